This design comes from an exercise in tuning for a short achievable clock period and few clock cycles on the open sky130 flow, not from production work.
RTL that was checked went through simulation tests only; none was proved equivalent to the original.
Order is by start time. A run may have started before the one above it ended, and the first run may already hold edits.
Not every run is shown, and edits may drop behaviour that the tests do not exercise.
Function not checked in run 4: the RTL went through the layout flow alone.

## config.mk

```make
export PLATFORM = sky130hd
export DESIGN_NAME = cpu
export DESIGN_NICKNAME = cpu
export VERILOG_FILES = /design/flow/design.v
export SDC_FILE = /design/flow/constraint.sdc
export NUM_CORES = 4
export LEC_CHECK = 0
export CAP_MARGIN = 20
export CORE_MARGIN = 2
export CORE_UTILIZATION = 40
export SLEW_MARGIN = 20
```

## constraint.sdc

```tcl
create_clock -name core_clock -period 6.0 [get_ports {clk}]
set_input_delay 1.2000 -clock core_clock [delete_from_list [all_inputs] [get_ports {clk}]]
set_output_delay 1.2000 -clock core_clock [all_outputs]
set_load 0.01 [all_outputs]
```

## design.v

```verilog
module cpu(clk,reset,s,in,out,N,V,Z,w,mem_addr,mem_cmd);
	input clk, reset, s;
	input [15:0] in;
	output N, V, Z, w;
	output [1:0] mem_cmd;
	output [8:0] mem_addr;
	output [15:0] out;
	reg N, V, Z, w;
	reg [1:0] mem_cmd;
	reg [8:0] mem_addr;
	reg [15:0] out;
	reg [4:0] state;
	reg [15:0] instruction;
	reg [1:0] op;
	reg [2:0] opcode;
	reg [1:0] nsel,vsel;
	reg [1:0] shift;
	reg [2:0] readnum, writenum;
	reg [15:0] sximm8, sximm5;
	reg asel, bsel, csel;
	reg loada, loadb, loadc, loads, write;
	reg [8:0] PC,next_pc,data_address;
	reg addr_sel,load_pc,reset_pc,load_ir,load_addr;
	wire [2:0] Z_out;
	wire [15:0] C;
	always @(posedge clk) begin
		if(load_ir == 1)
			instruction <= in;
	end
	always @(*) begin
		opcode = instruction[15:13];
		op  = instruction[12:11];
		case(nsel)
			0: begin
				readnum = instruction[2:0];
				writenum = instruction[2:0];
			end
			1: begin
				readnum = instruction[7:5];
				writenum = instruction[7:5];
			end
			2: begin
				readnum = instruction[10:8];
				writenum = instruction[10:8];
			end
			default: begin
				readnum = instruction[10:8];
				writenum = instruction[10:8];
			end
		endcase
		if(instruction[7] == 0)
			sximm8 = {8'b00000000,instruction[7:0]};
		else
			sximm8 = {8'b11111111,instruction[7:0]};
		if(instruction[4] == 0)
			sximm5 = {11'b00000000000,instruction[4:0]};
		else
			sximm5 = {11'b11111111111,instruction[4:0]};
		if (opcode == 3'b100)
			shift = 2'b00;
		else		
			shift = instruction[4:3];
	end
	always @(posedge clk) begin
		if(reset == 1) begin
			state <= 5'b0;
			w <= 0;
			mem_cmd <= 2'd0;
			write <= 0;
			loada <= 0;
			loadb <= 0;
			loadc <= 0;
			loads <= 0;
			load_ir <= 0;
			load_addr <= 0;
			load_pc <= 0;
			reset_pc <= 0;
			addr_sel <= 0;
		end
		else begin
			case(state)
				5'd0: begin  
					reset_pc <= 1;
					load_pc <= 1;
					mem_cmd <= 2'd0;
					state <= 5'd1;  
				end
				5'd1: begin  
					write <= 0;
					loada <= 0;
					loadb <= 0;
					loadc <= 0;
					loads <= 0;
					load_ir <= 0;
					load_addr <=0;
					asel <= 0;
					bsel <= 0;
					vsel <= 0;
					nsel <= 0;
					reset_pc <= 0;
					load_pc <= 0;
					addr_sel <= 1;
					mem_cmd <= 2'd1;
					state <= 5'd2;  
				end
				5'd2: begin  
					load_ir <= 1;
					state <= 5'd3;  
				end
				5'd3: begin  
					addr_sel <= 0;
					mem_cmd <= 2'd0;
					load_ir <= 0;
					load_pc <= 1;
					state <= 5'd4;  
				end
				5'd4: begin  
					load_pc <= 0;
					if(s == 1) begin
						if(opcode == 3'b110) begin
							case(op)
								2'b00: state <= 5'd5;  
								2'b10: state <= 5'd8;  
							endcase
						end
						if(opcode == 3'b101) begin
							case(op)
								2'b00: state <= 5'd9;  
								2'b01: state <= 5'd13;  
								2'b10: state <= 5'd9;  
								2'b11: state <= 5'd10;  
							endcase
						end
						if(opcode == 3'b011)
							state <= 5'd16;  
						if(opcode == 3'b100)
							state <= 5'd16;  
						if(opcode == 3'b111) begin
							w <= 1;
							state <= 5'd24;  
						end
					end
				end
				5'd5: begin  
					nsel <= 2'd0;
					asel <= 1;
					loadb <= 1;
					state <= 5'd6;
				end  
				5'd6: begin
					loadb <= 0;
					loadc <= 1;
					state <= 5'd7;
				end  
				5'd7: begin
					loadc <= 0;
					vsel <= 2'd0;
					nsel <= 2'd1;
					write <= 1;
					state <= 5'd1;
				end  
				5'd8: begin  
					nsel <= 2'd2;
					vsel <= 2'd2;
					write <= 1;
					state <= 5'd1;
				end  
				5'd9: begin  
					nsel <= 2'd2;
					loada <= 1;
					state <= 5'd10;
				end  
				5'd10: begin  
					loada <= 0;
					loadb <= 1;
					nsel <= 2'd0;
					state <= 5'd11;
				end  
				5'd11: begin
					loadb <= 0;
					loadc <= 1;
					state <= 5'd12;
				end  
				5'd12: begin
					loadc <= 0;
					vsel <= 2'd0;
					nsel <= 2'd1;
					write <= 1;
					state <= 5'd1;
				end  
				5'd13: begin  
					nsel <= 2'd2;
					loada <= 1;
					state <= 5'd14;
				end  
				5'd14: begin
					nsel <= 2'd0;
					loada <= 0;
					loadb <= 1;
					state <= 5'd15;
				end  
				5'd15: begin
					loadb <= 0;
					loads <= 1;
					state <= 5'd1;
				end  
				5'd16: begin  
					nsel <= 2'd2;
					loada <= 1;
					state <= 5'd17;
				end  
				5'd17: begin
					loada <= 0;
					bsel <= 1;
					loadc <= 1;
					state <= 5'd18;
				end  
				5'd18: begin
					loadc <= 0;
					bsel <= 0;
					load_addr <= 1;
					if (opcode == 3'b011)
						state <= 5'd19;  
					if (opcode == 3'b100)
						state <= 5'd21;  
				end  
				5'd19: begin  
					load_addr <= 0;
					addr_sel <= 0;
					mem_cmd <= 2'd1;
					state <= 5'd20;
				end  
				5'd20: begin
					mem_cmd <= 2'd0;
					vsel <= 2'd3;
					nsel <= 2'd1;
					write <= 1;
					state <= 5'd1;
				end  
				5'd21: begin  
					load_addr <= 0;
					addr_sel <= 0;
					nsel <= 2'd1;
					loadb <= 1;
					state <= 5'd22;
				end  
				5'd22: begin
					nsel <= 2'd0;
					loadb <= 0;
					asel <= 1;
					loadc <= 1;
					state <= 5'd23;
				end  
				5'd23: begin
					asel <= 0;
					loadc <= 0;
					mem_cmd <= 2'd2;
					state <= 5'd1;
				end  
				5'd24: begin  
					state <= 5'd24;
				end
			endcase			
		end
	end
	datapath DP
		(
		.clk(clk),
		.readnum(readnum),
		.vsel(vsel),
		.loada(loada),
		.loadb(loadb),
		.shift(shift),
		.asel(asel),
		.bsel(bsel),
		.ALUop(op),
		.loadc(loadc),
		.loads(loads),
		.writenum(writenum),
		.write(write),
		.Z_out(Z_out),
		.sximm5(sximm5),
		.sximm8(sximm8),
		.PC(PC),
		.mdata(in),
		.C(C)
		);
	always @(*) begin
		out = C;
		Z = Z_out[0];
		N = Z_out[1];
		V = Z_out[2];
	end
	always @(*) begin
		if (reset_pc == 1)
			next_pc = 9'b0;
		else
			next_pc = PC + 9'b1;
	end
	always @(*) begin
		if (addr_sel == 1)
			mem_addr = PC;
		else
			mem_addr = data_address;
	end
	always @(posedge clk) begin
		if (load_pc == 1)
			PC <= next_pc;
	end
	always @(posedge clk) begin
		if (load_addr == 1)
			data_address <= out[8:0];
	end
endmodule
module datapath (clk,readnum,vsel,loada,loadb,shift,asel,bsel,ALUop,loadc,loads,writenum,write,Z_out,sximm5,sximm8,PC,mdata,C);
	input clk,loada,loadb,asel,bsel,loadc,loads,write;
	input [1:0] vsel,shift,ALUop;
	input [2:0] readnum,writenum;
	input [8:0] PC;
	input [15:0] sximm5,sximm8, mdata;
	output reg [2:0] Z_out;
	output reg [15:0] C;
	reg [15:0] data_in,A,B,Ain,Bin;
	wire [2:0] Z;
	wire [15:0] data_out,sout,out;
	always @(*) begin
		case(vsel)
			0: data_in = C;
			1: data_in = {7'b0, PC};
			2: data_in = sximm8;
			3: data_in = mdata;
		endcase
	end
	regfile REGFILE (.data_in(data_in),.writenum(writenum),.write(write),.readnum(readnum),.clk(clk),.data_out(data_out));
	always @(posedge clk) begin
		if(loada == 1)
			A <= data_out;
	end
	always @(*) begin
		if(asel == 1)
			Ain = 16'b0;
		else
			Ain = A;
	end
	always @(posedge clk) begin
		if(loadb == 1)
			B <= data_out;
	end
	shifter SHIFTER (.in(B),.shift(shift),.sout(sout));
	always @(*) begin
		if(bsel == 1)
			Bin = sximm5;
		else
			Bin = sout;
	end
	ALU alu(.Ain(Ain),.Bin(Bin),.ALUop(ALUop),.out(out),.Z(Z));
	always @(posedge clk) begin
		if(loads == 1)
			Z_out <= Z;
	end
	always @(posedge clk) begin
		if(loadc == 1) begin
			C <= out;
		end
	end
endmodule
module regfile(data_in,writenum,write,readnum,clk,data_out);
 input [15:0] data_in;
 input [2:0] writenum, readnum;
 input write, clk;
 output reg [15:0] data_out;
 reg [15:0] R0,R1,R2,R3,R4,R5,R6,R7;
always @(*) begin
	case(readnum)
		0: data_out = R0;
		1: data_out = R1;
		2: data_out = R2;
		3: data_out = R3;
		4: data_out = R4;
		5: data_out = R5;
		6: data_out = R6;
		7: data_out = R7;
	endcase
end
always @(posedge clk) begin
	if(write == 1) begin
		case(writenum)
			0: R0 <= data_in;
			1: R1 <= data_in;
			2: R2 <= data_in;
			3: R3 <= data_in;
			4: R4 <= data_in;
			5: R5 <= data_in;
			6: R6 <= data_in;
			7: R7 <= data_in;
		endcase
	end
end
endmodule
module shifter(in,shift,sout);
	input [15:0] in;
	input [1:0] shift;
	output [15:0] sout;
	reg [15:0] sout;
	reg temp;
	always @(*) begin
		temp = in[15];
		case(shift)
			0: sout = in;
			1: sout = in << 1;
			2: sout = in >> 1;
			3: begin
				sout = in >> 1;
				sout[15] = temp;
			end
		endcase
	end
endmodule
module ALU(Ain,Bin,ALUop,out,Z);
	input [15:0] Ain, Bin;
	input [1:0] ALUop;
	output [15:0] out;
	output [2:0] Z;
	reg [15:0] out;
	reg [2:0] Z;
	always @(*) begin
		case(ALUop)
			0: out = Ain + Bin;
			1: out = Ain - Bin;
			2: out = Ain & Bin;
			3: out = ~Bin;
		endcase
		if(out == 16'b0)
			Z[0] = 1'b1;
		else
			Z[0] = 1'b0;
		if(out[15] == 1)
			Z[1] = 1'b1;
		else
			Z[1] = 1'b0;
		if(Ain[15] == Bin[15] && Ain[15] != out[15])
			Z[2] = 1'b1;
		else
			Z[2] = 1'b0;
	end
endmodule
```

## run.sh

```bash
#!/bin/bash
# synth_recipe.tcl (not shown) runs the flow's synth.tcl, then flattens the netlist and writes it again
# the make line also repeats each setting of config.mk as NAME=value (left out here)
make -C /OpenROAD-flow-scripts/flow DESIGN_CONFIG=/design/flow/config.mk WORK_HOME=/design/flow/orfs CLKGATE_MAP_FILE= SYNTH_SCRIPT=/design/flow/synth_recipe.tcl finish
```

==> flow_metrics.env, run 1 <==
export IMPL_drt_first_iter_violations=774
export IMPL_avgSynthCellArea_um2=11.57
export IMPL_layout_drive_gt1_share_pct=11.00
export IMPL_rr_endpoint="DP.Z_out[2]"
export IMPL_path_clk_slew_ps=60
export IMPL_hold_start="w"
export IMPL_ctsResizeCount=0
export IMPL_final_max_slew_viol_count=0
export IMPL_wire_per_inst_um=21.19
export IMPL_ys_warn_count=5
export IMPL_multi_input_area_mm2=0.004765
export IMPL_drt_pre_antenna_iters=6
export IMPL_grt_usage_pct=20.21
export IMPL_grt_pass1_wl_mm=48.33
export IMPL_clock_fmax_mhz=181.5
export IMPL_clkSinkCount=237
export IMPL_hold_viol_final=0
export IMPL_post_cts_setup_buffers=0
export IMPL_synthArstFlopShare_pct=0
export IMPL_place_detailed_hpwl_mm=22.28
export IMPL_skew_ps=15.79
export IMPL_crit_required_ps=6300
export IMPL_startpoint_type="register"
export IMPL_status="timing/DRC/antenna clean"
export IMPL_fin_tns_setup_ps=0
export IMPL_hold_path_endpoint="w"
export IMPL_reg2reg_depth=20
export IMPL_setup_viol=0
export IMPL_synth_commonest_cells="219 x edfxtp_1, 107 x nand2_1, 95 x nor2_1"
export IMPL_post_route_min_period_ps=5511
export IMPL_synth_most_common_cell="edfxtp_1"
export IMPL_cts_tree="yes"
export IMPL_nFillCells=2719
export IMPL_rsz0062_at_grt="false"
export IMPL_synth_xor_area_share_pct=2.335
export IMPL_r2r_start="instruction[14]"
export IMPL_synth_compound_area_share_pct=14.46
export IMPL_drc=0
export IMPL_synth_simple_gate_area_share_pct=13.75
export IMPL_fp_dieArea_mm2=0.03141
export IMPL_netlist_area_mm2=0.01200
export IMPL_final_nets=1124
export IMPL_synth_top_family_by_area="compound AO/OA/AOI/OAI gates"
export IMPL_num_vias=8404
export IMPL_rows=63
export IMPL_die_w_um=177.2
export IMPL_start_util_pct=40.60
export IMPL_cts_path_max_buffers=3
export IMPL_tightest_slew_ps=1023
export IMPL_yosysTopAreaCell="edfxtp_1"
export IMPL_relSlewSlack_pct=31.10
export IMPL_wirelength_mm=31.58
export IMPL_regToRegSetupSlack_ps=490
export IMPL_avgViaCountPerCell=5.640
export IMPL_gp_congestion=0.8650
export IMPL_cp_end_kind="register"
export IMPL_ys_flop_type="edfxtp_1"
export IMPL_first_global_vias=7912
export IMPL_synthAdderAreaFrac_pct=2.460
export IMPL_muxShareOfSynthArea_pct=6.391
export IMPL_final_seq_area_mm2=0.006937
export IMPL_hold_path_class="reg2reg"
export IMPL_drv_cap=0
export IMPL_grt_max_degree=40
export IMPL_cp_arrival_ps=5810
export IMPL_seq_area_frac_synth_pct=57.80
export IMPL_worstSetupPathType="reg2reg"
export IMPL_n_antenna_cell=0
export IMPL_area_growth_pct=15.34
export IMPL_cts_made_buffers=27
export IMPL_ios=50
export IMPL_antenna_found_initial=0
export IMPL_clk_insertion_delay_late_ps=550
export IMPL_cts_root_buf="clkbuf_16"
export IMPL_yosysUniqueCellTypes=72
export IMPL_synth_top_area_share_pct=54.80
export IMPL_synth_seq_cells=237
export IMPL_synth_cells=1037
export IMPL_period_share_pct=91.85
export IMPL_grt_overflow=0
export IMPL_dieHeight_um=177.2
export IMPL_synth_edf_count=219
export IMPL_ctsHoldBuffers=0
export IMPL_ant_nets=0
export IMPL_cp_max_fo=12
export IMPL_core_mm2=0.02956
export IMPL_io_buffers=49
export IMPL_holdPathStages=2
export IMPL_ctsHtreeMaxLevel=1
export IMPL_synthTopCellsByArea="edfxtp_1 55%, a21oi_1 3.5%, mux4_2 3.4%, nand2_1 3.3%, dfxtp_1 3.0%"
export IMPL_synth_nets=1079
-- cells by family after synthesis --
| logic type | Yosys count |
|---|---|
| buffers and inverters | 82 |
| XOR/XNOR | 32 |
| multiplexers | 52 |
| AND/OR/NAND/NOR | 344 |
| adder cells (fa/ha/maj) | 23 |
| AO/OA/AOI/OAI | 267 |
| flip-flops | 237 |
-- worst max path at each step --
| stage | startpoint | to | cells past startpoint |
|---|---|---|---|
| global route | instruction[14] | DP.Z_out[2] | 21 |
| CTS | instruction[14] | DP.Z_out[2] | 20 |
| finish | instruction[14] | DP.Z_out[2] | 20 |
| detailed placement | instruction[14] | DP.Z_out[2] | 20 |
| global placement | instruction[14] | DP.Z_out[2] | 20 |
| floorplan | instruction[14] | DP.Z_out[2] | 24 |
-- per-stage QoR --
step	hold WS (ps)	utilization (%)	cell area (µm²)	worst slack [ps]	cells
2_1_floorplan	487.0	-	12000	959.2	1037
3_3_place_gp	453.0	43.88	12970	652.0	1443
3_5_place_dp	490.6	43.88	12970	555.6	1443
4_1_cts	503.8	46.83	13840	510.6	1490
5_1_grt	514.4	46.83	13840	83.16	1490
6_report	495.2	46.83	13840	489.2	1490
-- cells in the final DEF, fill, tap and decap left out, types with 7 or more instances in the layout --
cell type and instances:
inv_1 23, mux4_2 18, nand2b_1 14, dfxtp_1 18, mux2_2 13, clkbuf_16 27, nand2_1 107, and2_1 10
xor2_1 7, o211ai_1 7, xnor2_1 25, buf_4 25, a211oi_1 7, a31oi_1 14, edfxtp_1 219, a21oi_1 84
nand3_1 22, nor2_1 95, nor3_1 14, nor2b_1 39, clkdlybuf4s50_1 49, ha_1 22, o22ai_1 8, o21a_1 11
a22oi_1 8, o21ai_0 60, mux2i_1 20
-- state kept, by name, indices dropped and copies added (netlist names), 2 cells and up --
| register | flops |
|---|---|
| DP.A | 16 |
| DP.B | 16 |
| DP.C | 16 |
| DP.REGFILE.R0 | 16 |
| DP.REGFILE.R1 | 16 |
| DP.REGFILE.R2 | 16 |
| DP.REGFILE.R3 | 16 |
| DP.REGFILE.R4 | 16 |
| DP.REGFILE.R5 | 16 |
| DP.REGFILE.R6 | 16 |
| DP.REGFILE.R7 | 16 |
| DP.Z_out | 3 |
| PC | 9 |
| data_address | 9 |
| instruction | 16 |
| mem_cmd | 2 |
| nsel | 2 |
| state | 5 |
| vsel | 2 |
-- metal layers --
metal	GRT usage, %	wire (µm)
met5	0	0
met4	4.614	631
met3	3.136	1731
met2	32.36	14870
met1	28.95	14350
-- area by class of cell --
type,instances,area share (%)
clock inverter,18,1.365
multi-input combinational,718,34.42
inverter,24,0.7412
clock buffer,29,4.935
sequential,237,50.11
timing repair buffer,74,4.899
tap,390,3.525
-- worst max-delay path, cell delays in order, from the launching register on --
cell and delay, ps:
edfxtp_1 470, or3b_4 530, and2_4 230, clkinv_8 80, ha_1 180, or3b_2 440
o21ai_0 90, a21oi_1 140, nor3b_2 280, and3_4 250, nor2_1 50, xnor2_1 170
ha_1 370, a21o_1 190, a21oi_1 360, nand2_1 120, o2111ai_1 250, nand2_1 140
and3_4 180, a2111oi_4 390, mux2_4 330
Testbench counts, summed over its fixed seeds: cycles 45,025.
Power of run 1 is not shown: the default activity estimate is doubtful for this run.
==> run 2: changes to the inputs <==
==> design.v (replaced) <==
module cpu(clk,reset,s,in,out,N,V,Z,w,mem_addr,mem_cmd);
	input clk, reset, s;
	input [15:0] in;
	output N, V, Z, w;
	output [1:0] mem_cmd;
	output [8:0] mem_addr;
	output [15:0] out;
	reg N, V, Z, w;
	reg [1:0] mem_cmd;
	reg [8:0] mem_addr;
	reg [15:0] out;
	reg [8:0] pc;           
	reg busF, busL;         
	reg prevF, prevL;       
	reg [2:0] bus_rd;       
	reg [2:0] ld_rd;        
	reg [15:0] q0, q1, q2, q3;
	reg v0, v1, v2, v3;
	reg halt_issued;
	reg ex_v, ex_wen, ex_cmp, ex_ldr, ex_str, ex_halt, ex_and, ex_pass, ex_cin;
	reg [2:0] ex_rd;
	reg [15:0] A, B, S;
	wire [2:0] opc = q0[15:13];
	wire [1:0] op  = q0[12:11];
	wire is_movi = (opc == 3'b110) && (op == 2'b10);
	wire is_movr = (opc == 3'b110) && (op == 2'b00);
	wire is_alu  = (opc == 3'b101);
	wire is_add  = is_alu && (op == 2'b00);
	wire is_cmp  = is_alu && (op == 2'b01);
	wire is_and  = is_alu && (op == 2'b10);
	wire is_mvn  = is_alu && (op == 2'b11);
	wire is_ldr  = (opc == 3'b011);
	wire is_str  = (opc == 3'b100);
	wire is_halt = (opc == 3'b111);
	wire [2:0] rn = q0[10:8];
	wire [2:0] rm = q0[2:0];
	wire [2:0] rdf = q0[7:5];
	wire [2:0] wd = is_movi ? rn : rdf;
	wire useA = is_add | is_cmp | is_and | is_ldr | is_str;
	wire useB = is_movr | is_alu;
	wire useS = is_str;
	wire wen  = is_movi | is_movr | is_add | is_and | is_mvn;
	wire wany = wen | is_ldr;
	wire [15:0] sum;
	wire [15:0] res;
	wire [2:0] fl;
	ALU alu(.A(A), .B(B), .cin(ex_cin), .sel_and(ex_and), .sel_pass(ex_pass),
	        .sum(sum), .res(res), .flags(fl));
	wire ex_fw = ex_v & ex_wen;
	wire [15:0] va, vb, vs;
	regfile RF(.clk(clk),
	           .we1(ex_fw), .wn1(ex_rd), .wd1(res),
	           .we2(prevL), .wn2(ld_rd), .wd2(in),
	           .rn_a(rn), .rn_b(rm), .rn_s(rdf),
	           .da(va), .db(vb), .ds(vs));
	wire [15:0] vb_sh;
	shifter SH(.in(vb), .shift(q0[4:3]), .sout(vb_sh));
	wire [15:0] sx5 = {{11{q0[4]}}, q0[4:0]};
	wire [15:0] sx8 = {{8{q0[7]}}, q0[7:0]};
	wire [15:0] nextB = is_movi ? sx8 :
	                    (is_ldr | is_str) ? sx5 :
	                    ((is_cmp | is_mvn) ? ~vb_sh : vb_sh);
	wire hz_ex = ex_v & ex_ldr &
	             ((useA & (rn == ex_rd)) | (useB & (rm == ex_rd)) |
	              (useS & (rdf == ex_rd)) | (wany & (wd == ex_rd)));
	wire hz_bus = busL &
	             ((useA & (rn == bus_rd)) | (useB & (rm == bus_rd)) |
	              (useS & (rdf == bus_rd)));
	wire rd_go = v0 & ~halt_issued & ~hz_ex & ~hz_bus;
	always @(posedge clk) begin
		A <= va;
		B <= nextB;
		S <= vs;
		ex_rd <= wd;
		ex_wen <= wen;
		ex_cmp <= is_cmp;
		ex_ldr <= is_ldr;
		ex_str <= is_str;
		ex_halt <= is_halt;
		ex_and <= is_and;
		ex_pass <= is_movi | is_movr | is_mvn;
		ex_cin <= is_cmp;
		if (reset)
			ex_v <= 1'b0;
		else
			ex_v <= rd_go;
	end
	always @(posedge clk) begin
		if (ex_v & ex_cmp) begin
			N <= fl[2];
			V <= fl[1];
			Z <= fl[0];
		end
		if (reset)
			w <= 1'b0;
		else if (ex_v & ex_halt)
			w <= 1'b1;
		if (reset)
			halt_issued <= 1'b0;
		else if (rd_go & is_halt)
			halt_issued <= 1'b1;
	end
	wire ex_mem = ex_v & (ex_ldr | ex_str);
	wire [2:0] cnt = {2'b0, v0} + {2'b0, v1} + {2'b0, v2} + {2'b0, v3};
	wire [2:0] pend = cnt + {2'b0, prevF} + {2'b0, busF};
	wire fetch = s & ~halt_issued & ~w & (pend < 3'd4);
	always @(posedge clk) begin
		if (reset) begin
			mem_cmd <= 2'd1;
			mem_addr <= 9'd0;
			pc <= 9'd1;
			busF <= 1'b1;
			busL <= 1'b0;
			prevF <= 1'b0;
			prevL <= 1'b0;
		end else begin
			prevF <= busF;
			prevL <= busL;
			if (ex_mem) begin
				mem_cmd <= ex_ldr ? 2'd1 : 2'd2;
				mem_addr <= sum[8:0];
				busF <= 1'b0;
				busL <= ex_ldr;
			end else if (fetch) begin
				mem_cmd <= 2'd1;
				mem_addr <= pc;
				pc <= pc + 9'd1;
				busF <= 1'b1;
				busL <= 1'b0;
			end else begin
				mem_cmd <= 2'd0;
				busF <= 1'b0;
				busL <= 1'b0;
			end
		end
		out <= S;
		bus_rd <= ex_rd;
		ld_rd <= bus_rd;
	end
	wire e0v = rd_go ? v1 : v0;
	wire e1v = rd_go ? v2 : v1;
	wire e2v = rd_go ? v3 : v2;
	wire e3v = rd_go ? 1'b0 : v3;
	wire [15:0] e0 = rd_go ? q1 : q0;
	wire [15:0] e1 = rd_go ? q2 : q1;
	wire [15:0] e2 = rd_go ? q3 : q2;
	wire [15:0] e3 = q3;
	always @(posedge clk) begin
		q0 <= (prevF & ~e0v) ? in : e0;
		q1 <= (prevF & e0v & ~e1v) ? in : e1;
		q2 <= (prevF & e1v & ~e2v) ? in : e2;
		q3 <= (prevF & e2v & ~e3v) ? in : e3;
		if (reset) begin
			v0 <= 1'b0;
			v1 <= 1'b0;
			v2 <= 1'b0;
			v3 <= 1'b0;
		end else begin
			v0 <= e0v | prevF;
			v1 <= e1v | (prevF & e0v);
			v2 <= e2v | (prevF & e1v);
			v3 <= e3v | (prevF & e2v);
		end
	end
endmodule
module regfile(clk,we1,wn1,wd1,we2,wn2,wd2,rn_a,rn_b,rn_s,da,db,ds);
	input clk, we1, we2;
	input [2:0] wn1, wn2, rn_a, rn_b, rn_s;
	input [15:0] wd1, wd2;
	output [15:0] da, db, ds;
	reg [15:0] R0, R1, R2, R3, R4, R5, R6, R7;
	function [15:0] rd;
		input [2:0] n;
		input [15:0] r0, r1, r2, r3, r4, r5, r6, r7;
		case (n)
			3'd0: rd = r0;
			3'd1: rd = r1;
			3'd2: rd = r2;
			3'd3: rd = r3;
			3'd4: rd = r4;
			3'd5: rd = r5;
			3'd6: rd = r6;
			default: rd = r7;
		endcase
	endfunction
	function [15:0] fw;
		input [2:0] n;
		input [15:0] r;
		input e1, e2;
		input [2:0] n1, n2;
		input [15:0] d1, d2;
		if (e1 && n1 == n)
			fw = d1;
		else if (e2 && n2 == n)
			fw = d2;
		else
			fw = r;
	endfunction
	assign da = fw(rn_a, rd(rn_a, R0, R1, R2, R3, R4, R5, R6, R7), we1, we2, wn1, wn2, wd1, wd2);
	assign db = fw(rn_b, rd(rn_b, R0, R1, R2, R3, R4, R5, R6, R7), we1, we2, wn1, wn2, wd1, wd2);
	assign ds = fw(rn_s, rd(rn_s, R0, R1, R2, R3, R4, R5, R6, R7), we1, we2, wn1, wn2, wd1, wd2);
	always @(posedge clk) begin
		if (we1 && wn1 == 3'd0) R0 <= wd1; else if (we2 && wn2 == 3'd0) R0 <= wd2;
		if (we1 && wn1 == 3'd1) R1 <= wd1; else if (we2 && wn2 == 3'd1) R1 <= wd2;
		if (we1 && wn1 == 3'd2) R2 <= wd1; else if (we2 && wn2 == 3'd2) R2 <= wd2;
		if (we1 && wn1 == 3'd3) R3 <= wd1; else if (we2 && wn2 == 3'd3) R3 <= wd2;
		if (we1 && wn1 == 3'd4) R4 <= wd1; else if (we2 && wn2 == 3'd4) R4 <= wd2;
		if (we1 && wn1 == 3'd5) R5 <= wd1; else if (we2 && wn2 == 3'd5) R5 <= wd2;
		if (we1 && wn1 == 3'd6) R6 <= wd1; else if (we2 && wn2 == 3'd6) R6 <= wd2;
		if (we1 && wn1 == 3'd7) R7 <= wd1; else if (we2 && wn2 == 3'd7) R7 <= wd2;
	end
endmodule
module shifter(in,shift,sout);
	input [15:0] in;
	input [1:0] shift;
	output [15:0] sout;
	reg [15:0] sout;
	always @(*) begin
		case(shift)
			0: sout = in;
			1: sout = {in[14:0], 1'b0};
			2: sout = {1'b0, in[15:1]};
			default: sout = {in[15], in[15:1]};
		endcase
	end
endmodule
module ALU(A,B,cin,sel_and,sel_pass,sum,res,flags);
	input [15:0] A, B;
	input cin, sel_and, sel_pass;
	output [15:0] sum, res;
	output [2:0] flags;
	assign sum = A + B + {15'b0, cin};
	assign res = sel_and ? (A & B) : (sel_pass ? B : sum);
	assign flags = {sum[15], (A[15] != B[15]) && (sum[15] != A[15]), sum == 16'b0};
endmodule
==> run 2 against run 1 <==
Still clean. Critical endpoint is now q2[9]. Worst hold slack worse by 170 ps. Largest cell class is now multi-input combinational cells. Flip-flop and latch count up 69. First-iteration DRC count up 120%. Register-to-register slack gained 1500 ps. Critical path depth shrank 11. Setup slack gained 1500 ps. Clock skew hardly changed. Maximum frequency up 39%.
==> flow_metrics.env, run 2 <==
export IMPL_worstSetupPathType="reg2reg"
export IMPL_synthTopCellsByArea="edfxtp_1 33%, dfxtp_1 13%, mux2_2 6.6%, o21ai_0 4.9%, nand2_1 4.3%"
export IMPL_hold_path_class="reg2reg"
export IMPL_gp_congestion=0.9241
export IMPL_die_w_um=214.8
export IMPL_status="timing/DRC/antenna clean"
export IMPL_grtUsageMet3_pct=5.053
export IMPL_post_route_min_period_ps=3967
export IMPL_wirelength_mm=57.78
export IMPL_grt_use_met1_pct=31.65
export IMPL_first_global_vias=14490
export IMPL_clkSinkCount=306
export IMPL_synth_nets=1848
export IMPL_grt_usage_pct=24.79
export IMPL_avgSynthCellArea_um2=9.838
export IMPL_grt_pass1_wl_mm=88.04
export IMPL_ctsResizeCount=0
export IMPL_drc=0
export IMPL_ys_warn_count=3
export IMPL_worstSetupPathDepth=9
export IMPL_ctsHoldBuffers=0
export IMPL_period_share_pct=66.11
export IMPL_start_util_pct=40.38
export IMPL_yosysUniqueCellTypes=85
export IMPL_cts_tree="yes"
export IMPL_ant_nets=0
export IMPL_final_max_slew_viol_count=0
export IMPL_slowest_stage="o311ai_4"
export IMPL_grt_max_degree=57
export IMPL_skew_ps=16.03
export IMPL_cp_cell_sequence="nand3b_2, nor2_4, mux2_4, xnor2_1, o2111ai_1, o311ai_4, mux2i_1, nand2_2, nand2_1"
export IMPL_met2_usage_pct=40.08
export IMPL_grt_overflow=0
export IMPL_synth_edf_count=195
export IMPL_place_detailed_hpwl_mm=38.42
export IMPL_synth_cells=1807
export IMPL_synth_top_area_share_pct=32.94
export IMPL_ctsHtreeMaxLevel=2
export IMPL_clock_fmax_mhz=252.1
export IMPL_yosysTopAreaCell="edfxtp_1"
export IMPL_avgViaCountPerCell=6.090
export IMPL_r2r_start="q0[11]"
export IMPL_rows=77
export IMPL_rr_endpoint="q2[9]"
export IMPL_path_clk_slew_ps=60
export IMPL_regToRegSetupSlack_ps=2030
export IMPL_crit_buf_inv=0
export IMPL_cts_root_buf="clkbuf_16"
export IMPL_core_mm2=0.04403
export IMPL_critPathLaunch="q0[11]"
export IMPL_dieHeight_um=214.8
export IMPL_final_cell_mix="204 x nand2_1, 195 x edfxtp_1, 167 x o21ai_0, 123 x nor2_1, 111 x dfxtp_1"
export IMPL_hold_viol_final=0
export IMPL_cts_path_max_buffers=3
export IMPL_hold_start="S[13]"
export IMPL_reg2reg_depth=9
export IMPL_setup_worst_path_end="q2[9]"
export IMPL_busiest_layer="met2"
export IMPL_clk_insertion_delay_late_ps=570
export IMPL_tightest_slew_ps=1038
export IMPL_n_antenna_cell=0
export IMPL_area_growth_pct=12.72
export IMPL_setup_viol=0
export IMPL_netlist_area_mm2=0.01778
export IMPL_fin_tns_setup_ps=0
export IMPL_post_cts_setup_buffers=0
export IMPL_final_nets=1831
export IMPL_antenna_found_initial=0
export IMPL_fp_dieArea_mm2=0.04615
export IMPL_ys_flop_type="edfxtp_1"
export IMPL_synth_commonest_cells="204 x nand2_1, 195 x edfxtp_1, 175 x o21ai_0"
export IMPL_synthArstFlopShare_pct=0
export IMPL_crit_required_ps=6190
export IMPL_layout_drive_gt1_share_pct=16.39
export IMPL_cts_made_buffers=36
export IMPL_synth_most_common_cell="nand2_1"
export IMPL_io_buffers=49
export IMPL_num_vias=14680
export IMPL_cp_max_fo=17
export IMPL_cp_arrival_ps=4160
export IMPL_cp_end_kind="register"
export IMPL_ios=50
export IMPL_drv_cap=0
export IMPL_seq_area_frac_synth_pct=45.44
export IMPL_cpPeakStageDelay_ps=700
export IMPL_rsz0062_at_grt="false"
export IMPL_wire_per_inst_um=23.97
export IMPL_synth_seq_cells=306
export IMPL_layout_commonest_cell="nand2_1"
export IMPL_drt_first_iter_violations=1701
export IMPL_critPathTopFamily="simple AND/OR/NAND/NOR gates"
export IMPL_relSlewSlack_pct=29.02
export IMPL_startpoint_type="register"
export IMPL_drt_pre_antenna_iters=7
run 2: changes by cell type after synthesis, moves of 19 or more:
cell,change
o21ai_0,+114
nand2_1,+97
dfxtp_1,+93
mux2_2,+91
clkbuf_1,+85
a211oi_1,+37
mux2i_1,+32
nor2_1,+29
edfxtp_1,-24
o22ai_1,+24
a21oi_1,+19
run 2: worst register-to-register path: cells and delay by family (launching register included):
family | cells | cell delay [ps]
DFF | 1 | 490
muxes | 2 | 640
xor gates and xnor gates | 1 | 140
AOI/OAI and AO/OA | 2 | 880
and+or+nand+nor | 4 | 1450
run 2: how the worst min path moves through the flow:
stage,endpoint,slack [ps],cells past startpoint
2_1_floorplan,out[0],310,0
3_3_place_gp,out[6],310,0
3_5_place_dp,out[13],310,0
4_1_cts,out[13],330,0
5_1_grt,out[12],330,0
6_report,out[13],320,0
run 2: area by class of cell:
class / instances / area, µm²
multi-input cells: 1308 / 9012
clock inverters: 16 / 150.1
well taps: 592 / 740.7
clock buffers: 50 / 1005
fillers: 4092 / 23990
flip-flops and latches: 306 / 8078
inverters: 27 / 101.3
repair buffers: 111 / 950.9
run 2: logic make-up (layout without fill, tap and decap cells):
logic type                 after synthesis  in the layout  share of synthesized area [%]
AOI/OAI and AO/OA                      533            533                          19.07
and+or+nand+nor                        504            504                          13.14
DFF                                    306            306                          45.44
buffers and inverters                  193            204                          4.364
muxes                                  190            190                          13.36
xor gates and xnor gates                59             59                          2.907
adders and majority gates               22             22                          1.717
run 2: layer usage:
metal	part of all wire, %	up-vias
met5	0	-
met4	5.2	0
met3	9.0	166
met2	46	742
met1	40	7062
li1	-	6706
run 2: metrics by stage:
stage / hold WS (ps) / util, % / instance area [µm²] / std cells / setup WS [ps]
2_1_floorplan: 309.6 / - / 17780 / 1807 / 2482
3_3_place_gp: 311.3 / 42.90 / 18890 / 2344 / 2106
3_5_place_dp: 312.1 / 42.90 / 18890 / 2344 / 2042
4_1_cts: 325.4 / 45.52 / 20040 / 2410 / 2026
5_1_grt: 328.6 / 45.51 / 20040 / 2410 / 1727
6_report: 324.3 / 45.51 / 20040 / 2410 / 2033
Testbench counts for the RTL of run 2, summed over its fixed seeds: cycles 8,450.
Power of run 2 is not shown: the default activity estimate is doubtful for this run.
==> run 3: changes to the inputs <==
--- a/config.mk
+++ b/config.mk
@@ -8,4 +8,5 @@
 export CAP_MARGIN = 20
 export CORE_MARGIN = 2
 export CORE_UTILIZATION = 40
+export SETUP_SLACK_MARGIN = 4
 export SLEW_MARGIN = 20
==> run 3 against run 2 <==
Synthesized cell count did not move. Setup slack improved by 970 ps. Final cell count increased by 9.2%. Flip-flop and latch count stayed put. Synthesized area unchanged. Critical path type unchanged. Highest routed layer unchanged.
==> flow_metrics.env, run 3 <==
export IMPL_io_buffers=49
export IMPL_r2r_start="q0[11]"
export IMPL_worstSetupPathType="reg2reg"
export IMPL_placedCellCount=2341
export IMPL_cp_end_kind="register"
export IMPL_synth_nets=1848
export IMPL_seq_area_frac_synth_pct=45.44
export IMPL_final_cell_mix="195 x edfxtp_1, 186 x nand2_1, 151 x buf_4, 103 x nor2_1, 93 x mux2_2"
export IMPL_layout_drive_gt1_share_pct=41.64
export IMPL_cts_path_max_buffers=3
export IMPL_ys_warn_count=3
export IMPL_post_route_min_period_ps=2998
export IMPL_rsz0062_at_grt="true"
export IMPL_crit_required_ps=6320
export IMPL_fp_dieArea_mm2=0.04615
export IMPL_ys_flop_type="edfxtp_1"
export IMPL_core_mm2=0.04403
export IMPL_gp_congestion=0.9274
export IMPL_antenna_found_initial=0
export IMPL_num_vias=16680
export IMPL_fin_cells=2631
export IMPL_cp_arrival_ps=3310
export IMPL_synth_cells=1807
export IMPL_synth_top_area_share_pct=32.94
export IMPL_hold_path_class="reg2reg"
export IMPL_wirelength_mm=71.48
export IMPL_layout_commonest_cell="edfxtp_1"
export IMPL_drt_first_iter_violations=2367
export IMPL_synth_commonest_cells="204 x nand2_1, 195 x edfxtp_1, 175 x o21ai_0"
export IMPL_ant_nets=0
export IMPL_n_antenna_cell=0
export IMPL_drc=0
export IMPL_cts_made_buffers=36
export IMPL_grt_overflow=0
export IMPL_clkSinkCount=306
export IMPL_area_growth_pct=40.47
export IMPL_tightest_slew_ps=1109
export IMPL_drv_cap=0
export IMPL_yosysUniqueCellTypes=85
export IMPL_cts_tree="yes"
export IMPL_final_nets=2052
export IMPL_hold_viol_final=0
export IMPL_dieHeight_um=214.8
export IMPL_period_share_pct=49.97
export IMPL_nFillCells=3563
export IMPL_relSlewSlack_pct=25.80
export IMPL_start_util_pct=40.38
export IMPL_clk_insertion_delay_late_ps=580
export IMPL_ctsHtreeMaxLevel=2
export IMPL_synth_edf_count=195
export IMPL_hold_start="S[1]"
export IMPL_die_w_um=214.8
export IMPL_synth_seq_cells=306
export IMPL_place_detailed_hpwl_mm=39.32
export IMPL_synth_most_common_cell="nand2_1"
export IMPL_synthArstFlopShare_pct=0
export IMPL_cp_max_fo=8
export IMPL_avgViaCountPerCell=6.338
export IMPL_skew_ps=22.31
export IMPL_cts_root_buf="clkbuf_16"
export IMPL_path_clk_slew_ps=60
export IMPL_ios=50
export IMPL_netlist_area_mm2=0.01778
export IMPL_grt_pass1_wl_mm=101.3
export IMPL_grt_max_degree=50
export IMPL_rows=77
export IMPL_yosysTopAreaCell="edfxtp_1"
export IMPL_clock_fmax_mhz=333.5
export IMPL_synthTopCellsByArea="edfxtp_1 33%, dfxtp_1 13%, mux2_2 6.6%, o21ai_0 4.9%, nand2_1 4.3%"
export IMPL_fin_tns_setup_ps=0
export IMPL_first_global_vias=15930
export IMPL_startpoint_type="register"
export IMPL_grt_usage_pct=28.92
export IMPL_wire_per_inst_um=27.17
export IMPL_ctsHoldBuffers=0
export IMPL_final_max_slew_viol_count=0
export IMPL_drt_pre_antenna_iters=9
export IMPL_status="timing/DRC/antenna clean"
export IMPL_avgSynthCellArea_um2=9.838
export IMPL_setup_viol=0
export IMPL_critPathLaunch="q0[11]"
[run 3: cell counts after synthesis]
No cell type changed its count.
[run 3: cell families after synthesis]
family	after synthesis	synth area share [%]
compound gates	533	19.07
xor+xnor	59	2.907
fa+ha+maj	22	1.717
buf+inv	193	4.364
flops	306	45.44
mux	190	13.36
simple gates	504	13.14
[run 3: final timing paths]
check | to | cells after the start | slack (ps)
worst max-delay path | q1[8] | 10 | 3000
worst min-delay path | out[1] | 0 | 320
worst max register to register | q1[8] | 10 | 3000
worst min register to register | out[1] | 0 | 320
[run 3: per-layer routing]
metal  track usage, %  vias to the layer above  routed length, µm
met3            7.006                      365               8050
met2            45.38                     1056              31640
met5                0                        -                  0
met4            17.59                        0               4994
li1                 -                     7194                  -
met1            36.08                     8061              26790
[run 3: final cells by class]
class | instances | area (µm²) | area share, %
Multi-Input combinational cell | 1318 | 11280 | 45.15
Sequential cell | 306 | 8127 | 32.54
Timing Repair Buffer | 322 | 3530 | 14.13
Clock buffer | 44 | 940.9 | 3.768
Tap cell | 592 | 740.7 | 2.966
Clock inverter | 22 | 249.0 | 0.9971
Inverter | 27 | 108.9 | 0.4359
[run 3: per-stage QoR]
step | hold WS (ps) | worst slack, ps | cell area [µm²] | util (%)
after global routing | 330.0 | 2864 | 24970 | 56.72
after detailed placement | 312.1 | 2444 | 19390 | 44.04
final | 324.7 | 3002 | 24970 | 56.72
after CTS | 325.2 | 3047 | 23180 | 52.65
after floorplan | 309.6 | 3149 | 18530 | -
after global placement | 312.9 | 2508 | 19390 | 44.04
[run 3: repair_timing]
item	in CTS	in global routing
pin swaps	72	88
setup buffers	112	77
gates cloned	23	12
endpoints found under the setup margin	464	379
resized for setup	428	227
[run 3: worst max-delay path, cell delays in order (launching register included)]
cell	delay, ps
edfxtp_1	410
nand3b_4	190
nor2_4	190
mux2_4	340
xnor2_2	150
o2111ai_2	150
o311ai_4	300
buf_6	180
mux2i_4	310
nand3_4	190
mux2_2	330
Power of run 3 is not shown: the default activity estimate is doubtful for this run.
==> run 4: changes to the inputs <==
--- a/design.v
+++ b/design.v
@@ -9,77 +9,87 @@
 	reg [1:0] mem_cmd;
 	reg [8:0] mem_addr;
 	reg [15:0] out;
+	function [13:0] predec;
+		input [15:0] x;
+		reg movi, movr, add, cmp, andi, mvn, ldr, str, halt;
+		begin
+			movi = (x[15:11] == 5'b11010);
+			movr = (x[15:11] == 5'b11000);
+			add  = (x[15:11] == 5'b10100);
+			cmp  = (x[15:11] == 5'b10101);
+			andi = (x[15:11] == 5'b10110);
+			mvn  = (x[15:11] == 5'b10111);
+			ldr  = (x[15:13] == 3'b011);
+			str  = (x[15:13] == 3'b100);
+			halt = (x[15:13] == 3'b111);
+			predec = {halt, str, ldr, mvn, andi, cmp, add, movr, movi,
+			          add | cmp | andi | ldr | str,    
+			          movi,                            
+			          str,                             
+			          movr | add | andi | mvn | ldr,   
+			          movr | add | cmp | andi | mvn};  
+		end
+	endfunction
 	reg [8:0] pc;           
 	reg busF, busL;         
 	reg prevF, prevL;       
 	reg [2:0] bus_rd;       
 	reg [2:0] ld_rd;        
-	reg [15:0] q0, q1, q2, q3;
-	reg v0, v1, v2, v3;
+	reg [15:0] b0, b1, b2, b3;
+	reg [13:0] p0, p1, p2, p3;
+	reg [1:0] wp, rp;
+	reg [2:0] cnt;
+	reg [15:0] q0;
+	reg [13:0] qd;
+	reg v0;
 	reg halt_issued;
 	reg ex_v, ex_wen, ex_cmp, ex_ldr, ex_str, ex_halt, ex_and, ex_pass, ex_cin;
 	reg [2:0] ex_rd;
 	reg [15:0] A, B, S;
-	wire [2:0] opc = q0[15:13];
-	wire [1:0] op  = q0[12:11];
-	wire is_movi = (opc == 3'b110) && (op == 2'b10);
-	wire is_movr = (opc == 3'b110) && (op == 2'b00);
-	wire is_alu  = (opc == 3'b101);
-	wire is_add  = is_alu && (op == 2'b00);
-	wire is_cmp  = is_alu && (op == 2'b01);
-	wire is_and  = is_alu && (op == 2'b10);
-	wire is_mvn  = is_alu && (op == 2'b11);
-	wire is_ldr  = (opc == 3'b011);
-	wire is_str  = (opc == 3'b100);
-	wire is_halt = (opc == 3'b111);
-	wire [2:0] rn = q0[10:8];
-	wire [2:0] rm = q0[2:0];
-	wire [2:0] rdf = q0[7:5];
-	wire [2:0] wd = is_movi ? rn : rdf;
-	wire useA = is_add | is_cmp | is_and | is_ldr | is_str;
-	wire useB = is_movr | is_alu;
-	wire useS = is_str;
-	wire wen  = is_movi | is_movr | is_add | is_and | is_mvn;
-	wire wany = wen | is_ldr;
+	wire d_halt = qd[13], d_str = qd[12], d_ldr = qd[11], d_mvn = qd[10];
+	wire d_and = qd[9], d_cmp = qd[8], d_add = qd[7], d_movr = qd[6], d_movi = qd[5];
+	wire rA = qd[4], wA = qd[3], rD = qd[2], wD = qd[1], rM = qd[0];
+	wire [2:0] fa = q0[10:8];
+	wire [2:0] fd = q0[7:5];
+	wire [2:0] fm = q0[2:0];
 	wire [15:0] sum;
 	wire [15:0] res;
 	wire [2:0] fl;
 	ALU alu(.A(A), .B(B), .cin(ex_cin), .sel_and(ex_and), .sel_pass(ex_pass),
 	        .sum(sum), .res(res), .flags(fl));
-	wire ex_fw = ex_v & ex_wen;
 	wire [15:0] va, vb, vs;
 	regfile RF(.clk(clk),
-	           .we1(ex_fw), .wn1(ex_rd), .wd1(res),
+	           .we1(ex_v & ex_wen), .wn1(ex_rd), .wd1(res),
 	           .we2(prevL), .wn2(ld_rd), .wd2(in),
-	           .rn_a(rn), .rn_b(rm), .rn_s(rdf),
+	           .rn_a(fa), .rn_b(fm), .rn_s(fd),
 	           .da(va), .db(vb), .ds(vs));
 	wire [15:0] vb_sh;
 	shifter SH(.in(vb), .shift(q0[4:3]), .sout(vb_sh));
 	wire [15:0] sx5 = {{11{q0[4]}}, q0[4:0]};
 	wire [15:0] sx8 = {{8{q0[7]}}, q0[7:0]};
-	wire [15:0] nextB = is_movi ? sx8 :
-	                    (is_ldr | is_str) ? sx5 :
-	                    ((is_cmp | is_mvn) ? ~vb_sh : vb_sh);
+	wire [15:0] nextB = d_movi ? sx8 :
+	                    (d_ldr | d_str) ? sx5 :
+	                    ((d_cmp | d_mvn) ? ~vb_sh : vb_sh);
 	wire hz_ex = ex_v & ex_ldr &
-	             ((useA & (rn == ex_rd)) | (useB & (rm == ex_rd)) |
-	              (useS & (rdf == ex_rd)) | (wany & (wd == ex_rd)));
+	             (((rA | wA) & (fa == ex_rd)) | ((rD | wD) & (fd == ex_rd)) |
+	              (rM & (fm == ex_rd)));
 	wire hz_bus = busL &
-	             ((useA & (rn == bus_rd)) | (useB & (rm == bus_rd)) |
-	              (useS & (rdf == bus_rd)));
+	             ((rA & (fa == bus_rd)) | (rD & (fd == bus_rd)) |
+	              (rM & (fm == bus_rd)));
 	wire rd_go = v0 & ~halt_issued & ~hz_ex & ~hz_bus;
 	always @(posedge clk) begin
 		A <= va;
 		B <= nextB;
 		S <= vs;
-		ex_rd <= wd;
-		ex_wen <= wen;
-		ex_cmp <= is_cmp;
-		ex_ldr <= is_ldr;
-		ex_str <= is_str;
-		ex_halt <= is_halt;
-		ex_and <= is_and;
-		ex_pass <= is_movi | is_movr | is_mvn;
-		ex_cin <= is_cmp;
+		ex_rd <= wA ? fa : fd;
+		ex_wen <= wA | (wD & ~d_ldr);
+		ex_cmp <= d_cmp;
+		ex_ldr <= d_ldr;
+		ex_str <= d_str;
+		ex_halt <= d_halt;
+		ex_and <= d_and;
+		ex_pass <= d_movi | d_movr | d_mvn;
+		ex_cin <= d_cmp;
 		if (reset)
 			ex_v <= 1'b0;
 		else
@@ -97,12 +107,11 @@
 			w <= 1'b1;
 		if (reset)
 			halt_issued <= 1'b0;
-		else if (rd_go & is_halt)
+		else if (rd_go & d_halt)
 			halt_issued <= 1'b1;
 	end
 	wire ex_mem = ex_v & (ex_ldr | ex_str);
-	wire [2:0] cnt = {2'b0, v0} + {2'b0, v1} + {2'b0, v2} + {2'b0, v3};
-	wire [2:0] pend = cnt + {2'b0, prevF} + {2'b0, busF};
+	wire [2:0] pend = cnt + {2'b0, v0} + {2'b0, prevF} + {2'b0, busF};
 	wire fetch = s & ~halt_issued & ~w & (pend < 3'd4);
 	always @(posedge clk) begin
 		if (reset) begin
@@ -137,29 +146,47 @@
 		bus_rd <= ex_rd;
 		ld_rd <= bus_rd;
 	end
-	wire e0v = rd_go ? v1 : v0;
-	wire e1v = rd_go ? v2 : v1;
-	wire e2v = rd_go ? v3 : v2;
-	wire e3v = rd_go ? 1'b0 : v3;
-	wire [15:0] e0 = rd_go ? q1 : q0;
-	wire [15:0] e1 = rd_go ? q2 : q1;
-	wire [15:0] e2 = rd_go ? q3 : q2;
-	wire [15:0] e3 = q3;
-	always @(posedge clk) begin
-		q0 <= (prevF & ~e0v) ? in : e0;
-		q1 <= (prevF & e0v & ~e1v) ? in : e1;
-		q2 <= (prevF & e1v & ~e2v) ? in : e2;
-		q3 <= (prevF & e2v & ~e3v) ? in : e3;
+	wire [13:0] pin = predec(in);
+	wire ld0 = rd_go | ~v0;
+	wire empty = (cnt == 3'd0);
+	wire avail = ~empty | prevF;
+	wire take = ld0 & avail;
+	reg [15:0] bh;
+	reg [13:0] ph;
+	always @(*) begin
+		case (rp)
+			2'd0: begin bh = b0; ph = p0; end
+			2'd1: begin bh = b1; ph = p1; end
+			2'd2: begin bh = b2; ph = p2; end
+			default: begin bh = b3; ph = p3; end
+		endcase
+	end
+	always @(posedge clk) begin
+		if (prevF) begin
+			case (wp)
+				2'd0: begin b0 <= in; p0 <= pin; end
+				2'd1: begin b1 <= in; p1 <= pin; end
+				2'd2: begin b2 <= in; p2 <= pin; end
+				default: begin b3 <= in; p3 <= pin; end
+			endcase
+		end
+		if (take) begin
+			q0 <= empty ? in : bh;
+			qd <= empty ? pin : ph;
+		end
 		if (reset) begin
+			wp <= 2'd0;
+			rp <= 2'd0;
+			cnt <= 3'd0;
 			v0 <= 1'b0;
-			v1 <= 1'b0;
-			v2 <= 1'b0;
-			v3 <= 1'b0;
 		end else begin
-			v0 <= e0v | prevF;
-			v1 <= e1v | (prevF & e0v);
-			v2 <= e2v | (prevF & e1v);
-			v3 <= e3v | (prevF & e2v);
+			if (prevF)
+				wp <= wp + 2'd1;
+			if (take)
+				rp <= rp + 2'd1;
+			cnt <= cnt + {2'b0, prevF} - {2'b0, take};
+			if (ld0)
+				v0 <= avail;
 		end
 	end
 endmodule
==> run 4 against run 3 <==
Still clean on timing, DRC and antenna. Maximum frequency barely moved. Cell area rose by 5.0%. Highest routed layer unchanged. Synthesized cell count rose by 4.9%. Critical path depth did not move. Critical path type unchanged.
==> flow_metrics.env, run 4 <==
export IMPL_ant_nets=0
export IMPL_rows=81
export IMPL_path_clk_slew_ps=60
export IMPL_dieHeight_um=225.8
export IMPL_tightest_slew_ps=926.2
export IMPL_layout_commonest_cell="edfxtp_1"
export IMPL_drt_first_iter_violations=2017
export IMPL_clkSinkCount=356
export IMPL_die_w_um=225.8
export IMPL_cp_max_fo=10
export IMPL_netlist_area_mm2=0.01968
export IMPL_final_cell_mix="241 x edfxtp_1, 209 x nand2_1, 104 x buf_4, 91 x o21ai_0, 85 x nor2_1"
export IMPL_wire_per_inst_um=27.49
export IMPL_antenna_found_initial=1
export IMPL_grt_usage_pct=28.38
export IMPL_synthArstFlopShare_pct=0
export IMPL_fin_tns_setup_ps=0
export IMPL_seq_area_frac_synth_pct=48.48
export IMPL_num_vias=17110
export IMPL_cp_arrival_ps=3450
export IMPL_grt_overflow=0
export IMPL_synth_nets=1946
export IMPL_skew_ps=27.31
export IMPL_area_growth_pct=33.21
export IMPL_status="timing/DRC/antenna clean"
export IMPL_avgViaCountPerCell=6.277
export IMPL_cts_tree="yes"
export IMPL_synth_cells=1895
export IMPL_hold_path_class="reg2reg"
export IMPL_yosysUniqueCellTypes=81
export IMPL_final_nets=2079
export IMPL_synthTopCellsByArea="edfxtp_1 37%, dfxtp_1 12%, mux2_2 5.0%, o21ai_0 4.8%, nand2_1 4.2%"
export IMPL_ctsHoldBuffers=0
export IMPL_ys_flop_type="edfxtp_1"
export IMPL_worstSetupPathType="reg2reg"
export IMPL_ios=50
export IMPL_final_max_slew_viol_count=0
export IMPL_cts_made_buffers=41
export IMPL_yosysTopAreaCell="edfxtp_1"
export IMPL_synth_most_common_cell="edfxtp_1"
export IMPL_cts_root_buf="clkbuf_16"
export IMPL_cts_path_max_buffers=3
export IMPL_clk_insertion_delay_late_ps=590
export IMPL_drt_pre_antenna_iters=6
export IMPL_startpoint_type="register"
export IMPL_grt_pass1_wl_mm=106.3
export IMPL_core_mm2=0.04875
export IMPL_synth_commonest_cells="241 x edfxtp_1, 218 x nand2_1, 188 x o21ai_0"
export IMPL_first_global_vias=16110
export IMPL_fp_dieArea_mm2=0.05098
export IMPL_synth_top_area_share_pct=36.78
export IMPL_post_route_min_period_ps=2999
export IMPL_drc=0
export IMPL_io_buffers=49
export IMPL_clock_fmax_mhz=333.4
export IMPL_drv_cap=0
export IMPL_ys_warn_count=3
export IMPL_whs_ps=324.1
export IMPL_start_util_pct=40.36
export IMPL_gp_congestion=0.9216
export IMPL_crit_required_ps=6460
export IMPL_avgSynthCellArea_um2=10.38
export IMPL_layout_drive_gt1_share_pct=35.42
export IMPL_hold_viol_final=0
export IMPL_rsz0062_at_grt="true"
export IMPL_ctsHtreeMaxLevel=2
export IMPL_synth_edf_count=241
export IMPL_place_detailed_hpwl_mm=45.30
export IMPL_relSlewSlack_pct=38.25
export IMPL_grt_max_degree=45
export IMPL_setup_viol=0
export IMPL_wirelength_mm=74.93
export IMPL_period_share_pct=49.99
export IMPL_cp_end_kind="register"
export IMPL_synth_seq_cells=356
-- run 4: repair_timing --
item	in CTS	in global routing
gates cloned	12	7
buffers inserted	87	45
pin swaps	60	62
endpoints found under the setup margin	443	364
resized for setup	413	188
-- run 4: cell type report --
class | instances | area, µm²
Timing Repair Buffer | 248 | 2904
Inverter | 36 | 168.9
Tap cell | 664 | 830.8
Antenna cell | 1 | 2.502
Sequential cell | 356 | 9594
Multi-Input combinational cell | 1344 | 11310
Clock buffer | 50 | 1187
Timing Repair inverter | 1 | 11.26
Clock inverter | 26 | 203.9
Fill cell | 4074 | 22540
-- run 4: logic make-up (layout without fill, tap and decap cells) --
kind of cell / Yosys count / after routing / share of synthesized area (%)
AOI/OAI and AO/OA: 547 / 550 / 18.34
and+or+nand+nor: 514 / 514 / 12.15
DFF: 356 / 356 / 48.48
buffers and inverters: 198 / 361 / 4.076
muxes: 190 / 190 / 12.19
xor gates and xnor gates: 58 / 58 / 2.582
adders and majority gates: 32 / 32 / 2.187
other: 0 / 1 / 0
-- run 4: critical path: stages (launching register included) --
cell	delay [ps]
edfxtp_1	440
buf_6	170
buf_12	150
inv_12	100
mux4_2	500
or3_4	340
a22oi_2	250
o21ai_2	90
and2_4	140
or4_1	460
a31o_1	220
-- run 4: per-layer routing --
metal | GRT usage [%] | vias up | share of wire [%] | wire length, µm
met2 | 43.81 | 1004 | 44 | 32870
met4 | 16.96 | 0 | 6.6 | 4967
li1 | - | 7450 | - | -
met1 | 37.00 | 8403 | 40 | 29810
met5 | 0 | - | 0 | 0
met3 | 5.464 | 254 | 9.7 | 7274
-- run 4: worst paths after layout --
path                            start      to  slack, ps  depth (start not counted)
worst max-delay path            q0[0]    B[8]       3000                         10
worst max register to register  q0[0]    B[8]       3000                         10
worst min register to register   S[4]  out[4]        320                          0
worst min-delay path             S[4]  out[4]        320                          0
-- run 4: stage by stage --
| step | area [µm²] | worst slack [ps] | std cells | util [%] |
|---|---|---|---|---|
| floorplan | 20410 | 3036 | 1895 | - |
| global placement | 21360 | 2334 | 2497 | 43.82 |
| detailed placement | 21390 | 2322 | 2498 | 43.88 |
| CTS | 24870 | 3021 | 2673 | 51.02 |
| global route | 26210 | 2930 | 2725 | 53.76 |
| finish | 26210 | 3001 | 2726 | 53.77 |
Power of run 4 is not shown: the default activity estimate is doubtful for this run.
==> run 5: changes to the inputs <==
==> design.v (replaced) <==
module cpu(clk,reset,s,in,out,N,V,Z,w,mem_addr,mem_cmd);
	input clk, reset, s;
	input [15:0] in;
	output N, V, Z, w;
	output [1:0] mem_cmd;
	output [8:0] mem_addr;
	output [15:0] out;
	reg N, V, Z, w;
	reg [1:0] mem_cmd;
	reg [8:0] mem_addr;
	reg [15:0] out;
	localparam BW = 2;           
	localparam BN = 1 << BW;     
	function [7:0] onehot;
		input [2:0] n;
		onehot = 8'b1 << n;
	endfunction
	function [57:0] decode;
		input [15:0] x;
		reg movi, movr, add, cmp, andi, mvn, ldr, str, halt;
		reg [7:0] ma, md, mm, rmask, wmask, dest;
		begin
			movi = (x[15:11] == 5'b11010);
			movr = (x[15:11] == 5'b11000);
			add  = (x[15:11] == 5'b10100);
			cmp  = (x[15:11] == 5'b10101);
			andi = (x[15:11] == 5'b10110);
			mvn  = (x[15:11] == 5'b10111);
			ldr  = (x[15:13] == 3'b011);
			str  = (x[15:13] == 3'b100);
			halt = (x[15:13] == 3'b111);
			ma = onehot(x[10:8]);
			md = onehot(x[7:5]);
			mm = onehot(x[2:0]);
			rmask = ({8{add | cmp | andi | ldr | str}} & ma) |
			        ({8{str}} & md) |
			        ({8{movr | add | cmp | andi | mvn}} & mm);
			dest = movi ? ma : md;
			wmask = {8{movi | movr | add | andi | mvn | ldr}} & dest;
			decode = {halt, str, ldr, mvn, andi, cmp, add, movr, movi,
			          movi | movr | add | andi | mvn,
			          rmask, wmask, ma, md, mm, dest};
		end
	endfunction
	reg [8:0] pc;           
	reg busF, busL;         
	reg prevF, prevL;       
	reg [7:0] bus_ld;       
	reg [7:0] ld_rd;        
	reg [16*BN-1:0] ib;
	reg [BW-1:0] wp, rp;
	reg [BW:0] cnt;
	reg empty;
	reg [15:0] q0;
	reg [57:0] qd;
	reg v0;
	reg ex_v, ex_wen, ex_add, ex_cmp, ex_ldr, ex_str, ex_and, ex_cin;
	reg [7:0] ex_rd;        
	reg [7:0] ex_addm;      
	reg [7:0] ex_ldm;       
	reg [15:0] A, B, S;
	wire d_halt = qd[57], d_str = qd[56], d_ldr = qd[55], d_mvn = qd[54];
	wire d_and = qd[53], d_cmp = qd[52], d_add = qd[51], d_movr = qd[50], d_movi = qd[49];
	wire d_wen = qd[48];
	wire [7:0] rmask = qd[47:40], wmask = qd[39:32];
	wire [7:0] ma = qd[31:24], md = qd[23:16], mm = qd[15:8], dest = qd[7:0];
	wire [15:0] sum, early;
	wire [2:0] fl;
	ALU alu(.A(A), .B(B), .cin(ex_cin), .sel_and(ex_and),
	        .sum(sum), .early(early), .flags(fl));
	wire [15:0] res = ex_add ? sum : early;
	wire [15:0] ra, rb, rs;
	regfile RF(.clk(clk),
	           .we1(ex_v & ex_wen), .wn1(ex_rd), .wd1(res),
	           .we2(prevL), .wn2(ld_rd), .wd2(in),
	           .sel_a(ma), .sel_b(mm), .sel_s(md),
	           .da(ra), .db(rb), .ds(rs));
	wire fw_ok = ex_v & ex_wen & ~ex_add;
	wire [15:0] va = (fw_ok & |(ex_rd & ma)) ? early : (prevL & |(ld_rd & ma)) ? in : ra;
	wire [15:0] vb = (fw_ok & |(ex_rd & mm)) ? early : (prevL & |(ld_rd & mm)) ? in : rb;
	wire [15:0] vs = (fw_ok & |(ex_rd & md)) ? early : (prevL & |(ld_rd & md)) ? in : rs;
	wire [15:0] vb_sh;
	shifter SH(.in(vb), .shift(q0[4:3]), .sout(vb_sh));
	wire [15:0] sx5 = {{11{q0[4]}}, q0[4:0]};
	wire [15:0] sx8 = {{8{q0[7]}}, q0[7:0]};
	wire [15:0] nextB = d_movi ? sx8 :
	                    (d_ldr | d_str) ? sx5 :
	                    ((d_cmp | d_mvn) ? ~vb_sh : vb_sh);
	wire hz = |(rmask & (ex_addm | ex_ldm | (bus_ld & {8{busL}}))) | |(wmask & ex_ldm);
	wire rd_go = v0 & ~d_halt & ~w & ~hz;
	always @(posedge clk) begin
		A <= va;
		B <= nextB;
		S <= vs;
		ex_rd <= dest;
		ex_wen <= d_wen;
		ex_add <= d_add;
		ex_cmp <= d_cmp;
		ex_ldr <= d_ldr;
		ex_str <= d_str;
		ex_and <= d_and;
		ex_cin <= d_cmp;
		ex_addm <= dest & {8{d_add & rd_go}};
		ex_ldm <= dest & {8{d_ldr & rd_go}};
		if (reset)
			ex_v <= 1'b0;
		else
			ex_v <= rd_go;
	end
	wire in_halt = ~v0 & empty & prevF & (in[15:13] == 3'b111);
	wire halt_now = ((v0 & d_halt) | in_halt) & ~(ex_v & ex_str);
	always @(posedge clk) begin
		if (ex_v & ex_cmp) begin
			N <= fl[2];
			V <= fl[1];
			Z <= fl[0];
		end
		if (reset)
			w <= 1'b0;
		else if (halt_now)
			w <= 1'b1;
	end
	wire ex_mem = ex_v & (ex_ldr | ex_str);
	reg [BW+1:0] outst;
	wire fetch = s & ~(v0 & d_halt) & ~w & (outst <= BN);
	wire fetch_go = fetch & ~ex_mem;
	wire [BW+1:0] outst_f = fetch_go ? outst + 1'b1 : outst;
	wire [BW+1:0] outst_fd = fetch_go ? outst : outst - 1'b1;
	always @(posedge clk) begin
		if (reset)
			outst <= 1;
		else
			outst <= rd_go ? outst_fd : outst_f;
	end
	always @(posedge clk) begin
		if (reset) begin
			mem_cmd <= 2'd1;
			mem_addr <= 9'd0;
			pc <= 9'd1;
			busF <= 1'b1;
			busL <= 1'b0;
			prevF <= 1'b0;
			prevL <= 1'b0;
		end else begin
			prevF <= busF;
			prevL <= busL;
			if (ex_mem) begin
				mem_cmd <= ex_ldr ? 2'd1 : 2'd2;
				mem_addr <= sum[8:0];
				busF <= 1'b0;
				busL <= ex_ldr;
			end else if (fetch) begin
				mem_cmd <= 2'd1;
				mem_addr <= pc;
				pc <= pc + 9'd1;
				busF <= 1'b1;
				busL <= 1'b0;
			end else begin
				mem_cmd <= 2'd0;
				busF <= 1'b0;
				busL <= 1'b0;
			end
		end
		out <= S;
		bus_ld <= ex_rd;
		ld_rd <= bus_ld;
	end
	wire ld0 = rd_go | ~v0;
	wire avail = ~empty | prevF;
	wire take = ld0 & avail;
	wire [15:0] bh = ib[16*rp +: 16];
	wire [15:0] nq = empty ? in : bh;
	wire [BW:0] cnt_t = prevF ? cnt : cnt - 1'b1;
	wire [BW:0] cnt_n = prevF ? cnt + 1'b1 : cnt;
	wire empty_t = prevF ? empty : (cnt == 1);
	wire empty_n = empty & ~prevF;
	always @(posedge clk) begin
		if (prevF)
			ib[16*wp +: 16] <= in;
		if (take) begin
			q0 <= nq;
			qd <= decode(nq);
		end
		if (reset) begin
			wp <= 0;
			rp <= 0;
			cnt <= 0;
			empty <= 1'b1;
			v0 <= 1'b0;
		end else begin
			if (prevF)
				wp <= wp + 1'b1;
			if (take)
				rp <= rp + 1'b1;
			cnt <= take ? cnt_t : cnt_n;
			empty <= take ? empty_t : empty_n;
			if (ld0)
				v0 <= avail;
		end
	end
endmodule
module regfile(clk,we1,wn1,wd1,we2,wn2,wd2,sel_a,sel_b,sel_s,da,db,ds);
	input clk, we1, we2;
	input [7:0] wn1, wn2;            
	input [15:0] wd1, wd2;
	input [7:0] sel_a, sel_b, sel_s;  
	output [15:0] da, db, ds;
	reg [16*8-1:0] R;
	function [15:0] rd;
		input [7:0] sel;
		input [16*8-1:0] r;
		integer k;
		begin
			rd = 16'b0;
			for (k = 0; k < 8; k = k + 1)
				rd = rd | (r[16*k +: 16] & {16{sel[k]}});
		end
	endfunction
	assign da = rd(sel_a, R);
	assign db = rd(sel_b, R);
	assign ds = rd(sel_s, R);
	integer i;
	always @(posedge clk) begin
		for (i = 0; i < 8; i = i + 1) begin
			if (we1 && wn1[i])
				R[16*i +: 16] <= wd1;
			else if (we2 && wn2[i])
				R[16*i +: 16] <= wd2;
		end
	end
endmodule
module shifter(in,shift,sout);
	input [15:0] in;
	input [1:0] shift;
	output [15:0] sout;
	reg [15:0] sout;
	always @(*) begin
		case(shift)
			0: sout = in;
			1: sout = {in[14:0], 1'b0};
			2: sout = {1'b0, in[15:1]};
			default: sout = {in[15], in[15:1]};
		endcase
	end
endmodule
module ALU(A,B,cin,sel_and,sum,early,flags);
	input [15:0] A, B;
	input cin, sel_and;
	output [15:0] sum, early;
	output [2:0] flags;
	wire [16:0] s17 = {A, 1'b1} + {B, cin};
	assign sum = s17[16:1];
	assign early = sel_and ? (A & B) : B;
	wire [15:0] p = A ^ B;
	wire [15:0] t = A | B;
	wire zero = &(p ~^ {t[14:0], cin});
	assign flags = {sum[15], (A[15] != B[15]) && (sum[15] != A[15]), zero};
endmodule
==> run 5 against run 4 <==
Still clean. Worst hold slack better by 1.0 ps. Global-route usage is 1.8 points higher. Routed wire length is 13% higher. Cell area is 9.8% higher. Register-to-register slack better by 260 ps. Maximum frequency is 9.6% higher. Non-clock buffer count is 72 higher. Final cell count is 11% higher. Sequential share of layout area is 1.2 points higher. Die area is 6.5% higher. Clock-buffer cell count is 22 higher. Synthesized area is 6.6% higher.
==> flow_metrics.env, run 5 <==
export IMPL_status="timing/DRC/antenna clean"
export IMPL_netlist_area_mm2=0.02098
export IMPL_cts_tree="yes"
export IMPL_synth_edf_count=260
export IMPL_clkSinkCount=409
export IMPL_hold_viol_final=0
export IMPL_num_vias=19160
export IMPL_period_share_pct=45.62
export IMPL_busiest_layer="met2"
export IMPL_grt_pass1_wl_mm=120.3
export IMPL_avgViaCountPerCell=6.332
export IMPL_drv_cap=0
export IMPL_grt_usage_pct=30.19
export IMPL_rr_endpoint="qd[13]"
export IMPL_start_util_pct=40.65
export IMPL_final_max_slew_viol_count=0
export IMPL_crit_required_ps=6320
export IMPL_cts_path_max_buffers=3
export IMPL_die_w_um=233.0
export IMPL_hold_path_endpoint="out[1]"
export IMPL_synthArstFlopShare_pct=0
export IMPL_rows=83
export IMPL_synth_cells=2091
export IMPL_nFillCells=4172
export IMPL_setup_ws_ps=3263
export IMPL_clock_fmax_mhz=365.3
export IMPL_synthTopCellsByArea="edfxtp_1 37%, dfxtp_1 14%, o21ai_0 5.6%, a22oi_1 5.3%, nand2_1 4.9%"
export IMPL_yosysUniqueCellTypes=71
export IMPL_fp_dieArea_mm2=0.05430
export IMPL_layout_commonest_cell="edfxtp_1"
export IMPL_worstSetupPathType="reg2reg"
export IMPL_gp_congestion=0.9243
export IMPL_setup_viol=0
export IMPL_cp_max_fo=8
export IMPL_final_nets=2371
export IMPL_grt_use_met1_pct=39.35
export IMPL_tightest_slew_ps=909.3
export IMPL_ctsHoldBuffers=0
export IMPL_hold_start="S[1]"
export IMPL_ant_nets=0
export IMPL_place_detailed_hpwl_mm=47.86
export IMPL_first_global_vias=18260
export IMPL_cp_arrival_ps=3060
export IMPL_clk_insertion_delay_late_ps=620
export IMPL_finalInstanceArea_mm2=0.02877
export IMPL_avgSynthCellArea_um2=10.03
export IMPL_layout_drive_gt1_share_pct=34.93
export IMPL_path_clk_slew_ps=60
export IMPL_ios=50
export IMPL_synth_most_common_cell="nand2_1"
export IMPL_ys_warn_count=3
export IMPL_core_mm2=0.05161
export IMPL_io_buffers=49
export IMPL_wire_per_inst_um=27.93
export IMPL_cp_end_kind="register"
export IMPL_final_cell_mix="260 x edfxtp_1, 253 x nand2_1, 158 x buf_4, 132 x a22oi_1"
export IMPL_drt_pre_antenna_iters=9
export IMPL_grt_max_degree=39
export IMPL_cts_made_buffers=45
export IMPL_r2r_start="busL"
export IMPL_synth_nets=2154
export IMPL_synth_commonest_cells="276 x nand2_1, 260 x edfxtp_1, 235 x o21ai_0"
export IMPL_post_route_min_period_ps=2737
export IMPL_largest_register_ffs=128
export IMPL_placed_area_mm2=0.02253
export IMPL_area_growth_pct=37.11
export IMPL_largest_register="RF.R"
export IMPL_wirelength_mm=84.49
export IMPL_synth_top_area_share_pct=37.21
export IMPL_met2_usage_pct=45.88
export IMPL_startpoint_type="register"
export IMPL_multi_input_area_mm2=0.01145
export IMPL_top_regs="RF.R: 128 flops, ib: 64 flops, qd: 57 flops"
export IMPL_cts_root_buf="clkbuf_16"
export IMPL_reg2reg_depth=11
export IMPL_dieHeight_um=233.0
export IMPL_drc=0
export IMPL_holdPathStages=0
export IMPL_ctsHtreeMaxLevel=2
export IMPL_antenna_found_initial=0
export IMPL_n_antenna_cell=0
export IMPL_synth_seq_cells=409
export IMPL_drt_first_iter_violations=2934
export IMPL_grt_overflow=0
export IMPL_grtUsageMet3_pct=7.966
export IMPL_final_seq_area_mm2=0.01087
export IMPL_yosysTopAreaCell="edfxtp_1"
export IMPL_skew_ps=25.59
export IMPL_hold_path_class="reg2reg"
export IMPL_fin_tns_setup_ps=0
export IMPL_relSlewSlack_pct=38.74
export IMPL_seq_area_frac_synth_pct=51.43
export IMPL_ys_flop_type="edfxtp_1"
export IMPL_rsz0062_at_grt="true"
export IMPL_regToRegSetupSlack_ps=3260
export IMPL_dpl_worst_slack_ps=1871
-- run 5: changes by cell type after synthesis, sizes merged, moves of 48 or more --
cell,before,now
nand2,218,277
inv,34,128
nand4,13,61
o21ai,193,257
a22oi,14,148
mux2,87,32
-- run 5: cells by family after synthesis --
logic type | synth area share (%)
AOI/OAI and AO/OA | 20.03
and+or+nand+nor | 12.33
DFF | 51.43
buffers and inverters | 5.468
muxes | 5.510
xor gates and xnor gates | 2.546
adders and majority gates | 2.695
-- run 5: how the worst max path moves through the flow --
stage / startpoint / endpoint / slack [ps] / cells past startpoint
after floorplan: busL / cnt[2] / 2590 / 11
after global routing: busL / outst[3] / 3180 / 12
final: busL / qd[13] / 3260 / 11
after detailed placement: s / pc[7] / 1870 / 6
after CTS: A[9] / RF.R[78] / 3300 / 10
after global placement: s / pc[7] / 1960 / 6
-- run 5: area by class of cell --
| type | count | area share (%) |
|---|---|---|
| tap | 680 | 2.958 |
| multi-input combinational | 1404 | 39.79 |
| sequential | 409 | 37.77 |
| timing repair buffer | 320 | 12.27 |
| clock inverter | 12 | 0.4001 |
| inverter | 128 | 1.766 |
| clock buffer | 72 | 5.045 |
-- run 5: worst max-delay path: stages, from the launching register on --
cell and delay (ps):
dfxtp_4 370, a211o_1 320, a222oi_1 370, nand4_1 230, nor2_4 170, buf_12 150
buf_6 110, a2bb2oi_4 220, buf_6 140, buf_12 100, buf_12 110, buf_16 130
-- run 5: layer usage --
metal | up-vias | wire length, µm
met5 | - | 0
met4 | 0 | 5233
met3 | 334 | 10130
met2 | 1389 | 37280
met1 | 9232 | 31850
li1 | 8200 | -
-- run 5: timing repair --
action	4_1_cts	5_1_grt
setup endpoints to repair	581	399
resized for setup	595	224
cloned	16	3
buffers inserted	168	48
pin swaps	127	90
-- run 5: through the flow --
step,utilization (%),instances,hold slack (ps)
floorplan,-,2091,309.6
global placement,43.64,2706,310.2
detailed placement,43.64,2706,312.1
CTS,53.40,2974,325.4
global route,55.74,3025,328.8
finish,55.74,3025,325.2
Testbench counts for the RTL of run 5, summed over its fixed seeds: cycles 8,289.
Power of run 5 is not shown: the default activity estimate is doubtful for this run.
==> run 6: changes to the inputs <==
--- a/design.v
+++ b/design.v
@@ -56,9 +56,13 @@
 	reg v0;
 	reg ex_v, ex_wen, ex_add, ex_cmp, ex_ldr, ex_str, ex_and, ex_cin;
 	reg [7:0] ex_rd;        
-	reg [7:0] ex_addm;      
 	reg [7:0] ex_ldm;       
+	reg hz;                 
+	reg [2:0] fsa, fsb, fss;
 	reg [15:0] A, B, S;
+	reg w_v;
+	reg [7:0] w_rd;
+	reg [15:0] w_val;
 	wire d_halt = qd[57], d_str = qd[56], d_ldr = qd[55], d_mvn = qd[54];
 	wire d_and = qd[53], d_cmp = qd[52], d_add = qd[51], d_movr = qd[50], d_movi = qd[49];
 	wire d_wen = qd[48];
@@ -68,17 +72,26 @@
 	wire [2:0] fl;
 	ALU alu(.A(A), .B(B), .cin(ex_cin), .sel_and(ex_and),
 	        .sum(sum), .early(early), .flags(fl));
-	wire [15:0] res = ex_add ? sum : early;
+	always @(posedge clk) begin
+		w_v <= ~reset & ex_v & ex_wen;
+		w_rd <= ex_rd;
+		w_val <= ex_add ? sum : early;
+	end
 	wire [15:0] ra, rb, rs;
 	regfile RF(.clk(clk),
-	           .we1(ex_v & ex_wen), .wn1(ex_rd), .wd1(res),
+	           .we1(w_v), .wn1(w_rd), .wd1(w_val),
 	           .we2(prevL), .wn2(ld_rd), .wd2(in),
 	           .sel_a(ma), .sel_b(mm), .sel_s(md),
 	           .da(ra), .db(rb), .ds(rs));
-	wire fw_ok = ex_v & ex_wen & ~ex_add;
-	wire [15:0] va = (fw_ok & |(ex_rd & ma)) ? early : (prevL & |(ld_rd & ma)) ? in : ra;
-	wire [15:0] vb = (fw_ok & |(ex_rd & mm)) ? early : (prevL & |(ld_rd & mm)) ? in : rb;
-	wire [15:0] vs = (fw_ok & |(ex_rd & md)) ? early : (prevL & |(ld_rd & md)) ? in : rs;
+	function [15:0] pick;
+		input [2:0] f;
+		input [15:0] e, wv, l, r;
+		pick = ({16{f[2]}} & e) | ({16{f[1]}} & wv) | ({16{f[0]}} & l) |
+		       ({16{~|f}} & r);
+	endfunction
+	wire [15:0] va = pick(fsa, early, w_val, in, ra);
+	wire [15:0] vb = pick(fsb, early, w_val, in, rb);
+	wire [15:0] vs = pick(fss, early, w_val, in, rs);
 	wire [15:0] vb_sh;
 	shifter SH(.in(vb), .shift(q0[4:3]), .sout(vb_sh));
 	wire [15:0] sx5 = {{11{q0[4]}}, q0[4:0]};
@@ -86,7 +99,6 @@
 	wire [15:0] nextB = d_movi ? sx8 :
 	                    (d_ldr | d_str) ? sx5 :
 	                    ((d_cmp | d_mvn) ? ~vb_sh : vb_sh);
-	wire hz = |(rmask & (ex_addm | ex_ldm | (bus_ld & {8{busL}}))) | |(wmask & ex_ldm);
 	wire rd_go = v0 & ~d_halt & ~w & ~hz;
 	always @(posedge clk) begin
 		A <= va;
@@ -100,7 +112,6 @@
 		ex_str <= d_str;
 		ex_and <= d_and;
 		ex_cin <= d_cmp;
-		ex_addm <= dest & {8{d_add & rd_go}};
 		ex_ldm <= dest & {8{d_ldr & rd_go}};
 		if (reset)
 			ex_v <= 1'b0;
@@ -109,12 +120,11 @@
 	end
 	wire in_halt = ~v0 & empty & prevF & (in[15:13] == 3'b111);
 	wire halt_now = ((v0 & d_halt) | in_halt) & ~(ex_v & ex_str);
-	always @(posedge clk) begin
-		if (ex_v & ex_cmp) begin
-			N <= fl[2];
-			V <= fl[1];
-			Z <= fl[0];
-		end
+	reg [2:0] flags;
+	always @(posedge clk) begin
+		if (ex_v & ex_cmp)
+			flags <= fl;
+		{N, V, Z} <= (ex_v & ex_cmp) ? fl : flags;
 		if (reset)
 			w <= 1'b0;
 		else if (halt_now)
@@ -170,6 +180,23 @@
 	wire take = ld0 & avail;
 	wire [15:0] bh = ib[16*rp +: 16];
 	wire [15:0] nq = empty ? in : bh;
+	wire [57:0] dn = decode(nq);
+	wire nx_early = rd_go & d_wen & ~d_add;
+	wire nx_slow = rd_go & (d_add | d_ldr);
+	wire nw_v = ex_v & ex_wen;
+	function [2:0] fsel;
+		input [7:0] m;
+		reg e, f, l;
+		begin
+			e = nx_early & |(dest & m);
+			f = nw_v & |(ex_rd & m);
+			l = busL & |(bus_ld & m);
+			fsel = {e, f & ~e, l & ~e & ~f};
+		end
+	endfunction
+	wire hz_keep = |(rmask & ex_ldm);
+	wire [7:0] busy_n = ex_ldm | (dest & {8{nx_slow}});
+	wire hz_take = |(dn[47:40] & busy_n);
 	wire [BW:0] cnt_t = prevF ? cnt : cnt - 1'b1;
 	wire [BW:0] cnt_n = prevF ? cnt + 1'b1 : cnt;
 	wire empty_t = prevF ? empty : (cnt == 1);
@@ -177,10 +204,12 @@
 	always @(posedge clk) begin
 		if (prevF)
 			ib[16*wp +: 16] <= in;
-		if (take) begin
-			q0 <= nq;
-			qd <= decode(nq);
-		end
+		q0 <= take ? nq : (q0 & {16{v0}});
+		qd <= take ? dn : (qd & {58{v0}});
+		hz <= take ? hz_take : hz_keep;
+		fsa <= take ? fsel(dn[31:24]) : fsel(ma);
+		fsb <= take ? fsel(dn[15:8]) : fsel(mm);
+		fss <= take ? fsel(dn[23:16]) : fsel(md);
 		if (reset) begin
 			wp <= 0;
 			rp <= 0;
==> run 6 against run 5 <==
Register-to-register slack worse by 100 ps. Critical path depth down 3. Core utilization fell by 4.2 points. Via count grew 8.1%. Highest routed layer is now met5.
==> flow_metrics.env, run 6 <==
export IMPL_grt_max_degree=71
export IMPL_avgSynthCellArea_um2=9.816
export IMPL_synth_edf_count=195
export IMPL_cts_made_buffers=45
export IMPL_hold_viol_final=0
export IMPL_core_mm2=0.05531
export IMPL_final_max_slew_viol_count=0
export IMPL_muxShareOfSynthArea_pct=11.26
export IMPL_synthAdderAreaFrac_pct=2.523
export IMPL_final_nets=2478
export IMPL_dieHeight_um=240.7
export IMPL_fp_dieArea_mm2=0.05796
export IMPL_synthArstFlopShare_pct=0
export IMPL_ctsHtreeMaxLevel=2
export IMPL_synth_simple_gate_area_share_pct=12.41
export IMPL_hold_path_class="reg2reg"
export IMPL_status="timing/DRC/antenna clean"
export IMPL_cp_max_fo=18
export IMPL_cp_end_kind="register"
export IMPL_ant_nets=0
export IMPL_cts_tree="yes"
export IMPL_synth_commonest_cells="273 x nand2_1, 234 x a22oi_1, 225 x dfxtp_1"
export IMPL_final_cell_mix="248 x nand2_1, 222 x a22oi_1, 195 x edfxtp_1, 179 x dfxtp_1, 152 x buf_4"
export IMPL_seq_area_frac_synth_pct=46.21
export IMPL_wire_per_inst_um=28.78
export IMPL_drc=0
export IMPL_largest_register="RF.R"
export IMPL_path_clk_slew_ps=60
export IMPL_ios=50
export IMPL_period_share_pct=47.49
export IMPL_clkSinkCount=420
export IMPL_gp_congestion=0.9640
export IMPL_reg2reg_depth=9
export IMPL_synthTopCellsByArea="edfxtp_1 26%, dfxtp_1 20%, a22oi_1 7.8%, mux2_2 7.5%, nand2_1 4.6%"
export IMPL_grt_overflow=0
export IMPL_cp_arrival_ps=3330
export IMPL_antenna_found_initial=3
export IMPL_layout_drive_gt1_share_pct=32.79
export IMPL_drt_first_iter_violations=3175
export IMPL_clock_fmax_mhz=351.0
export IMPL_cts_path_max_buffers=3
export IMPL_ys_flop_type="dfxtp_1"
export IMPL_synth_xor_area_share_pct=2.305
export IMPL_grt_usage_pct=30.27
export IMPL_io_buffers=49
export IMPL_largest_register_ffs=128
export IMPL_relSlewSlack_pct=19.40
export IMPL_drv_cap=0
export IMPL_netlist_area_mm2=0.02242
export IMPL_area_growth_pct=27.22
export IMPL_clk_insertion_delay_late_ps=600
export IMPL_rsz0062_at_grt="true"
export IMPL_yosysTopAreaCell="edfxtp_1"
export IMPL_startpoint_type="primary input"
export IMPL_synth_nets=2347
export IMPL_post_route_min_period_ps=2849
export IMPL_worstSetupPathType="in2reg"
export IMPL_wirelength_mm=92.20
export IMPL_top_regs="RF.R: 128 flops, ib: 64 flops, qd: 49 flops"
export IMPL_layout_commonest_cell="nand2_1"
export IMPL_skew_ps=19.26
export IMPL_holdPathStages=0
export IMPL_ctsHoldBuffers=0
export IMPL_synth_seq_cells=420
export IMPL_synth_most_common_cell="nand2_1"
export IMPL_num_vias=20710
export IMPL_place_detailed_hpwl_mm=54.59
export IMPL_tightest_slew_ps=1207
export IMPL_rows=86
export IMPL_die_w_um=240.7
export IMPL_start_util_pct=40.53
export IMPL_synth_top_area_share_pct=26.12
export IMPL_yosysUniqueCellTypes=84
export IMPL_cts_root_buf="clkbuf_16"
export IMPL_synth_compound_area_share_pct=19.47
export IMPL_synth_top_family_by_area="compound AO/OA/AOI/OAI gates"
export IMPL_setup_viol=0
export IMPL_avgViaCountPerCell=6.465
export IMPL_drt_pre_antenna_iters=7
export IMPL_crit_required_ps=6480
export IMPL_grt_pass1_wl_mm=128.7
export IMPL_synth_cells=2284
export IMPL_fin_tns_setup_ps=0
export IMPL_ys_warn_count=3
export IMPL_first_global_vias=19630
## run 6: cell types whose count changed in the layout (fill, tap and decap cells not counted), sizes merged, moves of 22 or more
cell    change
o21ai      -90
edfxtp     -65
a22oi      +86
dfxtp      +76
buf        -22
o211ai     -33
nand3      +63
mux2      +118
a222oi     +34
## run 6: worst paths after layout
path	start	end	slack (ps)
worst max-delay path	in[14]	hz	3150
worst max register to register	rp[0]	hz	3160
worst min register to register	S[14]	out[14]	330
worst min-delay path	S[14]	out[14]	330
## run 6: cells by family (layout without fill, tap and decap cells)
| kind of cell | Yosys count | count (layout) |
|---|---|---|
| AO/OA/AOI/OAI | 627 | 627 |
| AND/OR/NAND/NOR | 596 | 597 |
| flip-flops | 420 | 420 |
| buffers and inverters | 327 | 493 |
| multiplexers | 211 | 212 |
| XOR/XNOR | 59 | 59 |
| adder cells (fa/ha/maj) | 44 | 44 |
| other | 0 | 4 |
## run 6: timing repair
item,4_1_cts,5_1_grt
gates cloned,4,6
setup endpoints to repair,450,188
hold endpoints to repair,0,0
pin swaps,95,98
gates resized for setup,507,153
buffers inserted,107,58
## run 6: per-stage QoR
stage | setup WS (ps) | hold WS [ps] | instances | util [%] | area (µm²)
finish | 3151 | 325.3 | 3204 | 51.57 | 28520
global route | 3091 | 329.5 | 3200 | 51.55 | 28510
CTS | 3201 | 326.9 | 3136 | 49.42 | 27340
global placement | 1851 | 310.4 | 2940 | 43.25 | 23920
floorplan | 2981 | 309.6 | 2284 | - | 22970
detailed placement | 1834 | 313.2 | 2941 | 43.28 | 23940
## run 6: metal layers
layer | up-vias | wire [µm] | global-route usage, %
li1 | 8802 | - | -
met1 | 9827 | 34480 | 38.41
met2 | 1623 | 39700 | 46.91
met3 | 460 | 11840 | 9.287
met4 | 2 | 6170 | 14.80
met5 | - | 11 | 0
## run 6: critical path, cell delays in order
cell and delay (ps):
clkbuf_4 300, o22a_1 320, nand2_1 200, a22o_4 330, nand4b_1 130, a21oi_1 70, or4_1 530, o31a_1 240
## run 6: layout make-up
type | instances | area [µm²]
antenna | 4 | 10.01
sequential | 420 | 10450
inverter | 117 | 471.7
clock buffer | 62 | 1316
multi-input combinational | 1539 | 12150
timing repair inverter | 1 | 16.27
clock inverter | 22 | 195.2
fill | 4896 | 26790
timing repair buffer | 291 | 2975
tap | 748 | 935.9
Testbench counts for the RTL of run 6, summed over its fixed seeds: cycles 8,287.
Power of run 6 is not shown: the default activity estimate is doubtful for this run.
==> run 7: changes to the inputs <==
--- a/config.mk
+++ b/config.mk
@@ -7,6 +7,6 @@
 export LEC_CHECK = 0
 export CAP_MARGIN = 20
 export CORE_MARGIN = 2
-export CORE_UTILIZATION = 40
+export CORE_UTILIZATION = 50
 export SETUP_SLACK_MARGIN = 4
 export SLEW_MARGIN = 20
==> run 7 against run 6 <==
Still clean. Flip-flop and latch count unchanged. Maximum frequency down 0.87%. Die area down 20%. First-iteration DRC count up 3.1%. Final cell count down 5.0%. Routed wire length down 3.7%. Core utilization up 13 points. Critical path depth up 2.
==> flow_metrics.env, run 7 <==
export IMPL_grt_pass1_wl_mm=125.1
export IMPL_yosysUniqueCellTypes=84
export IMPL_die_w_um=215.8
export IMPL_largest_register="RF.R"
export IMPL_synth_cells=2284
export IMPL_yosysTopAreaCell="edfxtp_1"
export IMPL_layout_commonest_cell="nand2_1"
export IMPL_clk_insertion_delay_late_ps=600
export IMPL_finalInstanceArea_mm2=0.02858
export IMPL_synthArstFlopShare_pct=0
export IMPL_holdPathStages=0
export IMPL_ys_warn_count=3
export IMPL_wire_per_inst_um=29.19
export IMPL_core_mm2=0.04422
export IMPL_largest_register_ffs=128
export IMPL_cts_root_buf="clkbuf_16"
export IMPL_drc=0
export IMPL_final_cell_mix="240 x nand2_1, 210 x a22oi_1, 195 x edfxtp_1, 184 x dfxtp_1, 143 x buf_4"
export IMPL_synth_commonest_cells="273 x nand2_1, 234 x a22oi_1, 225 x dfxtp_1"
export IMPL_whs_ps=324.7
export IMPL_rsz0062_at_grt="true"
export IMPL_crit_buf_inv=2
export IMPL_clock_fmax_mhz=347.9
export IMPL_dieHeight_um=215.8
export IMPL_drt_pre_antenna_iters=9
export IMPL_final_max_slew_viol_count=0
export IMPL_synth_most_common_cell="nand2_1"
export IMPL_fp_dieArea_mm2=0.04655
export IMPL_hold_viol_final=0
export IMPL_worstSetupPathDepth=10
export IMPL_hold_path_class="reg2reg"
export IMPL_nFillCells=3510
export IMPL_final_nets=2475
export IMPL_worstSetupPathType="reg2reg"
export IMPL_cp_max_fo=5
export IMPL_critPathTopFamily="multiplexers"
export IMPL_ctsHoldBuffers=0
export IMPL_cts_made_buffers=48
export IMPL_tightest_slew_ps=1204
export IMPL_cts_path_max_buffers=3
export IMPL_top_regs="RF.R: 128 flops, ib: 64 flops, qd: 49 flops"
export IMPL_skew_ps=33.48
export IMPL_place_detailed_hpwl_mm=51.80
export IMPL_relSlewSlack_pct=19.60
export IMPL_drv_cap=0
export IMPL_cp_cell_sequence="buf_12, buf_16, mux4_2, mux2i_4, or2b_4, nor2_4, a221oi_2, o21ai_1, or4_1, o31a_1"
export IMPL_final_util_pct=64.63
export IMPL_grt_overflow=0
export IMPL_synth_nets=2347
export IMPL_avgViaCountPerCell=6.736
export IMPL_status="timing/DRC/antenna clean"
export IMPL_grt_usage_pct=36.12
export IMPL_cp_end_kind="register"
export IMPL_seq_area_frac_synth_pct=46.21
export IMPL_period_share_pct=47.91
export IMPL_fin_tns_setup_ps=0
export IMPL_ctsHtreeMaxLevel=2
export IMPL_placed_area_mm2=0.02364
export IMPL_reg2reg_depth=10
export IMPL_rows=77
export IMPL_synth_edf_count=195
export IMPL_drt_first_iter_violations=3272
export IMPL_path_clk_slew_ps=60
export IMPL_ant_nets=0
export IMPL_clkSinkCount=420
export IMPL_avgSynthCellArea_um2=9.816
export IMPL_wirelength_mm=88.81
export IMPL_cpPeakStageDelay_ps=580
export IMPL_layout_drive_gt1_share_pct=33.43
export IMPL_area_growth_pct=27.49
export IMPL_startpoint_type="register"
export IMPL_regToRegSetupSlack_ps=3130
export IMPL_synth_seq_cells=420
export IMPL_ios=50
export IMPL_gp_congestion=0.9175
export IMPL_io_buffers=49
export IMPL_num_vias=20500
export IMPL_cts_tree="yes"
export IMPL_post_route_min_period_ps=2874
export IMPL_slowest_stage="mux4_2"
export IMPL_setup_viol=0
export IMPL_crit_required_ps=6490
export IMPL_ys_flop_type="dfxtp_1"
export IMPL_cp_arrival_ps=3360
export IMPL_grt_max_degree=70
export IMPL_netlist_area_mm2=0.02242
export IMPL_antenna_found_initial=2
export IMPL_synth_top_area_share_pct=26.12
export IMPL_synthTopCellsByArea="edfxtp_1 26%, dfxtp_1 20%, a22oi_1 7.8%, mux2_2 7.5%, nand2_1 4.6%"
export IMPL_first_global_vias=19390
export IMPL_start_util_pct=50.70
## run 7: changes by cell type in the layout (fill, tap and decap cells not counted), moves of 5 or more
cell     before  now
a22oi_1     222  210
a22oi_2      12   24
buf_4       152  143
dfxtp_1     179  184
nand2_1     248  240
nand2_2      12   20
nor2_2        9    4
## run 7: worst paths after layout
kind | start | to
max | rp[0] | hz
max reg2reg | rp[0] | hz
min | S[4] | out[4]
min reg2reg | S[4] | out[4]
## run 7: layout make-up
class / instances / area, µm² / share of cell area, %
multi-input cells: 1539 / 12350 / 43.22
diodes: 1 / 2.502 / 0.008755
well taps: 592 / 740.7 / 2.592
repair buffers: 284 / 2998 / 10.49
flip-flops and latches: 420 / 10440 / 36.51
repair inverters: 2 / 20.02 / 0.07004
clock buffers: 65 / 1336 / 4.675
inverters: 117 / 498.0 / 1.742
clock inverters: 23 / 197.7 / 0.6917
## run 7: metrics by stage
step | cells | setup slack [ps]
CTS | 2991 | 3169
floorplan | 2284 | 2981
detailed placement | 2772 | 1518
global route | 3042 | 3065
finish | 3043 | 3126
global placement | 2772 | 1575
## run 7: kinds of logic after synthesis
logic type	Yosys count	synth area share (%)
compound gates	627	19.47
simple gates	596	12.41
flops	420	46.21
xor+xnor	59	2.305
buf+inv	327	5.827
mux	211	11.26
fa+ha+maj	44	2.523
## run 7: layer usage
metal | GRT usage, % | routed length, µm
met5 | 0 | 28
met1 | 48.50 | 34290
met3 | 10.40 | 11460
met4 | 16.37 | 4425
met2 | 54.06 | 38610
## run 7: timing repair
item | in CTS | in global routing
pin swaps | 99 | 101
setup endpoints to repair | 500 | 148
hold endpoints to repair | 0 | 0
cloned | 11 | 6
setup buffers | 120 | 45
gates resized for setup | 504 | 183
Power of run 7 is not shown: the default activity estimate is doubtful for this run.
==> run 8: changes to the inputs <==
--- a/design.v
+++ b/design.v
@@ -9,8 +9,7 @@
 	reg [1:0] mem_cmd;
 	reg [8:0] mem_addr;
 	reg [15:0] out;
-	localparam BW = 2;           
-	localparam BN = 1 << BW;     
+	localparam FN = 6;           
 	function [7:0] onehot;
 		input [2:0] n;
 		onehot = 8'b1 << n;
@@ -47,10 +46,8 @@
 	reg prevF, prevL;       
 	reg [7:0] bus_ld;       
 	reg [7:0] ld_rd;        
-	reg [16*BN-1:0] ib;
-	reg [BW-1:0] wp, rp;
-	reg [BW:0] cnt;
-	reg empty;
+	reg [16*FN-1:0] ib;     
+	reg [FN-1:0] occ;       
 	reg [15:0] q0;
 	reg [57:0] qd;
 	reg v0;
@@ -118,24 +115,24 @@
 		else
 			ex_v <= rd_go;
 	end
-	wire in_halt = ~v0 & empty & prevF & (in[15:13] == 3'b111);
-	wire halt_now = ((v0 & d_halt) | in_halt) & ~(ex_v & ex_str);
+	wire in_halt = ~v0 & ~occ[0] & prevF & (in[15:13] == 3'b111);
+	wire halt_now = ((v0 & d_halt) | in_halt) & ~(ex_v & (ex_str | ex_cmp));
 	reg [2:0] flags;
 	always @(posedge clk) begin
 		if (ex_v & ex_cmp)
 			flags <= fl;
-		{N, V, Z} <= (ex_v & ex_cmp) ? fl : flags;
+		{N, V, Z} <= flags;
 		if (reset)
 			w <= 1'b0;
 		else if (halt_now)
 			w <= 1'b1;
 	end
 	wire ex_mem = ex_v & (ex_ldr | ex_str);
-	reg [BW+1:0] outst;
-	wire fetch = s & ~(v0 & d_halt) & ~w & (outst <= BN);
+	reg [3:0] outst;
+	wire fetch = s & ~(v0 & d_halt) & ~w & (outst < FN);
 	wire fetch_go = fetch & ~ex_mem;
-	wire [BW+1:0] outst_f = fetch_go ? outst + 1'b1 : outst;
-	wire [BW+1:0] outst_fd = fetch_go ? outst : outst - 1'b1;
+	wire [3:0] outst_f = fetch_go ? outst + 1'b1 : outst;
+	wire [3:0] outst_fd = fetch_go ? outst : outst - 1'b1;
 	always @(posedge clk) begin
 		if (reset)
 			outst <= 1;
@@ -176,10 +173,8 @@
 		ld_rd <= bus_ld;
 	end
 	wire ld0 = rd_go | ~v0;
-	wire avail = ~empty | prevF;
-	wire take = ld0 & avail;
-	wire [15:0] bh = ib[16*rp +: 16];
-	wire [15:0] nq = empty ? in : bh;
+	wire take = ld0 & occ[0];
+	wire [15:0] nq = ib[15:0];
 	wire [57:0] dn = decode(nq);
 	wire nx_early = rd_go & d_wen & ~d_add;
 	wire nx_slow = rd_go & (d_add | d_ldr);
@@ -197,13 +192,18 @@
 	wire hz_keep = |(rmask & ex_ldm);
 	wire [7:0] busy_n = ex_ldm | (dest & {8{nx_slow}});
 	wire hz_take = |(dn[47:40] & busy_n);
-	wire [BW:0] cnt_t = prevF ? cnt : cnt - 1'b1;
-	wire [BW:0] cnt_n = prevF ? cnt + 1'b1 : cnt;
-	wire empty_t = prevF ? empty : (cnt == 1);
-	wire empty_n = empty & ~prevF;
-	always @(posedge clk) begin
-		if (prevF)
-			ib[16*wp +: 16] <= in;
+	wire [FN:0] occ1 = {1'b0, occ};
+	wire [FN:0] occ0 = {occ, 1'b1};    
+	integer i;
+	always @(posedge clk) begin
+		for (i = 0; i < FN; i = i + 1) begin
+			if (take)
+				ib[16*i +: 16] <= (prevF & occ1[i] & ~occ1[i+1]) ? in :
+				                  ((i + 1 < FN) ? ib[16*(i+1) +: 16] : 16'b0);
+			else
+				ib[16*i +: 16] <= (prevF & ~occ1[i] & occ0[i]) ? in :
+				                  (ib[16*i +: 16] & {16{occ[i]}});
+		end
 		q0 <= take ? nq : (q0 & {16{v0}});
 		qd <= take ? dn : (qd & {58{v0}});
 		hz <= take ? hz_take : hz_keep;
@@ -211,20 +211,15 @@
 		fsb <= take ? fsel(dn[15:8]) : fsel(mm);
 		fss <= take ? fsel(dn[23:16]) : fsel(md);
 		if (reset) begin
-			wp <= 0;
-			rp <= 0;
-			cnt <= 0;
-			empty <= 1'b1;
+			occ <= 0;
 			v0 <= 1'b0;
 		end else begin
-			if (prevF)
-				wp <= wp + 1'b1;
 			if (take)
-				rp <= rp + 1'b1;
-			cnt <= take ? cnt_t : cnt_n;
-			empty <= take ? empty_t : empty_n;
+				occ <= prevF ? occ : {1'b0, occ[FN-1:1]};
+			else
+				occ <= prevF ? {occ[FN-2:0], 1'b1} : occ;
 			if (ld0)
-				v0 <= avail;
+				v0 <= occ[0];
 		end
 	end
 endmodule
--- a/config.mk
+++ b/config.mk
@@ -7,6 +7,6 @@
 export LEC_CHECK = 0
 export CAP_MARGIN = 20
 export CORE_MARGIN = 2
-export CORE_UTILIZATION = 50
+export CORE_UTILIZATION = 40
 export SETUP_SLACK_MARGIN = 4
 export SLEW_MARGIN = 20
==> run 8 against run 7 <==
Global-route usage shrank 8.2 points. Cell area grew 0.53%. Final cell count grew 5.3%. Sequential share of layout area shrank 0.055 points. Register-to-register slack gained 550 ps. Clock-buffer cell count grew 10. Setup slack gained 550 ps. Core utilization shrank 14 points. First-iteration DRC count shrank 13%. Worst hold slack lost 0.96 ps. Non-clock buffer count shrank 38. Maximum frequency grew 23%.
==> flow_metrics.env, run 8 <==
export IMPL_worstSetupPathDepth=1
export IMPL_cp_cell_sequence="buf_6"
export IMPL_antenna_found_initial=0
export IMPL_area_growth_pct=26.13
export IMPL_crit_required_ps=4800
export IMPL_holdPathStages=0
export IMPL_synth_nets=2400
export IMPL_start_util_pct=40.40
export IMPL_post_route_min_period_ps=2328
export IMPL_netlist_area_mm2=0.02278
export IMPL_worstSetupPathType="reg2out"
export IMPL_placedCellCount=2960
export IMPL_wire_per_inst_um=27.98
export IMPL_clkSinkCount=453
export IMPL_rows=87
export IMPL_tightest_slew_ps=1027
export IMPL_seq_area_frac_synth_pct=45.56
export IMPL_gp_congestion=0.9212
export IMPL_cts_tree="yes"
export IMPL_final_nets=2466
export IMPL_synth_top_area_share_pct=28.30
export IMPL_cts_made_buffers=50
export IMPL_grt_overflow=0
export IMPL_reg2reg_depth=8
export IMPL_place_detailed_hpwl_mm=52.42
export IMPL_setup_viol=0
export IMPL_status="timing/DRC/antenna clean"
export IMPL_synth_edf_count=131
export IMPL_synth_seq_cells=453
export IMPL_period_share_pct=38.80
export IMPL_largest_register="RF.R"
export IMPL_startpoint_type="register"
export IMPL_synth_commonest_cells="322 x dfxtp_1, 272 x nand2_1, 243 x a22oi_1"
export IMPL_ys_flop_type="dfxtp_1"
export IMPL_dieHeight_um=242.7
export IMPL_num_vias=20910
export IMPL_cpPeakStageDelay_ps=390
export IMPL_clock_fmax_mhz=429.6
export IMPL_final_cell_mix="265 x dfxtp_1, 248 x nand2_1, 215 x a22oi_1, 132 x mux2_2, 131 x edfxtp_1"
export IMPL_hold_path_class="reg2reg"
export IMPL_avgViaCountPerCell=6.527
export IMPL_clk_insertion_delay_late_ps=620
export IMPL_drt_pre_antenna_iters=8
export IMPL_fin_cells=3203
export IMPL_drc=0
export IMPL_grt_pass1_wl_mm=126.7
export IMPL_n_antenna_cell=0
export IMPL_slowest_stage="dfxtp_4"
export IMPL_synth_most_common_cell="dfxtp_1"
export IMPL_largest_register_ffs=128
export IMPL_core_mm2=0.05639
export IMPL_cts_path_max_buffers=3
export IMPL_grt_usage_pct=27.95
export IMPL_layout_drive_gt1_share_pct=30.94
export IMPL_ant_nets=0
export IMPL_grt_max_degree=66
export IMPL_synth_cells=2345
export IMPL_first_global_vias=19870
export IMPL_cp_end_kind="output pin"
export IMPL_path_clk_slew_ps=60
export IMPL_cp_arrival_ps=1130
export IMPL_wirelength_mm=89.63
export IMPL_drv_cap=0
export IMPL_hold_viol_final=0
export IMPL_ios=50
export IMPL_rsz0062_at_grt="true"
export IMPL_critPathTopFamily="flip-flops"
export IMPL_die_w_um=242.7
export IMPL_ctsHtreeMaxLevel=2
export IMPL_yosysTopAreaCell="dfxtp_1"
export IMPL_synthTopCellsByArea="dfxtp_1 28%, edfxtp_1 17%, a22oi_1 8.0%, mux2_2 6.7%, nand2_1 4.5%"
export IMPL_ys_warn_count=3
export IMPL_crit_buf_inv=1
export IMPL_drt_first_iter_violations=2861
export IMPL_layout_commonest_cell="dfxtp_1"
export IMPL_cp_max_fo=2
export IMPL_top_regs="RF.R: 128 flops, ib: 96 flops, qd: 49 flops"
export IMPL_yosysUniqueCellTypes=83
export IMPL_fp_dieArea_mm2=0.05888
export IMPL_relSlewSlack_pct=31.13
export IMPL_io_buffers=49
export IMPL_nFillCells=5049
export IMPL_final_max_slew_viol_count=0
export IMPL_fin_tns_setup_ps=0
export IMPL_cts_root_buf="clkbuf_16"
export IMPL_ctsHoldBuffers=0
export IMPL_avgSynthCellArea_um2=9.715
export IMPL_synthArstFlopShare_pct=0
export IMPL_skew_ps=25.35
-- run 8: changes by cell type after synthesis, sizes merged, moves of 17 or more --
cell    delta
a21oi     +30
a221o     +18
a222oi    +29
a22o      +27
a32oi     +30
and3      +20
buf       +24
dfxtp     +97
edfxtp    -64
inv       -32
o21ai     -90
xnor2     -17
-- run 8: per-layer routing --
layer  vias to the layer above  share of wire (%)  global-route usage, %
li1                       9064                  -                      -
met1                     10130                 39                  37.01
met2                      1379                 44                  43.54
met3                       334                 12                  7.596
met4                         0                4.9                  10.65
met5                         -                  0                      0
-- run 8: final timing paths --
kind                                    end  start  slack (ps)
worst max-delay path                      w      w        3670
worst min-delay path                out[14]  S[14]         320
worst max register to register  mem_addr[8]   B[0]        3680
worst min register to register      out[14]  S[14]         320
-- run 8: timing repair --
item                       4_1_cts  5_1_grt
buffers inserted                82       47
pin swaps                       86      184
gates resized for setup        391      226
setup endpoints to repair      405      218
cloned                           5       21
-- run 8: cell type report --
cell class | instances | area [µm²] | share of cell area [%]
multi-input cells | 1575 | 12570 | 43.75
clock buffers | 75 | 1524 | 5.304
repair buffers | 246 | 2741 | 9.541
well taps | 756 | 945.9 | 3.292
flip-flops and latches | 453 | 10480 | 36.46
inverters | 85 | 325.3 | 1.132
clock inverters | 13 | 148.9 | 0.5182
-- run 8: cell families (layout without fill, tap and decap cells) --
group                      after synthesis  in the layout  synth area share, %
and+or+nand+nor                        620            628                12.80
AOI/OAI and AO/OA                      689            691                23.04
adders and majority gates               36             36                2.043
buffers and inverters                  327            419                5.898
xor gates and xnor gates                36             36                1.384
muxes                                  184            184                9.276
DFF                                    453            453                45.56
-- run 8: through the flow --
stage | setup slack, ps | util (%) | instance area (µm²) | hold WS, ps
after floorplan | 3659 | - | 23150 | 309.6
after global placement | 2707 | 42.13 | 23750 | 310.3
after detailed placement | 2670 | 42.13 | 23760 | 313.2
after CTS | 3674 | 47.78 | 26940 | 326.7
after global routing | 3656 | 50.96 | 28730 | 330.5
final | 3672 | 50.96 | 28730 | 323.7
Testbench counts for the RTL of run 8, summed over its fixed seeds: cycles 8,272.
Power of run 8 is not shown: the default activity estimate is doubtful for this run.
==> run 9: changes to the inputs <==
--- a/config.mk
+++ b/config.mk
@@ -8,5 +8,7 @@
 export CAP_MARGIN = 20
 export CORE_MARGIN = 2
 export CORE_UTILIZATION = 40
+export CTS_CLUSTER_DIAMETER = 60
+export CTS_CLUSTER_SIZE = 24
 export SETUP_SLACK_MARGIN = 4
 export SLEW_MARGIN = 20
==> run 9 against run 8 <==
Synthesized cell count stayed put. Flip-flop and latch count is the same. Clock-buffer cell count decreased by 31. Maximum frequency grew 0.32%. Critical path type unchanged. Register-to-register slack hardly changed. Core utilization fell by 1.4 points.
==> flow_metrics.env, run 9 <==
export IMPL_status="timing/DRC/antenna clean"
export IMPL_nFillCells=5145
export IMPL_final_max_slew_viol_count=0
export IMPL_critPathLaunch="w"
export IMPL_setup_ws_ps=3679
export IMPL_post_route_min_period_ps=2321
export IMPL_grt_pass1_wl_mm=125.2
export IMPL_drt_first_iter_violations=2940
export IMPL_antenna_found_initial=0
export IMPL_ios=50
export IMPL_place_detailed_hpwl_mm=52.42
export IMPL_num_vias=20710
export IMPL_clock_fmax_mhz=430.9
export IMPL_multi_input_area_mm2=0.01243
export IMPL_crit_buf_inv=1
export IMPL_netlist_area_mm2=0.02278
export IMPL_drv_cap=0
export IMPL_cts_root_buf="clkbuf_16"
export IMPL_ys_warn_count=3
export IMPL_cts_made_buffers=40
export IMPL_holdPathStages=0
export IMPL_setup_viol=0
export IMPL_io_buffers=49
export IMPL_first_global_vias=19660
export IMPL_worstSetupPathType="reg2out"
export IMPL_synth_edf_count=131
export IMPL_final_cell_mix="270 x dfxtp_1, 238 x nand2_1, 222 x a22oi_1, 134 x mux2_2, 131 x edfxtp_1"
export IMPL_final_util_pct=49.56
export IMPL_area_growth_pct=22.67
export IMPL_wire_per_inst_um=27.14
export IMPL_cts_path_max_buffers=3
export IMPL_ys_flop_type="dfxtp_1"
export IMPL_critPathTopFamily="flip-flops"
export IMPL_avgViaCountPerCell=6.523
export IMPL_synth_seq_cells=453
export IMPL_largest_register="RF.R"
export IMPL_top_regs="RF.R: 128 flops, ib: 96 flops, qd: 49 flops"
export IMPL_fin_tns_setup_ps=0
export IMPL_final_nets=2441
export IMPL_path_clk_slew_ps=100
export IMPL_ant_nets=0
export IMPL_rsz0062_at_grt="true"
export IMPL_rr_endpoint="mem_addr[8]"
export IMPL_yosysTopAreaCell="dfxtp_1"
export IMPL_seq_area_frac_synth_pct=45.56
export IMPL_cp_end_kind="output pin"
export IMPL_relSlewSlack_pct=31.95
export IMPL_reg2reg_depth=8
export IMPL_cts_tree="yes"
export IMPL_synth_commonest_cells="322 x dfxtp_1, 272 x nand2_1, 243 x a22oi_1"
export IMPL_layout_commonest_cell="dfxtp_1"
export IMPL_clk_insertion_delay_late_ps=610
export IMPL_ctsHtreeMaxLevel=2
export IMPL_crit_required_ps=4800
export IMPL_layout_drive_gt1_share_pct=29.78
export IMPL_cpPeakStageDelay_ps=400
export IMPL_synthTopCellsByArea="dfxtp_1 28%, edfxtp_1 17%, a22oi_1 8.0%, mux2_2 6.7%, nand2_1 4.5%"
export IMPL_regToRegSetupSlack_ps=3680
export IMPL_dieHeight_um=242.7
export IMPL_synth_top_area_share_pct=28.30
export IMPL_r2r_start="B[0]"
export IMPL_core_mm2=0.05639
export IMPL_start_util_pct=40.40
export IMPL_drc=0
export IMPL_placedCellCount=2960
export IMPL_gp_congestion=0.9212
export IMPL_cp_cell_sequence="buf_6"
export IMPL_period_share_pct=38.68
export IMPL_hold_path_class="reg2reg"
export IMPL_hold_start="S[1]"
export IMPL_fp_dieArea_mm2=0.05888
export IMPL_startpoint_type="register"
export IMPL_avgSynthCellArea_um2=9.715
export IMPL_grt_overflow=0
export IMPL_n_antenna_cell=0
export IMPL_final_seq_area_mm2=0.01046
export IMPL_die_w_um=242.7
export IMPL_synth_cells=2345
export IMPL_dpl_worst_slack_ps=2670
export IMPL_yosysUniqueCellTypes=83
export IMPL_rows=87
export IMPL_slowest_stage="dfxtp_4"
export IMPL_fin_cells=3174
export IMPL_drt_pre_antenna_iters=10
export IMPL_synth_nets=2400
export IMPL_grt_usage_pct=27.56
export IMPL_synth_most_common_cell="dfxtp_1"
export IMPL_cp_arrival_ps=1120
export IMPL_grt_max_degree=66
export IMPL_skew_ps=39.81
export IMPL_ctsHoldBuffers=0
export IMPL_largest_register_ffs=128
export IMPL_hold_viol_final=0
export IMPL_clkSinkCount=453
export IMPL_hold_path_endpoint="out[1]"
export IMPL_cp_max_fo=2
export IMPL_synthArstFlopShare_pct=0
export IMPL_tightest_slew_ps=1015
export IMPL_wirelength_mm=86.14
-- run 9: cell counts after synthesis --
No cell type changed its count.
-- run 9: per-stage QoR --
stage	area [µm²]	hold slack [ps]
after floorplan	23150	309.6
after global placement	23750	310.3
after detailed placement	23760	313.2
after CTS	26810	329.1
after global routing	27950	333.2
final	27950	327.3
-- run 9: area by class of cell --
cell class | instances | area share [%]
well taps | 756 | 3.385
multi-input cells | 1577 | 44.49
clock buffers | 44 | 3.783
inverters | 85 | 1.155
clock inverters | 30 | 1.415
flip-flops and latches | 453 | 37.44
repair buffers | 229 | 8.337
-- run 9: layer usage --
layer | track usage, % | up-vias | wire (µm)
li1 | - | 9017 | -
met1 | 36.86 | 10040 | 34350
met2 | 43.36 | 1357 | 38490
met3 | 6.612 | 291 | 9844
met4 | 10.05 | 0 | 3457
met5 | 0 | - | 0
-- run 9: how the worst max path moves through the flow --
stage | to | slack [ps] | cells after the start
finish | w | 3680 | 1
global route | w_val[10] | 3640 | 9
CTS | w | 3660 | 1
detailed placement | B[11] | 2670 | 6
global placement | B[11] | 2710 | 6
floorplan | B[3] | 3660 | 6
-- run 9: kinds of logic after synthesis --
| family | Yosys count | share of synthesized area (%) |
|---|---|---|
| mux | 184 | 9.276 |
| fa+ha+maj | 36 | 2.043 |
| buf+inv | 327 | 5.898 |
| simple gates | 620 | 12.80 |
| xor+xnor | 36 | 1.384 |
| compound gates | 689 | 23.04 |
| flops | 453 | 45.56 |
-- run 9: timing repair --
action / 4_1_cts / 5_1_grt
pin swaps: 82 / 148
buffers inserted: 81 / 43
cloned: 6 / 10
gates resized for setup: 409 / 173
setup endpoints to repair: 405 / 207
Power of run 9 is not shown: the default activity estimate is doubtful for this run.
==> run 10: changes to the inputs <==
--- a/config.mk
+++ b/config.mk
@@ -7,8 +7,6 @@
 export LEC_CHECK = 0
 export CAP_MARGIN = 20
 export CORE_MARGIN = 2
-export CORE_UTILIZATION = 40
-export CTS_CLUSTER_DIAMETER = 60
-export CTS_CLUSTER_SIZE = 24
+export CORE_UTILIZATION = 50
 export SETUP_SLACK_MARGIN = 4
 export SLEW_MARGIN = 20
==> run 10 against run 9 <==
Routed wire length up 3.8%. Worst hold slack worse by 6.8 ps. Synthesized area unchanged. Maximum frequency up 0.35%.
==> flow_metrics.env, run 10 <==
export IMPL_status="timing/DRC/antenna clean"
export IMPL_core_mm2=0.04519
export IMPL_relSlewSlack_pct=30.18
export IMPL_synth_most_common_cell="dfxtp_1"
export IMPL_avgViaCountPerCell=6.932
export IMPL_hold_viol_final=0
export IMPL_path_clk_slew_ps=60
export IMPL_grt_usage_pct=35.80
export IMPL_ctsHtreeMaxLevel=2
export IMPL_avgSynthCellArea_um2=9.715
export IMPL_period_share_pct=38.54
export IMPL_crit_buf_inv=1
export IMPL_start_util_pct=50.42
export IMPL_largest_register_ffs=128
export IMPL_r2r_start="w"
export IMPL_cp_arrival_ps=1110
export IMPL_ios=50
export IMPL_placedCellCount=2795
export IMPL_layout_drive_gt1_share_pct=30.51
export IMPL_final_max_slew_viol_count=0
export IMPL_rsz0062_at_grt="true"
export IMPL_synth_top_area_share_pct=28.30
export IMPL_synth_commonest_cells="322 x dfxtp_1, 272 x nand2_1, 243 x a22oi_1"
export IMPL_area_growth_pct=23.14
export IMPL_drt_first_iter_violations=2914
export IMPL_ys_warn_count=3
export IMPL_rows=78
export IMPL_worstSetupPathDepth=1
export IMPL_fin_cells=3030
export IMPL_drc=0
export IMPL_antenna_found_initial=4
export IMPL_synthTopCellsByArea="dfxtp_1 28%, edfxtp_1 17%, a22oi_1 8.0%, mux2_2 6.7%, nand2_1 4.5%"
export IMPL_num_vias=21000
export IMPL_cts_root_buf="clkbuf_16"
export IMPL_die_w_um=217.5
export IMPL_synth_cells=2345
export IMPL_clk_insertion_delay_late_ps=620
export IMPL_synthArstFlopShare_pct=0
export IMPL_fin_tns_setup_ps=0
export IMPL_grt_overflow=0
export IMPL_place_detailed_hpwl_mm=51.16
export IMPL_holdPathStages=0
export IMPL_hold_start="S[9]"
export IMPL_cts_tree="yes"
export IMPL_cp_max_fo=3
export IMPL_layout_commonest_cell="dfxtp_1"
export IMPL_setup_viol=0
export IMPL_ant_nets=0
export IMPL_io_buffers=49
export IMPL_final_cell_mix="264 x dfxtp_1, 223 x nand2_1, 212 x a22oi_1, 134 x mux2_2, 131 x edfxtp_1"
export IMPL_slowest_stage="dfxtp_4"
export IMPL_synth_edf_count=131
export IMPL_cp_end_kind="output pin"
export IMPL_top_regs="RF.R: 128 flops, ib: 96 flops, qd: 49 flops"
export IMPL_synth_nets=2400
export IMPL_cts_made_buffers=51
export IMPL_final_nets=2443
export IMPL_drv_cap=0
export IMPL_wire_per_inst_um=29.49
export IMPL_ctsHoldBuffers=0
export IMPL_fp_dieArea_mm2=0.04729
export IMPL_post_route_min_period_ps=2312
export IMPL_hold_path_class="reg2reg"
export IMPL_worstSetupPathType="reg2out"
export IMPL_reg2reg_depth=9
export IMPL_synth_seq_cells=453
export IMPL_whs_ps=320.5
export IMPL_clock_fmax_mhz=432.5
export IMPL_drt_pre_antenna_iters=10
export IMPL_tightest_slew_ps=1042
export IMPL_startpoint_type="register"
export IMPL_critPathTopFamily="flip-flops"
export IMPL_netlist_area_mm2=0.02278
export IMPL_cts_path_max_buffers=3
export IMPL_first_global_vias=19830
export IMPL_cp_cell_sequence="buf_6"
export IMPL_dieHeight_um=217.5
export IMPL_seq_area_frac_synth_pct=45.56
export IMPL_largest_register="RF.R"
export IMPL_skew_ps=24.83
export IMPL_gp_congestion=0.9360
export IMPL_grt_pass1_wl_mm=127.0
export IMPL_placed_area_mm2=0.02350
export IMPL_clkSinkCount=453
export IMPL_yosysTopAreaCell="dfxtp_1"
export IMPL_cpPeakStageDelay_ps=390
export IMPL_crit_required_ps=4800
export IMPL_critPathLaunch="w"
export IMPL_finalInstanceArea_mm2=0.02805
export IMPL_nFillCells=3727
export IMPL_ys_flop_type="dfxtp_1"
export IMPL_yosysUniqueCellTypes=83
export IMPL_grt_max_degree=103
export IMPL_wirelength_mm=89.37
-- run 10: path summary, 6_finish.rpt --
path / endpoint / slack [ps]
setup / recovery: w / 3690
hold / removal: out[9] / 320
setup reg to reg: fsa[0] / 3720
hold reg to reg: out[9] / 320
-- run 10: cell type report --
type                            instances  area, µm²  area share (%)
Antenna cell                            1      2.502        0.008920
Clock buffer                           77       1478           5.267
Clock inverter                         17      135.1          0.4817
Inverter                               85      322.8           1.151
Multi-Input combinational cell       1572      12410           44.25
Sequential cell                       453      10480           37.35
Tap cell                              600      750.7           2.676
Timing Repair Buffer                  225       2474           8.817
-- run 10: logic make-up after synthesis --
logic type / count (synthesis) / share of synthesized area (%)
multiplexers: 184 / 9.276
AO/OA/AOI/OAI: 689 / 23.04
AND/OR/NAND/NOR: 620 / 12.80
buffers and inverters: 327 / 5.898
XOR/XNOR: 36 / 1.384
adder cells (fa/ha/maj): 36 / 2.043
flip-flops: 453 / 45.56
-- run 10: layer usage --
metal / part of all wire, % / global-route usage [%] / wire length, µm
met1: 38 / 45.98 / 34130
met2: 43 / 54.04 / 38690
met3: 13 / 12.71 / 12020
met4: 5.1 / 16.16 / 4524
met5: 0.012 / 0 / 11
-- run 10: timing repair --
action,CTS,global route
buffers inserted,81,38
endpoints found under the setup margin,451,210
gates resized for setup,436,161
cloned,12,9
pin swaps,100,161
endpoints found under the hold margin,0,0
-- run 10: metrics by stage --
step	worst slack (ps)	util (%)
floorplan	3659	-
global placement	2732	51.99
detailed placement	2705	52.01
CTS	3666	59.49
global route	3633	62.08
finish	3688	62.09
Power of run 10 is not shown: the default activity estimate is doubtful for this run.
==> run 11: changes to the inputs <==
--- a/config.mk
+++ b/config.mk
@@ -8,5 +8,5 @@
 export CAP_MARGIN = 20
 export CORE_MARGIN = 2
 export CORE_UTILIZATION = 50
-export SETUP_SLACK_MARGIN = 4
+export SETUP_SLACK_MARGIN = 5
 export SLEW_MARGIN = 20
==> run 11 against run 10 <==
Setup slack improved by 27 ps. Critical path type is now reg2reg. Largest cell class unchanged. Global-route usage grew 9.0 points. Die area is the same. Highest routed layer is now met4. Routed wire length grew 26%. Critical endpoint is now mem_addr[8]. Cell area increased by 20%. Via count rose by 14%. Final cell count rose by 6.7%. Still clean on timing, DRC and antenna.
==> flow_metrics.env, run 11 <==
export IMPL_final_cell_mix="222 x dfxtp_1, 199 x nand2_1, 192 x a22oi_1, 134 x buf_4, 132 x buf_6"
export IMPL_tightest_slew_ps=859.4
export IMPL_seq_area_frac_synth_pct=45.56
export IMPL_ios=50
export IMPL_skew_ps=40.68
export IMPL_cts_path_max_buffers=3
export IMPL_hold_viol_final=0
export IMPL_drt_pre_antenna_iters=10
export IMPL_critPathLaunch="B[0]"
export IMPL_setup_viol=0
export IMPL_ant_nets=0
export IMPL_synth_edf_count=131
export IMPL_core_mm2=0.04519
export IMPL_antenna_found_initial=2
export IMPL_cts_tree="yes"
export IMPL_placed_area_mm2=0.02481
export IMPL_r2r_start="B[0]"
export IMPL_clk_insertion_delay_late_ps=630
export IMPL_period_share_pct=38.08
export IMPL_netlist_area_mm2=0.02278
export IMPL_largest_register="RF.R"
export IMPL_cts_root_buf="clkbuf_16"
export IMPL_hold_start="S[3]"
export IMPL_layout_drive_gt1_share_pct=45.40
export IMPL_ys_flop_type="dfxtp_1"
export IMPL_wirelength_mm=112.3
export IMPL_fp_dieArea_mm2=0.04729
export IMPL_ctsHoldBuffers=0
export IMPL_path_clk_slew_ps=60
export IMPL_largest_register_ffs=128
export IMPL_rsz0062_at_grt="true"
export IMPL_area_growth_pct=48.00
export IMPL_layout_commonest_cell="dfxtp_1"
export IMPL_yosysTopAreaCell="dfxtp_1"
export IMPL_start_util_pct=50.42
export IMPL_place_detailed_hpwl_mm=53.92
export IMPL_multi_input_area_mm2=0.01512
export IMPL_top_regs="RF.R: 128 flops, ib: 96 flops, qd: 49 flops"
export IMPL_synth_most_common_cell="dfxtp_1"
export IMPL_grt_overflow=0
export IMPL_drv_cap=0
export IMPL_nFillCells=2903
export IMPL_ys_warn_count=3
export IMPL_gp_congestion=0.9482
export IMPL_synth_top_area_share_pct=28.30
export IMPL_final_max_slew_viol_count=0
export IMPL_ctsHtreeMaxLevel=2
export IMPL_cp_arrival_ps=2750
export IMPL_worstSetupPathType="reg2reg"
export IMPL_synthTopCellsByArea="dfxtp_1 28%, edfxtp_1 17%, a22oi_1 8.0%, mux2_2 6.7%, nand2_1 4.5%"
export IMPL_grt_pass1_wl_mm=154.7
export IMPL_hold_path_class="reg2reg"
export IMPL_clkSinkCount=453
export IMPL_synth_nets=2400
export IMPL_synth_seq_cells=453
export IMPL_rows=78
export IMPL_final_nets=2648
export IMPL_synth_commonest_cells="322 x dfxtp_1, 272 x nand2_1, 243 x a22oi_1"
export IMPL_crit_required_ps=6470
export IMPL_yosysUniqueCellTypes=83
export IMPL_die_w_um=217.5
export IMPL_finalInstanceArea_mm2=0.03372
export IMPL_relSlewSlack_pct=42.70
export IMPL_grt_max_degree=39
export IMPL_drc=0
export IMPL_avgViaCountPerCell=7.379
export IMPL_cp_end_kind="register"
export IMPL_first_global_vias=21960
export IMPL_fin_tns_setup_ps=0
export IMPL_cp_max_fo=3
export IMPL_post_route_min_period_ps=2285
export IMPL_startpoint_type="register"
export IMPL_synthArstFlopShare_pct=0
export IMPL_status="timing/DRC/antenna clean"
export IMPL_dieHeight_um=217.5
export IMPL_io_buffers=49
export IMPL_avgSynthCellArea_um2=9.715
export IMPL_final_util_pct=74.62
export IMPL_drt_first_iter_violations=4296
export IMPL_final_seq_area_mm2=0.01059
export IMPL_num_vias=23860
export IMPL_grt_usage_pct=44.80
export IMPL_clock_fmax_mhz=437.7
export IMPL_wire_per_inst_um=34.73
export IMPL_synth_cells=2345
export IMPL_cts_made_buffers=51
run 11: cell types whose count changed in the layout (fill, tap and decap cells not counted), moves of 25 or more:
cell | previous run | this run
mux2_2 | 134 | 8
mux2_4 | 3 | 129
buf_6 | 51 | 132
nand3_1 | 64 | 7
nand3_2 | 1 | 57
nand2_8 | 1 | 56
buf_12 | 24 | 71
dfxtp_1 | 264 | 222
buf_4 | 96 | 134
o21ai_0 | 40 | 15
run 11: per-layer routing:
layer | part of all wire [%] | global-route usage [%] | up-vias
met4 | 8.1 | 26.58 | 0
met2 | 41 | 64.27 | 2148
met3 | 15 | 17.02 | 661
li1 | - | - | 9498
met1 | 35 | 57.22 | 11550
met5 | 0 | 0 | -
run 11: final cells by class:
class	count	area share [%]
Antenna cell	1	0.007422
Clock buffer	72	4.442
Clock inverter	20	0.7310
Inverter	85	1.032
Multi-Input combinational cell	1612	44.83
Sequential cell	453	31.41
Tap cell	600	2.227
Timing Repair Buffer	390	15.32
run 11: repair_timing:
item / CTS / global route
setup endpoints to repair: 563 / 566
pin swaps: 203 / 241
gates cloned: 74 / 8
buffers inserted: 173 / 85
resized for setup: 834 / 197
run 11: metrics by stage:
step | std cells | worst slack (ps) | hold WS [ps]
after floorplan | 2345 | 3659 | 309.5
after global placement | 2800 | 2673 | 310.7
after detailed placement | 2800 | 2629 | 312.0
after CTS | 3139 | 3708 | 327.1
after global routing | 3232 | 3692 | 337.4
final | 3233 | 3715 | 332.2
run 11: final timing paths:
kind | cells past startpoint | slack [ps] | end
max | 9 | 3720 | mem_addr[8]
min | 0 | 330 | out[3]
min reg2reg | 0 | 330 | out[3]
max reg2reg | 9 | 3720 | mem_addr[8]
run 11: cell families after synthesis:
| logic type | after synthesis | share of synthesized area [%] |
|---|---|---|
| AO/OA/AOI/OAI | 689 | 23.04 |
| AND/OR/NAND/NOR | 620 | 12.80 |
| flip-flops | 453 | 45.56 |
| buffers and inverters | 327 | 5.898 |
| multiplexers | 184 | 9.276 |
| XOR/XNOR | 36 | 1.384 |
| adder cells (fa/ha/maj) | 36 | 2.043 |
run 11: critical path: stages, from the launching register on:
cell and delay [ps]:
dfxtp_4 360, buf_6 130, ha_4 150, a21o_1 140
a21o_1 190, a2111o_1 450, a221oi_4 320, xor2_2 200
buf_6 150, a21oi_2 60
Power of run 11 is not shown: the default activity estimate is doubtful for this run.

[static timing again, ports no longer ideal]
Ports are ideal in the flow. The routed layouts listed here were re-timed in OpenROAD. Step 1, drivers: a clkbuf_16 drives clk and a buf_2 each remaining input, both assumed. Step 2, shift: input delay + t, output delay - t, t = (earliest + latest rising clock arrival at the registers) / 2. This alone moves slack from input paths to output paths. a / b / c = no drivers / after step 1 / after step 2; a / b = the first two.
run	shift t [ns]	setup slack, ns	hold WS [ns]	worst setup path at the end
run 1	0.596	0.489 / 0.489 / 0.489	0.495 / 0.495 / 0.495	register to register
run 2	0.616	2.033 / 2.033 / 2.033	0.324 / 0.324 / 0.324	register to register
run 3	0.633	3.002 / 3.002 / 2.582	0.325 / 0.325 / 0.325	input to register
run 4	0.629	3.001 / 3.001 / 2.631	0.324 / 0.324 / 0.324	input to register
run 5	0.669	3.263 / 3.263 / 2.905	0.325 / 0.325 / 0.325	input to register
run 6	0.650	3.151 / 3.131 / 2.481	0.325 / 0.325 / 0.325	input to register
run 7	0.643	3.126 / 3.126 / 2.592	0.325 / 0.325 / 0.325	input to register
run 8	0.667	3.672 / 3.610 / 3.351	0.324 / 0.324 / 0.324	input to register
run 9	0.647	3.679 / 3.618 / 3.411	0.327 / 0.327 / 0.327	input to register
run 10	0.665	3.688 / 3.629 / 3.312	0.320 / 0.320 / 0.320	input to register
run 11	0.677	3.715 / 3.666 / 3.332	0.332 / 0.332 / 0.332	input to register
After both steps setup and hold are still met in every run listed. The setup slack of run 6, which loses most, moves by -0.020 ns with the drivers and by -0.670 ns with both steps.
